This is an optimization exercise on Yosys and OpenROAD, whose aim is small area and a short achievable clock period, not a production implementation.
Where RTL was checked, it was by simulation tests only, not by an equivalence proof against the original.
Runs are listed by start time; runs that overlapped did not see each other's results, and the first one shown may already differ from the original design.
Not every run is shown, and edits may drop behaviour that the tests do not exercise.
No functional check of the RTL was part of runs 1 and 2.

**flow/design.v**
```verilog
module mux2 #(parameter N = 64)
             (input logic [N-1:0] d0, d1,
              input logic s,
              output logic [N-1:0] y);
    assign y = s ? d1 : d0;
endmodule
module mux4 #(parameter N=64)
                (input logic [N-1:0] d0, d1, d2, d3,
                 input logic [1:0] s,
                 output logic [N-1:0] y);
assign y = s[1] ? (s[0] ? d3 : d2):(s[0] ? d1 : d0);
endmodule
module adder #(parameter N = 64)
              (input logic [N-1:0] a, b,
               output logic [N-1:0] y);
    assign y = a + b;
endmodule
module sl2 #(parameter N = 64)
            (input logic [N-1:0] a,
             output logic [N-1:0] y);
    assign y[0] = 1'b0;
    assign y[1] = 1'b0;
    assign y[N-1:2] = a[N-3:0];
endmodule
module flopr #(parameter N = 64)
              (input logic clk, reset,
               input logic [N-1: 0] d,
               output logic [N-1: 0] q);
    always_ff @(posedge clk, posedge reset)
        if (reset) q <= 'b0;
        else       q <= d;
endmodule
module flopr_e #(parameter N = 64)
                (input logic clk, reset, enable,
                input logic [N-1: 0] d,
                output logic [N-1: 0] q);
    always_ff @(posedge clk, posedge reset)
        if (reset)       q <= '0;
        else if (enable) q <= d;
endmodule
module comp_n #(parameter N=64)
               (input logic [N-1:0] a, b,
                output logic eq);
    assign eq = a == b;
endmodule
module alu #(parameter N=64)
            (input logic [N-1:0] a, b,
             input logic [3:0] ALUControl,
             output logic [N-1:0] result,
             output logic zero);
    always_comb begin
        casez(ALUControl)
            4'b0000: result = a & b;
            4'b0001: result = a | b;
            4'b0010: result = a + b;
            4'b0110: result = a - b;
            4'b0111: result = b;
            default: result = '1;
        endcase
        zero = ~(|result); 
    end
endmodule
module aludec (input  logic [10:0] funct,
                    input  logic [1:0]  aluop,
                    output logic [3:0] alucontrol);
    always_comb
        if (aluop == 2'b00) alucontrol = 4'b0010;          
        else if (aluop == 2'b01) alucontrol = 4'b0111;     
        else if((aluop == 2'b10)  & (funct == 11'b10001011000)) alucontrol = 4'b0010;    
        else if((aluop == 2'b10)  & (funct == 11'b11001011000)) alucontrol = 4'b0110;    
        else if((aluop == 2'b10)  & (funct == 11'b10001010000)) alucontrol = 4'b0000;    
        else if((aluop == 2'b10)  & (funct == 11'b10101010000)) alucontrol = 4'b0001;    
        else alucontrol = 4'b0000;
endmodule
module maindec(
    input logic [10:0] Op,
    input logic ExtIRQ, reset,
    output logic Reg2Loc, MemtoReg, RegWrite, MemRead, MemWrite, Branch, ERet, Exc, BReg,
    output logic [3:0] EStatus,
    output logic [1:0] ALUSrc,
    output logic [1:0] ALUOp);
    logic NotAnInstr;  
    logic [12:0] out;
    assign {Reg2Loc,     
            ALUSrc,      
            MemtoReg,    
            RegWrite,    
            MemRead,     
            MemWrite,    
            Branch,      
            ALUOp,       
            ERet,        
            BReg,        
            NotAnInstr   
            } = out;
    assign Exc = ExtIRQ | NotAnInstr;
    always_comb begin
        if (reset) begin
            {out, EStatus} = '0;
        end
        else begin
            casez (Op)
                11'b100_0101_1000,
                11'b110_0101_1000,
                11'b100_0101_0000,
                11'b101_0101_0000: {out, EStatus} = {13'b0_00_0_1_0_0_0_10_0_0_0, 4'b0000};
                11'b111_1100_0010: {out, EStatus} = {13'b0_01_1_1_1_0_0_00_0_0_0, 4'b0000};
                11'b111_1100_0000: {out, EStatus} = {13'b1_01_0_0_0_1_0_00_0_0_0, 4'b0000};
                11'b101_1010_0???: {out, EStatus} = {13'b1_00_0_0_0_0_1_01_0_0_0, 4'b0000};
                11'b110_1011_0100: {out, EStatus} = {13'b0_00_0_0_0_0_1_01_1_0_0, 4'b0000};
                11'b110_1010_1001: {out, EStatus} = {13'b1_10_0_1_0_0_0_01_0_0_0, 4'b0000};
                11'b110_1011_0000: {out, EStatus} = {13'b0_00_0_0_0_0_1_01_0_1_0, 4'b0000};
                default:           {out, EStatus} = {13'b0_00_0_0_0_0_0_00_0_0_1, 4'b0010};
            endcase
            if (ExtIRQ) EStatus = 4'b0001;
        end
    end
endmodule
module controller(input logic [10:0] instr,
                        input logic ExtIRQ, reset, ExcAck,
                        output logic [1:0] AluSrc,
                        output logic [3:0] AluControl, EStatus,
                        output logic reg2loc, regWrite,Branch,
                                memtoReg, memRead, memWrite, ERet, Exc, ExtIAck, BReg);
    logic [1:0] AluOp_s;
    logic IRQ;
    assign IRQ = ExtIRQ & ~ExcAck;
    maindec     decPpal     (.Op(instr),
                            .ExtIRQ(IRQ),
                            .reset(reset),
                            .Reg2Loc(reg2loc),
                            .ALUSrc(AluSrc),
                            .MemtoReg(memtoReg),
                            .RegWrite(regWrite),
                            .MemRead(memRead),
                            .MemWrite(memWrite),
                            .Branch(Branch),
                            .ALUOp(AluOp_s),
                            .ERet(ERet),
                            .Exc(Exc),
                            .BReg(BReg),
                            .EStatus(EStatus));
    aludec     decAlu     (.funct(instr),
                            .aluop(AluOp_s),
                            .alucontrol(AluControl));
    assign ExtIAck = ExcAck & ExtIRQ;
endmodule
module signext (input logic [31:0] a,
                output logic [63:0] y);
    always_comb
        casez (a[31:21])            
            11'b111_1100_00?0: y = {{55{a[20]}}, a[20:12]};
            11'b101_1010_????: y = {{45{a[23]}}, a[23:5]};   
            default: y = '0;
        endcase
endmodule
module regfile #(parameter N=64)
                (input logic clk,    we3,
                  input logic [4:0] ra1, ra2, wa3,
                  input logic [N-1:0] wd3,
                  output logic [N-1:0] rd1, rd2);
    logic [N-1:0] REGS [0:31];
    always @(posedge clk)
        if (we3)
            REGS[wa3] <= wd3;
        always_comb begin
            rd1 = (ra1 == 5'd31) ? 64'b0 : REGS[ra1];
            rd2 = (ra2 == 5'd31) ? 64'b0 : REGS[ra2];
        end
endmodule
module esync (input logic Exc, resetEsync, reset,
              output logic out);
    assign out = Exc & ~reset;
endmodule
module exception (input logic clk, reset, Exc, ERet,
                  input logic [3:0] EStatus,
                  input logic [63:0] NextPC_X, imem_addr_X, ALUBranch_X,
                  input logic [1:0] EDataSel,
                  output logic ExcAck, EProc_X,
                  output logic [63:0] PCBranch_X, readData_X,
                  output logic [63:0] EVAddr_X);
    logic [63:0] Exc_vector;
    assign Exc_vector = 64'hD8;
    assign EVAddr_X = Exc_vector;
    logic comp_out, sync_out, EProc;
    assign EProc = sync_out & ~reset;
    assign EProc_X = EProc;
    assign ExcAck = comp_out;
    comp_n  #(64) EV_Comp (imem_addr_X, Exc_vector, comp_out);
    esync         ESync   (Exc, comp_out, reset, sync_out);
    logic [63:0] ERR_out, ELR_out;
    logic [3:0] ESR_out;
    flopr_e #(64) ERR     (clk, reset, EProc, NextPC_X, ERR_out);
    flopr_e #(64) ELR     (clk, reset, EProc, imem_addr_X, ELR_out);
    flopr_e #(4)  ESR     (clk, reset, EProc, EStatus , ESR_out);
    mux2    #(64) RET_SEL (ALUBranch_X, ERR_out, ERet, PCBranch_X);
    mux4    #(64) D_SEL   (ERR_out, ELR_out, {60'b0, ESR_out}, 64'b0, EDataSel, readData_X);
endmodule
module fetch #(parameter N=64)
              (input logic PCSrc_F, clk, reset, EProc_F,
               input logic [N-1:0] PCBranch_F, EVAddr_F,
               output logic[N-1:0] imem_addr_F, NextPC_F);
    logic [N-1:0] PC_out, adder_out, mux1_out, mux2_out;
    flopr #(N) PC   (clk, reset, mux2_out, PC_out);
    adder #(N) Add  (PC_out, 64'h4, adder_out);
    mux2  #(N) MUX1 (adder_out, PCBranch_F, PCSrc_F, mux1_out);
    mux2  #(N) MUX2 (mux1_out, EVAddr_F, EProc_F, mux2_out);
    assign imem_addr_F = PC_out;
    assign NextPC_F = mux1_out;
endmodule
module decode #(parameter N = 64)
               (input logic regWrite_D, reg2loc_D, clk,
                input logic [N-1:0] writeData3_D,
                input logic [31:0] instr_D,
                output logic [N-1:0] signImm_D, readData1_D, readData2_D);
    logic [4:0] ra2;
    mux2 #(5) ra2mux    (.d0(instr_D[20:16]), .d1(instr_D[4:0]), .s(reg2loc_D), .y(ra2));
    regfile   registers (.clk(clk), .we3(regWrite_D), .ra1(instr_D[9:5]), .ra2(ra2), .wa3(instr_D[4:0]),
                         .wd3(writeData3_D), .rd1(readData1_D), .rd2(readData2_D));
    signext   ext       (.a(instr_D), .y(signImm_D));
endmodule
module execute #(parameter N=64)
                (input logic [1:0] AluSrc,
                 input logic [3:0] AluControl,
                 input logic [N-1:0] PC_E, signImm_E, readData1_E, readData2_E, readData3_E,
                 output logic [N-1:0] PCBranch_E, aluResult_E, writeData_E,
                 output logic zero_E);
    logic [N-1:0] mux_out, sl2_out;
    mux4  #(N) MUX_E(readData2_E, signImm_E, readData3_E, readData3_E, AluSrc, mux_out);
    alu        ALU(readData1_E, mux_out, AluControl, aluResult_E, zero_E);
    sl2   #(N) ShiftLeft_E(signImm_E, sl2_out);
    adder #(N) Add_E(sl2_out, PC_E, PCBranch_E);
    assign writeData_E = readData2_E;
endmodule
module memory (input logic Branch_M, zero_M,
               output logic PCSrc_M);
    assign PCSrc_M = Branch_M & zero_M;
endmodule
module writeback #(parameter N = 64)
                  (input logic [N-1:0] aluResult_W, DM_readData_W,
                   input logic memtoReg,
                   output logic [N-1:0] writeData3_W);
    mux2 #(64) MtoRmux (.d0(aluResult_W), .d1(DM_readData_W), .s(memtoReg), .y(writeData3_W));
endmodule
module datapath #(parameter N = 64)
                 (input logic reset, clk,
                  input logic reg2loc,
                  input logic [1:0] AluSrc,
                  input logic [3:0] AluControl,
                  input logic Branch,
                  input logic memRead,
                  input logic memWrite,
                  input logic regWrite,
                  input logic memtoReg,
                  input logic BReg,
                  input logic [31:0] IM_readData,
                  input logic [N-1:0] DM_readData,
                  input logic [3:0] EStatus,
                  input logic Exc, ERet,
                  output logic [N-1:0] IM_addr, DM_addr, DM_writeData,
                  output logic DM_writeEnable, DM_readEnable,
                  output logic ExcAck);
    logic PCSrc;
    logic [N-1:0] E_Branch, PCBranch, writeData3, PCBranch_F;
    logic [N-1:0] signImm, readData1, readData2, readData3;
    logic [N-1:0] NextPC, EVAddr;
    logic EProc;
    logic zero;
    fetch #(64)     FETCH      (.PCSrc_F(PCSrc),
                                .clk(clk),
                                .reset(reset),
                                .EProc_F(EProc),
                                .PCBranch_F(PCBranch_F),
                                .EVAddr_F(EVAddr),
                                .imem_addr_F(IM_addr),
                                .NextPC_F(NextPC));
    decode #(64)    DECODE     (.regWrite_D(regWrite),
                                .reg2loc_D(reg2loc),
                                .clk(clk),
                                .writeData3_D(writeData3),
                                .instr_D(IM_readData),
                                .signImm_D(signImm),
                                .readData1_D(readData1),
                                .readData2_D(readData2));
    execute #(64)   EXECUTE    (.AluSrc(AluSrc),
                                .AluControl(AluControl),
                                .PC_E(IM_addr),
                                .signImm_E(signImm),
                                .readData1_E(readData1),
                                .readData2_E(readData2),
                                .readData3_E(readData3),
                                .PCBranch_E(E_Branch),
                                .aluResult_E(DM_addr),
                                .writeData_E(DM_writeData),
                                .zero_E(zero));
    memory          MEMORY     (.Branch_M(Branch),
                                .zero_M(zero),
                                .PCSrc_M(PCSrc));
    writeback #(64) WRITEBACK  (.aluResult_W(DM_addr),
                                .DM_readData_W(DM_readData),
                                .memtoReg(memtoReg),
                                .writeData3_W(writeData3));
    exception       EXCEPTION  (.clk(clk), .reset(reset),
                                .Exc(Exc), .ERet(ERet),
                                .EStatus(EStatus),
                                .NextPC_X(NextPC),
                                .imem_addr_X(IM_addr),
                                .ALUBranch_X(E_Branch),
                                .EDataSel(IM_readData[13:12]),
                                .ExcAck(ExcAck),
                                .EProc_X(EProc),
                                .PCBranch_X(PCBranch),
                                .readData_X(readData3),
                                .EVAddr_X(EVAddr));
    mux2 MUX_BReg (.s(BReg), .y(PCBranch_F), .d0(PCBranch), .d1(readData1));
    assign DM_writeEnable = memWrite;
    assign DM_readEnable = memRead;
endmodule
module processor_arm #(parameter N = 64)
                      (input logic CLOCK_50, reset,
                       input logic ExtIRQ,
                       output logic [N-1:0] IM_addr,
                       input  logic [31:0] IM_readData,
                       output logic [N-1:0] DM_writeData, DM_addr,
                       input  logic [N-1:0] DM_readData,
                       output logic DM_writeEnable, DM_readEnable,
                       output logic ExtIAck);
    logic [31:0] q;
    logic [3:0] AluControl;
    logic reg2loc, regWrite, memtoReg, memRead, memWrite, BReg;
    logic [1:0] AluSrc;
    logic Exc, ExcAck, ERet, Branch;
    logic [3:0] EStatus;
    assign q = IM_readData;
    controller      c  (.reset(reset),
                        .instr(q[31:21]),
                        .ExcAck(ExcAck),
                        .ExtIRQ(ExtIRQ),
                        .AluControl(AluControl),
                        .reg2loc(reg2loc),
                        .regWrite(regWrite),
                        .AluSrc(AluSrc),
                        .Branch(Branch),
                        .memtoReg(memtoReg),
                        .memRead(memRead),
                        .memWrite(memWrite),
                        .Exc(Exc),
                        .ERet(ERet),
                        .EStatus(EStatus),
                        .ExtIAck(ExtIAck),
                        .BReg(BReg));
    datapath #(64)  dp (.reset(reset),
                        .clk(CLOCK_50),
                        .reg2loc(reg2loc),
                        .AluSrc(AluSrc),
                        .AluControl(AluControl),
                        .Branch(Branch),
                        .memRead(memRead),
                        .memWrite(memWrite),
                        .regWrite(regWrite),
                        .memtoReg(memtoReg),
                        .IM_readData(q),
                        .DM_readData(DM_readData),
                        .IM_addr(IM_addr),
                        .DM_addr(DM_addr),
                        .DM_writeData(DM_writeData),
                        .DM_writeEnable(DM_writeEnable),
                        .DM_readEnable(DM_readEnable),
                        .Exc(Exc),
                        .ERet(ERet),
                        .EStatus(EStatus),
                        .ExcAck(ExcAck),
                        .BReg(BReg));
endmodule
```
**flow/run.sh**
```bash
#!/bin/bash
# synth_recipe.tcl (not shown) runs the flow's synth.tcl, then flattens the netlist and writes it again
# the make line also repeats each setting of config.mk as NAME=value (left out here)
make -C /OpenROAD-flow-scripts/flow DESIGN_CONFIG=/design/flow/config.mk WORK_HOME=/design/flow/orfs CLKGATE_MAP_FILE= SYNTH_SCRIPT=/design/flow/synth_recipe.tcl finish
```
**flow/config.mk**
```make
export PLATFORM = sky130hd
export DESIGN_NAME = processor_arm
export DESIGN_NICKNAME = processor_arm
export VERILOG_FILES = /design/flow/design.v
export SDC_FILE = /design/flow/constraint.sdc
export NUM_CORES = 4
export LEC_CHECK = 0
export CAP_MARGIN = 20
export CORE_MARGIN = 2
export CORE_UTILIZATION = 40
export SETUP_SLACK_MARGIN = 0.5
export SLEW_MARGIN = 20
```
**flow/constraint.sdc**
```tcl
create_clock -name core_clock -period 17.0 [get_ports {CLOCK_50}]
set_input_delay 3.4000 -clock core_clock [delete_from_list [all_inputs] [get_ports {CLOCK_50}]]
set_output_delay 3.4000 -clock core_clock [all_outputs]
set_load 0.01 [all_outputs]
```
==> results of run 1 <==
[cell type report]
cell class	instances	area share
Sequential cell	2242	0.422
Multi-Input combinational cell	7922	0.398
Timing Repair Buffer	1503	0.0849
Clock buffer	311	0.0450
Tap cell	4366	0.0347
Clock inverter	169	0.0113
Inverter	122	0.00309
Antenna cell	70	0.00111
[worst max-delay path, delay by kind of cell]
kind                     cells  cell delay (ns)
multiplexers                 1             0.17
AND/OR/NAND/NOR              7             1.96
adder cells (fa/ha/maj)      1             0.35
AO/OA/AOI/OAI               15             3.56
XOR/XNOR                     1             0.17
buffers and inverters       15             3.45
[cells in the mapped netlist (all sizes together) (83+ instances only)]
master and n:
a2111oi 289, a211oi 240, a21o 101, a21oi 442, a311oi 120, a31oi 253, a32oi 162, and3 170
buf 411, clkbuf 604, dfrtp 194, edfxtp 2048, ha 129, inv 120, mux2 165, mux2i 394
mux4 732, nand2 1637, nand3 443, nand4 105, nor2 558, nor3 193, nor4 148, o21ai 493
o22ai 98, xnor2 134, xor2 83
[kinds of logic after synthesis]
logic type,count (synthesis)
buf+inv,1137
fa+ha+maj,133
mux,1291
flops,2242
compound gates,2735
simple gates,3544
xor+xnor,217
[state kept, by name (all words and copies together), names as in the netlist]
name,flops
dp.EXCEPTION.ERR.q,64
dp.EXCEPTION.ELR.q,64
dp.DECODE.registers.REGS,2048
dp.EXCEPTION.ESR.q,2
dp.FETCH.PC.q,64
[per-layer routing]
layer  vias up  global-route usage  wire length [um]
li1      46600                   -                 -
met1     62000               0.547            263000
met2     12600               0.606            307000
met3      3128               0.205            131000
met4        44               0.318             69200
met5         -                   0               290
[cell usage in the layout, fill, tap and decap left out, types with 44 or more instances in the layout]
cell	Yosys	final
sky130_fd_sc_hd__nand4_1	102	102
sky130_fd_sc_hd__mux2i_1	394	383
sky130_fd_sc_hd__buf_4	29	1106
sky130_fd_sc_hd__nor2b_1	46	44
sky130_fd_sc_hd__and2_1	53	51
sky130_fd_sc_hd__inv_1	116	111
sky130_fd_sc_hd__a2111oi_0	263	255
sky130_fd_sc_hd__a22oi_1	60	60
sky130_fd_sc_hd__a31oi_1	249	242
sky130_fd_sc_hd__clkinv_2	0	46
sky130_fd_sc_hd__ha_1	129	129
sky130_fd_sc_hd__nor3_1	189	184
sky130_fd_sc_hd__nor2_1	553	507
sky130_fd_sc_hd__nand3_1	442	440
sky130_fd_sc_hd__clkdlybuf4s50_1	0	274
sky130_fd_sc_hd__and3_1	170	170
sky130_fd_sc_hd__mux2_2	160	160
sky130_fd_sc_hd__dfrtp_1	194	194
sky130_fd_sc_hd__nand2_1	1634	1625
sky130_fd_sc_hd__buf_12	0	94
sky130_fd_sc_hd__a21o_1	101	100
sky130_fd_sc_hd__a32oi_1	162	162
sky130_fd_sc_hd__a21oi_1	439	399
sky130_fd_sc_hd__clkinv_1	2	57
sky130_fd_sc_hd__diode_2	0	70
sky130_fd_sc_hd__nor2_4	1	45
sky130_fd_sc_hd__a211oi_1	235	229
sky130_fd_sc_hd__nor4_1	145	120
sky130_fd_sc_hd__edfxtp_1	2048	2048
sky130_fd_sc_hd__mux4_2	732	732
sky130_fd_sc_hd__a311oi_1	119	118
sky130_fd_sc_hd__o21ai_0	481	474
sky130_fd_sc_hd__clkbuf_16	0	276
sky130_fd_sc_hd__o31ai_1	71	67
sky130_fd_sc_hd__xnor2_1	134	134
sky130_fd_sc_hd__o22ai_1	98	97
sky130_fd_sc_hd__xor2_1	83	83
sky130_fd_sc_hd__o211ai_1	59	59
[timing repair]
action / in CTS / in global routing
hold endpoints to repair: 0 / 0
gates resized for setup: 30 / 41
setup endpoints to repair: 20 / 16
gates cloned: 2 / 2
buffers inserted: 16 / 22
pin swaps: 10 / 15
[per-stage QoR]
step           hold slack, ns  area (sq um)  setup TNS [ns]  instances
2_1_floorplan           0.433        133000               0      11300
3_3_place_gp            0.447        147000          -0.681      16100
3_5_place_dp            0.455        148000          -0.601      16100
4_1_cts                 0.468        157000               0      16600
5_1_grt                 0.485        157000               0      16600
6_report                0.465        157000               0      16700
[worst max-delay path by stage]
stage / start / end / cells past startpoint
2_1_floorplan: reset / DM_addr[60] / 27
3_3_place_gp: IM_readData[22] / DM_addr[63] / 39
3_5_place_dp: IM_readData[22] / DM_addr[63] / 39
4_1_cts: IM_readData[22] / DM_addr[62] / 40
5_1_grt: IM_readData[25] / DM_addr[63] / 43
6_report: IM_readData[24] / DM_addr[56] / 40
==> summary.md, run 1 <==
The detailed-placement wirelength estimate was 521 mm; the maximum clock path buffer count was 4. After detailed routing, the average wire length per cell comes to 46.1 um. By area the synthesized netlist is led by sky130_fd_sc_hd__edfxtp_1 46%, sky130_fd_sc_hd__mux4_2 12%, sky130_fd_sc_hd__nand2_1 4.6%. Yosys mapped the design onto 123 distinct sky130hd cell types. The stage delay of the slowest cell on the critical path was 0.73 ns. STA classifies the critical path endpoint as a primary output.

The worst hold path begins at dp.EXCEPTION.ELR.q[54]. Measured in cells, the most critical reg-to-reg path has a length of 37. Height of the die: 580 um. The biggest area consumer among synthesized cells was sky130_fd_sc_hd__edfxtp_1. The fraction of synthesized cell area taken by the top area cell type was 0.464.

The area growth from synthesis to layout is 18.7%, and the count of state elements after synthesis is 2242. In this run the critical register-to-register path is launched from dp.DECODE.registers.REGS[5][12]. The area share of xor/xnor cells in the synthesized design is 0.0143, and the setup clock skew after layout is 0.0846 ns. After detailed routing, the number of vias per cell comes to 7.45.

The run gives 0 as the final count of negative-setup-slack endpoints. By area, the combinational part of the netlist is dominated by multiplexers. The logs give 116000 for the via count of the first global-routing pass and 336000 sq um for the full die area.

Counting flops with a built-in enable in the synthesized netlist gives 2048. For flop-to-flop paths, the worst setup slack is 6.66 ns. Static timing analysis puts the maximum clock frequency at 60.6 MHz. The number of buffers created by CTS is 265, and the area used by multi-input combinational logic is 62700 sq um. The post-synthesis adder-cell area fraction works out to 0.0126. The fraction of the mapped netlist area in compound gates is 0.145, and the time the final worst path needs with I/O delays and setup is 16.49 ns. Setup repair after global routing could not meet its margin everywhere. Entering global routing, the biggest net connects 90 pins. Data arrival at the endpoint of the critical path: 13.09 ns. The total DRC errors in the routed layout came out at 0. The slew at the pin with the worst max-slew slack is 1.33 ns, and the simple-gate portion of the synthesized area is 0.123.

Utilization of the core after routing: 0.477. The proportion of layout cells with a drive suffix above 1 came out at 0.231. The largest fanout of any net on the critical path is 10, and the required arrival time at the worst endpoint is 13.60 ns.

Critical path class: input pin to primary output. The path category of the worst min-delay check was register to register. The number of H-tree levels was 5. After clock tree synthesis, the clock-pin slew on the worst setup and hold paths is 0.05 ns.

The most used flip-flop cell after synthesis is sky130_fd_sc_hd__edfxtp_1. Registers take 66400 sq um. The relative slew slack came out at 0.115. Counting stages on the worst path, the most repeated cell is sky130_fd_sc_hd__buf_4.

The number of fill cells is 29200. The overall global routing resource usage is 0.443. Routability-driven placement finished with a final weighted congestion of 1.03. End of the worst register-to-register path: dp.FETCH.PC.q[15]. The tools report the initial antenna violation count as 95.

For the residual overflow from global routing, the log shows 0. The average cell area after synthesis is 11.7 sq um, and the row count is 211. For the total via count after detailed routing, the log shows 124000. Clock tree synthesis found a total of 2242 sinks. STA classifies the critical path startpoint as an input pin.

The proportion of synthesized flip-flops having asynchronous set or reset came out at 0.0865. Hold path endpoint: dp.EXCEPTION.ELR.q[54]. The cell area that synthesis handed to floorplanning was 133000 sq um. The run finished with no timing, DRC or antenna violations. The detailed router finished its first iteration with 23600 violations. Yosys printed 8 warnings.

At the placement stage, the worst setup path has a slack of -0.177 ns. The logs give 0.501 for the sequential-to-total area share from yosys stat and 294 for the top-level port count. The number of nets handed over by synthesis was 11500. The number of pins with negative max-slew slack in the final report was 0. The multiplexer fraction of the synthesized cell area was 0.168; the post-cts hold buffer count was 0. After the last flow step, the layout net total stands at 12300.

The worst hold path cell count was 2; the wire length after detailed routing was 770 mm. The number of max-cap violations came out at 0. The pre-antenna-repair detailed-routing pass consisted of 12 iterations. The fraction of the cycle the final worst path needs is 0.970, and the first-pass GRT wire length is 1020 mm.

For this design, the slowest cell found on the critical path is sky130_fd_sc_hd__or4_4. The master cell of the clock root buffer was sky130_fd_sc_hd__clkbuf_16. The number of hold violations in the final report was 0. In this run the horizontal extent of the chip is 580 um. Synthesis handed over a netlist of 11300 instances. Port buffering added 293 buffers. The initial core utilization is 0.402. The core region area is 330000 sq um. The clock reaches the later pin of the worst-skew pair after 0.97 ns. TritonCTS built the clock tree.

The number of nets with antenna violations after routing came out at 0. The setup slack of the critical path after layout is 0.510 ns.
Power of run 1 is not shown: the default activity estimate is doubtful for this run.
==> inputs of run 2 (changes only) <==
==> flow/design.v (replaced) <==
module ao222n (input  logic s0, d0, s1, d1, s2, d2,
               output logic y);
    assign y = ~((s0 & d0) | (s1 & d1) | (s2 & d2));
endmodule
module processor_arm #(parameter N = 64)
                      (input  logic CLOCK_50, reset,
                       input  logic ExtIRQ,
                       output logic [N-1:0] IM_addr,
                       input  logic [31:0] IM_readData,
                       output logic [N-1:0] DM_writeData, DM_addr,
                       input  logic [N-1:0] DM_readData,
                       output logic DM_writeEnable, DM_readEnable,
                       output logic ExtIAck);
    logic [31:0] instr;
    logic [10:0] op;
    assign instr = IM_readData;
    assign op    = instr[31:21];
    logic isR, isLD, isST, isCBZ, isBR, isERET, isMRS, valid;
    assign isR    = (op == 11'b100_0101_1000) | (op == 11'b110_0101_1000) |
                    (op == 11'b100_0101_0000) | (op == 11'b101_0101_0000);
    assign isLD   = op == 11'b111_1100_0010;
    assign isST   = op == 11'b111_1100_0000;
    assign isCBZ  = op[10:3] == 8'b1011_0100;
    assign isERET = op == 11'b110_1011_0100;
    assign isMRS  = op == 11'b110_1010_1001;
    assign isBR   = op == 11'b110_1011_0000;
    assign valid  = isR | isLD | isST | isCBZ | isERET | isMRS | isBR;
    logic regWrite;
    assign regWrite       = (isR | isLD | isMRS) & ~reset;
    assign DM_writeEnable = isST & ~reset;
    assign DM_readEnable  = isLD & ~reset;
    logic [N-1:0] PC, ERR, ELR;
    logic [3:0]   ESR;
    assign IM_addr = PC;
    logic [N*31-1:0] regs;
    logic [N-1:0]    rd1, rd2, wd;
    logic [4:0]      ra1, ra2, wa;
    assign ra1 = instr[9:5];
    assign ra2 = instr[25] ? instr[20:16] : instr[4:0];
    assign wa  = instr[4:0];
    genvar i, b;
    for (i = 0; i < 31; i++) begin : g_reg
        always_ff @(posedge CLOCK_50)
            if (regWrite && wa == i) regs[i*N +: N] <= wd;
    end
    logic [30:0] sel1, sel2;
    for (i = 0; i < 31; i++) begin : g_sel
        assign sel1[i] = ra1 == i;
        assign sel2[i] = ra2 == i;
    end
    for (b = 0; b < N; b++) begin : g_bit
        logic [10:0] n1, n2;
        for (i = 0; i < 10; i++) begin : g_grp
            ao222n c1 (.s0(sel1[3*i]),   .d0(regs[(3*i)*N + b]),
                       .s1(sel1[3*i+1]), .d1(regs[(3*i+1)*N + b]),
                       .s2(sel1[3*i+2]), .d2(regs[(3*i+2)*N + b]), .y(n1[i]));
            ao222n c2 (.s0(sel2[3*i]),   .d0(regs[(3*i)*N + b]),
                       .s1(sel2[3*i+1]), .d1(regs[(3*i+1)*N + b]),
                       .s2(sel2[3*i+2]), .d2(regs[(3*i+2)*N + b]), .y(n2[i]));
        end
        assign n1[10] = ~(sel1[30] & regs[30*N + b]);
        assign n2[10] = ~(sel2[30] & regs[30*N + b]);
        assign rd1[b] = ~&n1;
        assign rd2[b] = ~&n2;
    end
    logic [9:0]   addrLo;
    logic [N-10:0] hiA, hiZ;    
    logic         up, dn;
    assign addrLo = {1'b0, rd1[8:0]} + {1'b0, instr[20:12]};
    assign up     = addrLo[9] & ~instr[20];
    assign dn     = ~addrLo[9] & instr[20];
    always_comb begin
        hiA[0] = 1'b1;
        hiZ[0] = 1'b1;
        for (int k = 1; k <= N-10; k++) begin
            hiA[k] = hiA[k-1] & rd1[9+k-1];
            hiZ[k] = hiZ[k-1] & ~rd1[9+k-1];
        end
    end
    assign DM_addr      = {rd1[N-1:9] ^ ((hiA & {(N-9){up}}) | (hiZ & {(N-9){dn}})), addrLo[8:0]};
    assign DM_writeData = rd2;
    logic [N:0]   sum;
    logic [N-1:0] aluRes, excData;
    assign sum = {rd1, 1'b1} + {rd2 ^ {N{instr[30]}}, instr[30]};
    always_comb
        if (instr[24])      aluRes = sum[N:1];
        else if (instr[29]) aluRes = rd1 | rd2;
        else                aluRes = rd1 & rd2;
    always_comb
        case (instr[13:12])
            2'b00:   excData = ERR;
            2'b01:   excData = ELR;
            2'b10:   excData = {{(N-4){1'b0}}, ESR};
            default: excData = '0;
        endcase
    assign wd = ~instr[28] ? aluRes : (instr[26] ? excData : DM_readData);
    logic         zero, cbzTaken, regTaken, atVec, irq, eproc;
    logic [N-3:0] incr;
    logic [N-1:0] seqPC, nextPC;
    assign zero     = ~(|rd2);
    assign cbzTaken = isCBZ & zero;
    assign regTaken = (isBR | isERET) & zero;
    assign incr     = cbzTaken ? {{(N-21){instr[23]}}, instr[23:5]} : {{(N-3){1'b0}}, 1'b1};
    assign seqPC    = {PC[N-1:2] + incr, PC[1:0]};
    assign nextPC   = regTaken ? (instr[23] ? ERR : rd1) : seqPC;
    assign atVec   = PC == 64'hD8;
    assign irq     = ExtIRQ & ~atVec;
    assign eproc   = (irq | ~valid) & ~reset;
    assign ExtIAck = ExtIRQ & atVec;
    always_ff @(posedge CLOCK_50, posedge reset)
        if (reset)      PC <= '0;
        else if (eproc) PC <= 64'hD8;
        else            PC <= nextPC;
    always_ff @(posedge CLOCK_50, posedge reset)
        if (reset) begin
            ERR <= '0;
            ELR <= '0;
            ESR <= '0;
        end else if (eproc) begin
            ERR <= nextPC;
            ELR <= PC;
            ESR <= irq ? 4'd1 : 4'd2;
        end
endmodule
==> flow/flow/run.sh (new file) <==
#!/bin/bash
set -euo pipefail
bash standard.sh synth > synth.log 2>&1
bash standard.sh SETUP_SLACK_MARGIN=6 finish > layout.log 2>&1
==> flow/standard.sh (new file) <==
#!/bin/bash
# synth_recipe.tcl (not shown) runs the flow's synth.tcl, then flattens the netlist and writes it again
# the make line also repeats each setting of config.mk as NAME=value (left out here)
make -C /OpenROAD-flow-scripts/flow DESIGN_CONFIG=/design/flow/config.mk WORK_HOME=/design/flow/orfs CLKGATE_MAP_FILE= SYNTH_SCRIPT=/design/flow/synth_recipe.tcl "${@:-finish}"
--- a/flow/config.mk
+++ b/flow/config.mk
@@ -8,5 +8,5 @@
 export CAP_MARGIN = 20
 export CORE_MARGIN = 2
 export CORE_UTILIZATION = 40
-export SETUP_SLACK_MARGIN = 0.5
 export SLEW_MARGIN = 20
+export SYNTH_HIERARCHICAL = 1
removed: flow/run.sh
==> summary.md, run 2 <==
The flow ran to the end and the layout has no timing, DRC or antenna violations. The count of clock tree sinks is 2178 (was 2242), and the average cell area after synthesis is 14.4 sq um (was 11.7 sq um). The net count after synthesis was 7055 (was 11500).

The kind of start point of the critical path was an input pin (unchanged). The hold path endpoint is ELR[16] (was dp.EXCEPTION.ELR.q[54]). The tools report the kind of end point of the critical path as a primary output (unchanged). The detailed router's first-iteration violation count is 22100 (was 23600). The sequential-to-total area share from yosys stat was 0.656 (was 0.501); the unique cell type count in the Yosys netlist was 82 (was 123). The tools report the start point of the worst min-delay path as ELR[16] (was dp.EXCEPTION.ELR.q[54]).

Worst-skew pair later-pin latency: 0.93 ns (was 0.97 ns). The number of cells produced by synthesis came out at 6819 (was 11300). Area contributors post-synth: sky130_fd_sc_hd__edfxtp_1 61%, sky130_fd_sc_hd__a222oi_1 13%, sky130_fd_sc_hd__dfrtp_1 4.9% (was sky130_fd_sc_hd__edfxtp_1 46%, sky130_fd_sc_hd__mux4_2 12%, sky130_fd_sc_hd__nand2_1 4.6%). The logs give 0 (unchanged) for the post-cts hold buffer count and 13.60 ns (about the same) for the required arrival time at the worst endpoint. The number of H-tree levels came out at 4 (was 5). The run gives 3 (was 4) as the maximum clock path buffer count.

Critical path class: input pin to primary output (unchanged). The area growth from synthesis to layout is 22.6% (was 18.7%), and the via count of the first global-routing pass is 78000 (was 116000). The run gives 7 (was 8) as the count of yosys warnings during synthesis. Cell with the largest stage delay on the worst path: sky130_fd_sc_hd__a222oi_1 (was sky130_fd_sc_hd__or4_4).

The largest fanout of any net on the critical path came out at 10 (unchanged). The post-synthesis adder-cell area fraction came out at 0.0233 (was 0.0126). Fraction of synthesized cell area taken by the top area cell type: 0.607 (was 0.464). The tools report the row count as 181 (was 211). The final count of negative-setup-slack endpoints was 0 (unchanged); the number of buffers created by CTS was 225 (was 265). The total via count after detailed routing was 84400 (was 124000); the routed length per instance was 43.5 um (was 46.1 um).

The tools report the post-synthesis cell area as 98200 sq um (was 133000 sq um). The chip width works out to 499 um (was 580 um). The tools report the master cell of the clock root buffer as sky130_fd_sc_hd__clkbuf_16 (unchanged). The fraction of the cycle the final worst path needs came out at 0.777 (was 0.970). The dominant combinational cell family by area after synthesis is compound AO/OA/AOI/OAI gates (was multiplexers). The number of pins with negative max-slew slack in the final report was 0 (unchanged). Setup repair after global routing could not meet its margin everywhere. The first-pass GRT wire length is 644 mm (was 1020 mm).

The biggest area consumer among synthesized cells was sky130_fd_sc_hd__edfxtp_1 (unchanged). Maximum operating frequency: 75.7 MHz (was 60.6 MHz). Top post-synthesis cells by count: 1984 x sky130_fd_sc_hd__edfxtp_1, 1280 x sky130_fd_sc_hd__a222oi_1, 561 x sky130_fd_sc_hd__nand2_1, 363 x sky130_fd_sc_hd__nor2_1, 300 x sky130_fd_sc_hd__nand4_1 (was 2048 x sky130_fd_sc_hd__edfxtp_1, 1634 x sky130_fd_sc_hd__nand2_1, 732 x sky130_fd_sc_hd__mux4_2, 604 x sky130_fd_sc_hd__clkbuf_1, 553 x sky130_fd_sc_hd__nor2_1).

The number of cell instances on the worst register-to-register path is 17 (was 37). The number of nets with antenna violations after routing was 0 (unchanged). The time the final worst path needs with I/O delays and setup was 13.21 ns (was 16.49 ns); the relative slew slack was 0.147 (was 0.115). The final weighted congestion in routability-driven placement is 1.06 (was 1.03), and the fraction of the mapped netlist area in compound gates is 0.193 (was 0.145). For the detailed-placement wirelength estimate, the log shows 316 mm (was 521 mm). Wire length after detailed routing: 485 mm (was 770 mm). The most common cell after layout, fill and taps aside was sky130_fd_sc_hd__edfxtp_1 (unchanged).

For the setup clock skew after layout, the log shows 0.103 ns (was 0.0846 ns). The number of cells on the critical path came out at 28 (was 40). Proportion of layout cells with a drive suffix above 1: 0.183 (was 0.231).

The most used cell along the critical path was sky130_fd_sc_hd__buf_4 (unchanged). Initial core utilization: 0.403 (was 0.402). Most common flop cell mapped by yosys: sky130_fd_sc_hd__edfxtp_1 (unchanged).

Most numerous cell in the Yosys netlist: sky130_fd_sc_hd__edfxtp_1 (unchanged). The maximum number of pins on one net before global-route repair was 126 (was 90). The area share of xor/xnor cells in the synthesized design works out to 0.0206 (was 0.0143). The worst hold path cell count is 2 (unchanged). The total DRC errors in the routed layout is 0 (unchanged), and the number of enable-type register cells in the synthesized netlist is 1984 (was 2048). Core region area: 244000 sq um (was 330000 sq um). The run gives 249000 sq um (was 336000 sq um) as the full die area. Data arrival at the endpoint of the critical path: 9.81 ns (was 13.09 ns). The final net count is 7959 (was 12300).

Path category of the worst min-delay check: register to register (unchanged). The number of hold violations in the final report was 0 (unchanged). The overall global routing resource usage was 0.370 (was 0.443). The stage delay of the slowest cell on the critical path is 0.92 ns (was 0.73 ns), and the slew at the pin with the worst max-slew slack is 1.28 ns (was 1.33 ns).

Post-CTS clock slew at the launch and capture registers of the worst setup and hold paths: 0.07 ns (was 0.05 ns). Number of flip-flops in the largest register: 1984 (was 2048). The start of the worst register-to-register path is regs[23] (was dp.DECODE.registers.REGS[5][12]). The multiplexer fraction of the synthesized cell area was 0.0148 (was 0.168); the count of input and output buffers was 293 (unchanged). Commonest cells after routing, fill and taps aside: 1984 x sky130_fd_sc_hd__edfxtp_1, 1280 x sky130_fd_sc_hd__a222oi_1, 534 x sky130_fd_sc_hd__nand2_1, 431 x sky130_fd_sc_hd__buf_4, 300 x sky130_fd_sc_hd__nand4_1 (was 2048 x sky130_fd_sc_hd__edfxtp_1, 1625 x sky130_fd_sc_hd__nand2_1, 1106 x sky130_fd_sc_hd__buf_4, 732 x sky130_fd_sc_hd__mux4_2, 507 x sky130_fd_sc_hd__nor2_1). The count of state elements after synthesis was 2178 (was 2242).

The end of the worst register-to-register path was regs[447] (was dp.FETCH.PC.q[15]). The ratio of routed vias to standard cells is 7.57 (was 7.45), and the proportion of synthesized flip-flops having asynchronous set or reset is 0.0891 (was 0.0865). The top-level port count is 294 (unchanged). Register bank with the most flops: regs (was dp.DECODE.registers.REGS). The setup TNS was 0 ns (unchanged); the number of fill cells was 20700 (was 29200). The iteration count of the initial detailed-routing pass is 22 (was 12), and the simple-gate portion of the synthesized area is 0.0819 (was 0.123). Reg-to-reg setup timing slack: 9.61 ns (was 6.66 ns). TritonCTS built the clock tree. The height of the die was 499 um (was 580 um).

The dominant delay contributor by cell family on the critical path is compound AO/OA/AOI/OAI gates (unchanged). The tools report the residual overflow from global routing as 0 (unchanged). Number of buffers and inverters on the critical path: 9 (was 15). The run gives 0 (unchanged) as the number of max-cap violations. The initial antenna violation count is 49 (was 95).
[run 2: cell type report]
cell class | count | area [sq um] | area share
clock buffers | 269 | 5870 | 0.0488
inverters | 47 | 190 | 0.00158
diodes | 27 | 67.6 | 0.000561
clock inverters | 157 | 1660 | 0.0138
multi-input cells | 4410 | 35700 | 0.297
flip-flops and latches | 2178 | 64400 | 0.535
repair buffers | 861 | 8410 | 0.0699
well taps | 3202 | 4010 | 0.0333
[run 2: what timing repair did]
item	in CTS	in global routing
setup buffers	127	76
pin swaps	131	121
cloned	14	10
gates resized for setup	571	195
endpoints found under the setup margin	978	651
[run 2: modules after synthesis (local to each module, per instance)]
| module | cells inside | flops+latches | copies in the design | cell area (sq um) |
|---|---|---|---|---|
| ao222n | 1 | 0 | 1280 | 10.0 |
| processor_arm | 5539 | 2178 | 1 | 85300 |
[run 2: worst min-delay path: stages (launching register included)]
cell	delay [ns]
sky130_fd_sc_hd__dfrtp_1	0.34
sky130_fd_sc_hd__nand2_1	0.05
sky130_fd_sc_hd__nand2_1	0.05
[run 2: worst max path at each step]
stage                  end      startpoint  slack, ns
2_1_floorplan  DM_addr[63]  IM_readData[8]       4.63
3_3_place_gp   DM_addr[63]  IM_readData[5]       1.16
3_5_place_dp   DM_addr[63]  IM_readData[5]       1.18
4_1_cts        DM_addr[63]  IM_readData[5]       4.07
5_1_grt        DM_addr[63]  IM_readData[5]       3.82
6_report       DM_addr[63]  IM_readData[5]       3.79
[run 2: stage by stage]
stage | worst slack (ns) | cell area [sq um] | cells | utilization | hold WS [ns]
2_1_floorplan | 4.63 | 98800 | 6819 | - | 0.446
3_3_place_gp | 1.16 | 108000 | 10500 | 0.445 | 0.458
3_5_place_dp | 1.18 | 108000 | 10500 | 0.445 | 0.463
4_1_cts | 4.07 | 118000 | 11000 | 0.486 | 0.480
5_1_grt | 3.82 | 120000 | 11100 | 0.494 | 0.496
6_report | 3.79 | 120000 | 11200 | 0.494 | 0.477
[run 2: cells by family after synthesis]
logic type | Yosys count
adders and majority gates | 193
AOI/OAI and AO/OA | 2183
DFF | 2178
and+or+nand+nor | 1657
xor gates and xnor gates | 231
muxes | 140
buffers and inverters | 237
[run 2: metal layers]
metal | GRT usage | part of all wire
met1 | 0.458 | 0.33
met2 | 0.537 | 0.41
met3 | 0.146 | 0.17
met4 | 0.239 | 0.083
met5 | 0.00772 | 0.0022
Power of run 2 is not shown: the default activity estimate is doubtful for this run.
==> inputs of run 3 (changes only) <==
--- a/flow/design.v
+++ b/flow/design.v
@@ -1,6 +1,104 @@
 module ao222n (input  logic s0, d0, s1, d1, s2, d2,
                output logic y);
     assign y = ~((s0 & d0) | (s1 & d1) | (s2 & d2));
+endmodule
+module ao22 (input  logic we, d, wen, q,
+             output logic y);
+    assign y = (we & d) | (wen & q);
+endmodule
+module nand11 (input  logic [10:0] n,
+               output logic y);
+    assign y = ~&n;
+endmodule
+module dec5 (input  logic [4:0] a,
+             output logic [30:0] y);
+    always_comb
+        for (int k = 0; k < 31; k++) y[k] = a == k;
+endmodule
+module carryx #(parameter L = 9)
+              (input  logic [L-1:0] a, b,
+               input  logic s,
+               output logic e);
+    logic [L-1:0] G, T;
+    always_comb begin
+        G = a & b;
+        T = a | b;
+        for (int k = 1; k < L; k = k * 2)
+            for (int i = L-1; i >= k; i--) begin
+                G[i] = G[i] | (T[i] & G[i-k]);
+                T[i] = T[i] & T[i-k];
+            end
+        e = G[L-1] ^ s;
+    end
+endmodule
+module addlo #(parameter L = 9)
+             (input  logic [L-1:0] a, b,
+              output logic [L-1:0] y);
+    assign y = a + b;
+endmodule
+module prefand #(parameter W = 55)
+               (input  logic [W-1:0] w,
+                output logic [W-1:0] T);
+    always_comb begin
+        T = {w[W-2:0], 1'b1};
+        for (int k = 1; k < W; k = k * 2)
+            for (int i = W-1; i >= k; i--)
+                T[i] = T[i] & T[i-k];
+    end
+endmodule
+module flipand (input  logic h, t, e,
+                output logic y);
+    assign y = h ^ (t & e);
+endmodule
+module addsx #(parameter W = 64, L = 9, C = 1)
+             (input  logic [W-1:0] a,
+              input  logic [L-1:0] b,
+              output logic [W-1:0] y);
+    localparam H = W - L;
+    logic [C-1:0] e;
+    logic [H-1:0] T;
+    addlo   #(L) lo (.a(a[L-1:0]), .b(b), .y(y[L-1:0]));
+    prefand #(H) pr (.w(a[W-1:L] ^ {H{b[L-1]}}), .T(T));
+    genvar i;
+    for (i = 0; i < C; i++) begin : g_c
+        carryx #(L) c (.a(a[L-1:0]), .b(b), .s(b[L-1]), .e(e[i]));
+    end
+    for (i = 0; i < H; i++) begin : g_hi
+        flipand f (.h(a[L+i]), .t(T[i]), .e(e[i * C / H]), .y(y[L+i]));
+    end
+endmodule
+module bkadd #(parameter W = 64)
+             (input  logic [W-1:0] a, b,
+              input  logic cin,
+              output logic [W-1:0] s, g, p);
+    logic [W-1:0] G, P;
+    always_comb begin
+        g = a & b;
+        p = a ^ b;
+        G = g;
+        P = p;
+        G[0] = g[0] | (p[0] & cin);
+        for (int l = 0; (1 << l) < W; l++)
+            for (int i = (2 << l) - 1; i < W; i += (2 << l)) begin
+                G[i] = G[i] | (P[i] & G[i - (1 << l)]);
+                P[i] = P[i] & P[i - (1 << l)];
+            end
+        for (int l = 5; l >= 0; l--)
+            for (int i = 3 * (1 << l) - 1; i < W; i += (2 << l)) begin
+                G[i] = G[i] | (P[i] & G[i - (1 << l)]);
+                P[i] = P[i] & P[i - (1 << l)];
+            end
+        s[0] = p[0] ^ cin;
+        for (int i = 1; i < W; i++) s[i] = p[i] ^ G[i-1];
+    end
+endmodule
+module alu #(parameter N = 64)
+            (input  logic [N-1:0] a, b,
+             input  logic [10:0] op,
+             output logic [N-1:0] result);
+    logic [N-1:0] sum, g, p;
+    bkadd #(N) add (.a(a), .b(b ^ {N{op[9]}}), .cin(op[9]), .s(sum), .g(g), .p(p));
+    assign result = op[3] ? sum : (g | ({N{op[8]}} & p));
 endmodule
 module processor_arm #(parameter N = 64)
                       (input  logic CLOCK_50, reset,
@@ -40,52 +138,46 @@
     assign wa  = instr[4:0];
     genvar i, b;
     for (i = 0; i < 31; i++) begin : g_reg
+        logic         we, wen;
+        logic [N-1:0] d;
+        assign we  = regWrite && wa == i;
+        assign wen = ~we;
+        for (b = 0; b < N; b++) begin : g_hold
+            ao22 h (.we(we), .d(wd[b]), .wen(wen), .q(regs[i*N + b]), .y(d[b]));
+        end
         always_ff @(posedge CLOCK_50)
-            if (regWrite && wa == i) regs[i*N +: N] <= wd;
-    end
-    logic [30:0] sel1, sel2;
-    for (i = 0; i < 31; i++) begin : g_sel
-        assign sel1[i] = ra1 == i;
-        assign sel2[i] = ra2 == i;
+            regs[i*N +: N] <= d;
+    end
+    logic [30:0] sel1 [0:3];
+    logic [30:0] sel2 [0:1];
+    for (i = 0; i < 4; i++) begin : g_dec1
+        dec5 d1 (.a(ra1), .y(sel1[i]));
+    end
+    for (i = 0; i < 2; i++) begin : g_dec2
+        dec5 d2 (.a(ra2), .y(sel2[i]));
     end
     for (b = 0; b < N; b++) begin : g_bit
         logic [10:0] n1, n2;
+        logic [30:0] s1, s2;
+        assign s1 = sel1[b / 16];
+        assign s2 = sel2[b / 32];
         for (i = 0; i < 10; i++) begin : g_grp
-            ao222n c1 (.s0(sel1[3*i]),   .d0(regs[(3*i)*N + b]),
-                       .s1(sel1[3*i+1]), .d1(regs[(3*i+1)*N + b]),
-                       .s2(sel1[3*i+2]), .d2(regs[(3*i+2)*N + b]), .y(n1[i]));
-            ao222n c2 (.s0(sel2[3*i]),   .d0(regs[(3*i)*N + b]),
-                       .s1(sel2[3*i+1]), .d1(regs[(3*i+1)*N + b]),
-                       .s2(sel2[3*i+2]), .d2(regs[(3*i+2)*N + b]), .y(n2[i]));
+            ao222n c1 (.s0(s1[3*i]),   .d0(regs[(3*i)*N + b]),
+                       .s1(s1[3*i+1]), .d1(regs[(3*i+1)*N + b]),
+                       .s2(s1[3*i+2]), .d2(regs[(3*i+2)*N + b]), .y(n1[i]));
+            ao222n c2 (.s0(s2[3*i]),   .d0(regs[(3*i)*N + b]),
+                       .s1(s2[3*i+1]), .d1(regs[(3*i+1)*N + b]),
+                       .s2(s2[3*i+2]), .d2(regs[(3*i+2)*N + b]), .y(n2[i]));
         end
-        assign n1[10] = ~(sel1[30] & regs[30*N + b]);
-        assign n2[10] = ~(sel2[30] & regs[30*N + b]);
-        assign rd1[b] = ~&n1;
-        assign rd2[b] = ~&n2;
-    end
-    logic [9:0]   addrLo;
-    logic [N-10:0] hiA, hiZ;    
-    logic         up, dn;
-    assign addrLo = {1'b0, rd1[8:0]} + {1'b0, instr[20:12]};
-    assign up     = addrLo[9] & ~instr[20];
-    assign dn     = ~addrLo[9] & instr[20];
-    always_comb begin
-        hiA[0] = 1'b1;
-        hiZ[0] = 1'b1;
-        for (int k = 1; k <= N-10; k++) begin
-            hiA[k] = hiA[k-1] & rd1[9+k-1];
-            hiZ[k] = hiZ[k-1] & ~rd1[9+k-1];
-        end
-    end
-    assign DM_addr      = {rd1[N-1:9] ^ ((hiA & {(N-9){up}}) | (hiZ & {(N-9){dn}})), addrLo[8:0]};
+        assign n1[10] = ~(s1[30] & regs[30*N + b]);
+        assign n2[10] = ~(s2[30] & regs[30*N + b]);
+        nand11 o1 (.n(n1), .y(rd1[b]));
+        nand11 o2 (.n(n2), .y(rd2[b]));
+    end
+    addsx #(N, 9, 4) AGU (.a(rd1), .b(instr[20:12]), .y(DM_addr));
     assign DM_writeData = rd2;
-    logic [N:0]   sum;
     logic [N-1:0] aluRes, excData;
-    assign sum = {rd1, 1'b1} + {rd2 ^ {N{instr[30]}}, instr[30]};
-    always_comb
-        if (instr[24])      aluRes = sum[N:1];
-        else if (instr[29]) aluRes = rd1 | rd2;
-        else                aluRes = rd1 & rd2;
+    alu #(N) ALU (.a(rd1), .b(rd2), .op(op), .result(aluRes));
     always_comb
         case (instr[13:12])
             2'b00:   excData = ERR;
@@ -95,13 +187,15 @@
         endcase
     assign wd = ~instr[28] ? aluRes : (instr[26] ? excData : DM_readData);
     logic         zero, cbzTaken, regTaken, atVec, irq, eproc;
-    logic [N-3:0] incr;
+    logic [18:0]  incr;
+    logic [N-3:0] seqHi;
     logic [N-1:0] seqPC, nextPC;
     assign zero     = ~(|rd2);
     assign cbzTaken = isCBZ & zero;
     assign regTaken = (isBR | isERET) & zero;
-    assign incr     = cbzTaken ? {{(N-21){instr[23]}}, instr[23:5]} : {{(N-3){1'b0}}, 1'b1};
-    assign seqPC    = {PC[N-1:2] + incr, PC[1:0]};
+    assign incr     = cbzTaken ? instr[23:5] : 19'd1;
+    addsx #(N-2, 19, 1) PCADD (.a(PC[N-1:2]), .b(incr), .y(seqHi));
+    assign seqPC    = {seqHi, PC[1:0]};
     assign nextPC   = regTaken ? (instr[23] ? ERR : rd1) : seqPC;
     assign atVec   = PC == 64'hD8;
     assign irq     = ExtIRQ & ~atVec;
==> flow/run.sh (new file) <==
#!/bin/bash
# synth_recipe.tcl (not shown) runs the flow's synth.tcl, then flattens the netlist and writes it again
# the make line also repeats each setting of config.mk as NAME=value (left out here)
make -C /OpenROAD-flow-scripts/flow DESIGN_CONFIG=/design/flow/config.mk WORK_HOME=/design/flow/orfs CLKGATE_MAP_FILE= SYNTH_SCRIPT=/design/flow/synth_recipe.tcl finish
--- a/flow/config.mk
+++ b/flow/config.mk
@@ -7,6 +7,8 @@
 export LEC_CHECK = 0
 export CAP_MARGIN = 20
 export CORE_MARGIN = 2
-export CORE_UTILIZATION = 40
+export CORE_UTILIZATION = 65
+export CTS_BUF_LIST = sky130_fd_sc_hd__clkbuf_4
+export SETUP_SLACK_MARGIN = 5
 export SLEW_MARGIN = 20
 export SYNTH_HIERARCHICAL = 1
removed: flow/flow/run.sh
removed: flow/standard.sh
==> summary.md, run 3 <==
For the initial core utilization, the log shows 0.653 (was 0.403). The master cell of the clock root buffer is sky130_fd_sc_hd__clkbuf_4 (was sky130_fd_sc_hd__clkbuf_16). The run gives 72 (was 126) as the maximum number of pins on one net before global-route repair. The number of max-cap violations was 1 (was 0); the largest fanout of any net on the critical path was 49 (was 10).

For the final count of negative-setup-slack endpoints, the log shows 0 (unchanged). The post-CTS clock slew at the launch and capture registers of the worst setup and hold paths works out to 0.06 ns (was 0.07 ns). The register bank with the most flops was regs (unchanged).

For the count of yosys warnings during synthesis, the log shows 15 (was 7). The row count was 141 (was 181). Dominant delay contributor by cell family on the critical path: simple AND/OR/NAND/NOR gates (was compound AO/OA/AOI/OAI gates). The overall global routing resource usage came out at 0.585 (was 0.370). The proportion of layout cells with a drive suffix above 1 came out at 0.170 (was 0.183). The cell with the largest stage delay on the worst path was sky130_fd_sc_hd__nor4_2 (was sky130_fd_sc_hd__a222oi_1). Kind of start point of the critical path: an input pin (unchanged). Stage delay of the slowest cell on the critical path: 1.00 ns (was 0.92 ns). The average cell area after synthesis came out at 11.0 sq um (was 14.4 sq um).

The number of buffers and inverters on the critical path was 4 (was 9); the height of the die was 389 um (was 499 um). The slew at the pin with the worst max-slew slack was 1.73 ns (was 1.28 ns). The setup TNS was 0 ns (unchanged); the ratio of routed vias to standard cells was 8.57 (was 7.57). The number of cell instances on the worst register-to-register path works out to 19 (was 17).

For the final net count, the log shows 10100 (was 7959). For the required arrival time at the worst endpoint, the log shows 18.22 ns (was 13.60 ns). Maximum clock path buffer count: 4 (was 3). The flow ran to the end, but the layout failed its checks. The net count after synthesis was 8989 (was 7055); the data arrival at the endpoint of the critical path was 13.44 ns (was 9.81 ns). First-pass GRT wire length: 660 mm (was 644 mm).

The worst-skew pair later-pin latency was 1.41 ns (was 0.93 ns). Commonest cells after routing, fill and taps aside: 1988 x sky130_fd_sc_hd__a22o_1, 1984 x sky130_fd_sc_hd__dfxtp_1, 1281 x sky130_fd_sc_hd__a222oi_1, 813 x sky130_fd_sc_hd__clkbuf_4, 365 x sky130_fd_sc_hd__buf_4 (was 1984 x sky130_fd_sc_hd__edfxtp_1, 1280 x sky130_fd_sc_hd__a222oi_1, 534 x sky130_fd_sc_hd__nand2_1, 431 x sky130_fd_sc_hd__buf_4, 300 x sky130_fd_sc_hd__nand4_1). The logs give 23 (was 22) for the iteration count of the initial detailed-routing pass and 468 mm (was 485 mm) for the wire length after detailed routing. The hold path endpoint is regs[692] (was ELR[16]). The final weighted congestion in routability-driven placement came out at 1.07 (was 1.06). Setup repair after global routing left no endpoint under its margin. For the top-level port count, the log shows 294 (unchanged).

The run gives 147000 sq um (was 244000 sq um) as the core region area. Post-synthesis cell area: 96300 sq um (was 98200 sq um). The tools report the number of cells produced by synthesis as 8765 (was 6819). The count of input and output buffers is 293 (unchanged), and the number of flip-flops in the largest register is 1984 (unchanged).

Traced cell by cell, the critical path runs through clkdlybuf4s50_1, mux2_2, nand2b_1, nor2_4, buf_16, a222oi_1, nand4_1, or3_1, nor4_2, nand4_1, nor4_2, nor2b_1, buf_4, and2_2, buf_4, xor2_1, nand3_2, or4_4, nor4b_1, nand2_1, xnor2_1, a21oi_1, a31oi_1, mux2_1. The critical path class is input pin to register (was input pin to primary output). The start point of the worst min-delay path was regs[692] (was ELR[16]).

The logs give 9.17 ns (was 9.61 ns) for the reg-to-reg setup timing slack and 104000 (was 84400) for the total via count after detailed routing. The routed length per instance works out to 38.5 um (was 43.5 um). For the number of fill cells, the log shows 10300 (was 20700).

The detailed router's first-iteration violation count is 28300 (was 22100). The number of buffers created by CTS came out at 566 (was 225). The time the final worst path needs with I/O delays and setup was 12.22 ns (was 13.21 ns); the setup clock skew after layout was 0.152 ns (was 0.103 ns). Count of clock tree sinks: 2178 (unchanged).

The path category of the worst min-delay check is register to register (unchanged). TritonCTS built the clock tree. Worst hold path cell count: 1 (was 2). Most common cell after layout, fill and taps aside: sky130_fd_sc_hd__a22o_1 (was sky130_fd_sc_hd__edfxtp_1).

The run gives 0 (unchanged) as the number of hold violations in the final report. The area used by multi-input combinational logic is 51900 sq um (was 35700 sq um). The relative slew slack is -0.155 (was 0.147). The maximum operating frequency is 81.9 MHz (was 75.7 MHz), and the full die area is 151000 sq um (was 249000 sq um). Fraction of the cycle the final worst path needs: 0.719 (was 0.777). The start of the worst register-to-register path was regs[1555] (was regs[23]). The number of H-tree levels came out at 6 (was 4). Number of nets with antenna violations after routing: 0 (unchanged).

The run did not pass the layout checks because of capacitance limit, slew limit. The end of the worst register-to-register path is ERR[51] (was regs[447]). The run gives 0 (unchanged) as the post-cts hold buffer count.

The chip width works out to 389 um (was 499 um). The area growth from synthesis to layout is 16.7% (was 22.6%). For the sequential standard cell area, the log shows 44600 sq um (was 64400 sq um). The kind of end point of the critical path was a register (was a primary output). The via count of the first global-routing pass came out at 98600 (was 78000).

The run gives 276 mm (was 316 mm) as the detailed-placement wirelength estimate. For the residual overflow from global routing, the log shows 0 (unchanged). The number of pins with negative max-slew slack in the final report came out at 3 (was 0).

Total DRC errors in the routed layout: 0 (unchanged). The initial antenna violation count was 41 (was 49).
## run 3: area by class of cell
class | instances | area share
Clock buffer | 811 | 0.0542
Antenna cell | 28 | 0.000623
Inverter | 162 | 0.00548
Clock inverter | 127 | 0.00708
Tap cell | 1930 | 0.0215
Sequential cell | 2178 | 0.396
Timing Repair Buffer | 673 | 0.0534
Multi-Input combinational cell | 6253 | 0.461
## run 3: how the worst max path moves through the flow
stage | startpoint | end | slack (ns) | depth (start not counted)
global route | IM_readData[2] | ERR[51] | 4.92 | 24
floorplan | reset | regs[1792] | 5.79 | 5
finish | IM_readData[2] | ERR[51] | 4.78 | 24
global placement | IM_readData[2] | ERR[51] | 3.72 | 24
CTS | IM_readData[9] | DM_addr[62] | 5.00 | 17
detailed placement | IM_readData[3] | ERR[51] | 4.08 | 24
## run 3: metal layers
| metal | global-route usage | part of all wire | vias to the layer above |
|---|---|---|---|
| met5 | 0.0660 | 0.0037 | - |
| met4 | 0.450 | 0.10 | 64 |
| met3 | 0.359 | 0.21 | 3529 |
| met2 | 0.750 | 0.37 | 11800 |
| met1 | 0.688 | 0.32 | 48500 |
| li1 | - | - | 40300 |
## run 3: metrics by stage
stage | cell area (sq um) | hold WS, ns | util | std cells | setup WS (ns)
global placement | 104000 | 0.472 | 0.709 | 11200 | 3.72
finish | 112000 | 0.497 | 0.762 | 12200 | 4.78
CTS | 112000 | 0.495 | 0.758 | 12100 | 5.00
global route | 112000 | 0.508 | 0.762 | 12100 | 4.92
detailed placement | 105000 | 0.475 | 0.709 | 11200 | 4.08
floorplan | 96400 | 0.460 | - | 8765 | 5.79
## run 3: repair_timing
item,CTS,global route
resized for setup,44,51
pin swaps,13,19
cloned,0,2
endpoints found under the setup margin,55,102
buffers inserted,10,8
## run 3: worst reg2reg max path, stage by stage (launching register included)
cell and delay, ns:
sky130_fd_sc_hd__dfxtp_1 0.33, sky130_fd_sc_hd__a222oi_1 0.35, sky130_fd_sc_hd__nand3_1 0.37, sky130_fd_sc_hd__or3_1 0.63
sky130_fd_sc_hd__nor4_2 0.99, sky130_fd_sc_hd__nand4_1 0.71, sky130_fd_sc_hd__nor4_2 0.48, sky130_fd_sc_hd__nor2b_1 0.18
sky130_fd_sc_hd__buf_4 0.26, sky130_fd_sc_hd__and2_2 0.18, sky130_fd_sc_hd__buf_4 0.58, sky130_fd_sc_hd__xor2_1 0.41
sky130_fd_sc_hd__nand3_2 0.23, sky130_fd_sc_hd__or4_4 0.76, sky130_fd_sc_hd__nor4b_1 0.38, sky130_fd_sc_hd__nand2_1 0.12
sky130_fd_sc_hd__xnor2_1 0.16, sky130_fd_sc_hd__a21oi_1 0.14, sky130_fd_sc_hd__a31oi_1 0.08, sky130_fd_sc_hd__mux2_1 0.35
Power of run 3 is not shown: the default activity estimate is doubtful for this run.
==> inputs of run 4 (changes only) <==
--- a/flow/design.v
+++ b/flow/design.v
@@ -67,37 +67,43 @@
         flipand f (.h(a[L+i]), .t(T[i]), .e(e[i * C / H]), .y(y[L+i]));
     end
 endmodule
-module bkadd #(parameter W = 64)
-             (input  logic [W-1:0] a, b,
-              input  logic cin,
-              output logic [W-1:0] s, g, p);
+module pgen #(parameter W = 64)
+            (input  logic [W-1:0] a, b,
+             output logic [W-1:0] g, p);
+    assign g = a & b;
+    assign p = a ^ b;
+endmodule
+module carries #(parameter W = 64)
+               (input  logic [W-1:0] g, p,
+                input  logic cin,
+                output logic [W-1:0] c);
     logic [W-1:0] G, P;
     always_comb begin
-        g = a & b;
-        p = a ^ b;
         G = g;
         P = p;
         G[0] = g[0] | (p[0] & cin);
         for (int l = 0; (1 << l) < W; l++)
-            for (int i = (2 << l) - 1; i < W; i += (2 << l)) begin
-                G[i] = G[i] | (P[i] & G[i - (1 << l)]);
-                P[i] = P[i] & P[i - (1 << l)];
-            end
-        for (int l = 5; l >= 0; l--)
-            for (int i = 3 * (1 << l) - 1; i < W; i += (2 << l)) begin
-                G[i] = G[i] | (P[i] & G[i - (1 << l)]);
-                P[i] = P[i] & P[i - (1 << l)];
-            end
-        s[0] = p[0] ^ cin;
-        for (int i = 1; i < W; i++) s[i] = p[i] ^ G[i-1];
-    end
+            for (int i = 0; i < W; i++)
+                if (((i >> l) & 1) == 1) begin
+                    G[i] = G[i] | (P[i] & G[((i >> l) << l) - 1]);
+                    P[i] = P[i] & P[((i >> l) << l) - 1];
+                end
+        c = {G[W-2:0], cin};
+    end
+endmodule
+module sumx #(parameter W = 64)
+            (input  logic [W-1:0] p, c,
+             output logic [W-1:0] s);
+    assign s = p ^ c;
 endmodule
 module alu #(parameter N = 64)
             (input  logic [N-1:0] a, b,
              input  logic [10:0] op,
              output logic [N-1:0] result);
-    logic [N-1:0] sum, g, p;
-    bkadd #(N) add (.a(a), .b(b ^ {N{op[9]}}), .cin(op[9]), .s(sum), .g(g), .p(p));
+    logic [N-1:0] sum, g, p, c;
+    pgen    #(N) pg (.a(a), .b(b ^ {N{op[9]}}), .g(g), .p(p));
+    carries #(N) cr (.g(g), .p(p), .cin(op[9]), .c(c));
+    sumx    #(N) sm (.p(p), .c(c), .s(sum));
     assign result = op[3] ? sum : (g | ({N{op[8]}} & p));
 endmodule
 module processor_arm #(parameter N = 64)
@@ -149,18 +155,16 @@
             regs[i*N +: N] <= d;
     end
     logic [30:0] sel1 [0:3];
-    logic [30:0] sel2 [0:1];
-    for (i = 0; i < 4; i++) begin : g_dec1
+    logic [30:0] sel2 [0:3];
+    for (i = 0; i < 4; i++) begin : g_dec
         dec5 d1 (.a(ra1), .y(sel1[i]));
-    end
-    for (i = 0; i < 2; i++) begin : g_dec2
         dec5 d2 (.a(ra2), .y(sel2[i]));
     end
     for (b = 0; b < N; b++) begin : g_bit
         logic [10:0] n1, n2;
         logic [30:0] s1, s2;
         assign s1 = sel1[b / 16];
-        assign s2 = sel2[b / 32];
+        assign s2 = sel2[b / 16];
         for (i = 0; i < 10; i++) begin : g_grp
             ao222n c1 (.s0(s1[3*i]),   .d0(regs[(3*i)*N + b]),
                        .s1(s1[3*i+1]), .d1(regs[(3*i+1)*N + b]),
==> flow/flow/run.sh (new file) <==
#!/bin/bash
# Layout flow: the standard synthesis, then the standard ORFS layout with
#  - small buffers on the ports,
#  - a clock tree of clkbuf_8 on clusters of up to 16 flip-flops, no dummy loads.
set -euo pipefail
bash standard.sh synth > synth.log 2>&1
bash standard.sh SETUP_SLACK_MARGIN=6.5 \
  "BUFFER_PORTS_ARGS=-buffer_cell sky130_fd_sc_hd__buf_2" \
  "CTS_ARGS=-sink_clustering_enable -repair_clock_nets -buf_list sky130_fd_sc_hd__clkbuf_8 -dont_use_dummy_load -sink_clustering_size 16 -sink_clustering_max_diameter 50" \
  finish > layout.log 2>&1
==> flow/standard.sh (new file) <==
#!/bin/bash
# synth_recipe.tcl (not shown) runs the flow's synth.tcl, then flattens the netlist and writes it again
# the make line also repeats each setting of config.mk as NAME=value (left out here)
make -C /OpenROAD-flow-scripts/flow DESIGN_CONFIG=/design/flow/config.mk WORK_HOME=/design/flow/orfs CLKGATE_MAP_FILE= SYNTH_SCRIPT=/design/flow/synth_recipe.tcl "${@:-finish}"
--- a/flow/config.mk
+++ b/flow/config.mk
@@ -7,8 +7,6 @@
 export LEC_CHECK = 0
 export CAP_MARGIN = 20
 export CORE_MARGIN = 2
-export CORE_UTILIZATION = 65
-export CTS_BUF_LIST = sky130_fd_sc_hd__clkbuf_4
-export SETUP_SLACK_MARGIN = 5
+export CORE_UTILIZATION = 50
 export SLEW_MARGIN = 20
 export SYNTH_HIERARCHICAL = 1
removed: flow/run.sh
==> summary.md, run 4 <==
The flow ran to the end and the layout has no timing, DRC or antenna violations. The cell with the largest stage delay on the worst path is sky130_fd_sc_hd__or3_1 (was sky130_fd_sc_hd__nor4_2). Post-CTS clock slew at the launch and capture registers of the worst setup and hold paths: 0.04 ns (was 0.06 ns).

The fraction of the cycle the final worst path needs is 0.649 (was 0.719). The run gives 0.581 (was 0.762) as the utilization of the core after routing. The tools report the detailed router's first-iteration violation count as 26100 (was 28300). The chip width came out at 446 um (was 389 um). TritonCTS built the clock tree. The logs give 0.516 (was 0.585) for the overall global routing resource usage and 12500 (was 12200) for the count of placed standard cells in the final layout, fillers left out.

For the first-pass GRT wire length, the log shows 739 mm (was 660 mm). The logs give 5.97 ns (was 4.78 ns) for the setup slack of the critical path after layout and 1.04 (was 1.07) for the final weighted congestion in routability-driven placement. The average cell area after synthesis is 10.9 sq um (was 11.0 sq um). The ratio of routed vias to standard cells is 8.36 (was 8.57).

Data arrival at the endpoint of the critical path: 7.63 ns (was 13.44 ns). The number of nets with antenna violations after routing was 0 (unchanged); the height of the die was 446 um (was 389 um). The cell count after placement was 12100 (was 11200); the largest fanout of any net on the critical path was 16 (was 49).

Top-level port count: 294 (unchanged). Commonest cells after routing, fill and taps aside: 1988 x sky130_fd_sc_hd__a22o_1, 1984 x sky130_fd_sc_hd__dfxtp_1, 1281 x sky130_fd_sc_hd__a222oi_1, 535 x sky130_fd_sc_hd__buf_4, 347 x sky130_fd_sc_hd__nor2_1 (was 1988 x sky130_fd_sc_hd__a22o_1, 1984 x sky130_fd_sc_hd__dfxtp_1, 1281 x sky130_fd_sc_hd__a222oi_1, 813 x sky130_fd_sc_hd__clkbuf_4, 365 x sky130_fd_sc_hd__buf_4). The full die area was 199000 sq um (was 151000 sq um). Setup repair after global routing could not meet its margin everywhere. The count of yosys warnings during synthesis was 15 (unchanged); the slew at the pin with the worst max-slew slack was 1.26 ns (was 1.73 ns). The initial antenna violation count was 62 (was 41); the number of buffers created by CTS was 218 (was 566). The setup clock skew after layout came out at 0.123 ns (was 0.152 ns). The run gives 0 (unchanged) as the post-cts hold buffer count. The final count of negative-setup-slack endpoints is 0 (unchanged). The most used cell along the critical path is sky130_fd_sc_hd__buf_4. The maximum operating frequency is 90.6 MHz (was 81.9 MHz), and the worst slack at placement is 4.08 ns (about the same).

Post-synthesis cell area: 97500 sq um (was 96300 sq um). The critical path class is input pin to primary output (was input pin to register). Most common cell after layout, fill and taps aside: sky130_fd_sc_hd__a22o_1 (unchanged).

The tools report the row count as 162 (was 141). The residual overflow from global routing is 0 (unchanged), and the initial core utilization is 0.502 (was 0.653). Dominant delay contributor by cell family on the critical path: simple AND/OR/NAND/NOR gates (unchanged). The run gives 194000 sq um (was 147000 sq um) as the core region area. The wire length after detailed routing is 542 mm (was 468 mm), and the worst-skew pair later-pin latency is 1.11 ns (was 1.41 ns). The path category of the worst min-delay check is register to register (unchanged). The net count after synthesis is 9174 (was 8989).

Cell Chain, Critical Path: buf_16, buf_12, nand3_1, nor2_1, buf_4, a222oi_1, nand4_1, or3_1, buf_4, xor2_4, nand4_1, buf_4, nor3_2, nand4_4, buf_8, clkbuf_16, nor3_4, nand2_1, xnor2_1, buf_2 (was clkdlybuf4s50_1, mux2_2, nand2b_1, nor2_4, buf_16, a222oi_1, nand4_1, or3_1, nor4_2, nand4_1, nor4_2, nor2b_1, buf_4, and2_2, buf_4, xor2_1, nand3_2, or4_4, nor4b_1, nand2_1, xnor2_1, a21oi_1, a31oi_1, mux2_1). Register bank with the most flops: regs (unchanged). The kind of start point of the critical path is an input pin (unchanged). The area growth from synthesis to layout was 15.9% (was 16.7%); the routed length per instance was 43.5 um (was 38.5 um).

The count of input and output buffers is 293 (unchanged), and the setup TNS is 0 ns (unchanged). The stage delay of the slowest cell on the critical path works out to 0.51 ns (was 1.00 ns). Master cell of the clock root buffer: sky130_fd_sc_hd__clkbuf_8 (was sky130_fd_sc_hd__clkbuf_4). For the via count of the first global-routing pass, the log shows 96600 (was 98600).

The time the final worst path needs with I/O delays and setup works out to 11.03 ns (was 12.22 ns). The total via count after detailed routing came out at 104000 (about the same). Count of clock tree sinks: 2178 (unchanged). For the number of max-cap violations, the log shows 0 (was 1). The total DRC errors in the routed layout is 0 (unchanged), and the number of cells produced by synthesis is 8983 (was 8765). The number of pins with negative max-slew slack in the final report came out at 0 (was 3). The required arrival time at the worst endpoint was 13.60 ns (was 18.22 ns).

The detailed-placement wirelength estimate is 332 mm (was 276 mm), and the number of flip-flops in the largest register is 1984 (unchanged). The final net count was 10100 (about the same). The tools report the number of hold violations in the final report as 0 (unchanged). Relative slew slack: 0.160 (was -0.155). The iteration count of the initial detailed-routing pass was 23 (unchanged); the number of H-tree levels was 4 (was 6). The maximum clock path buffer count was 3 (was 4); the maximum number of pins on one net before global-route repair was 87 (was 72).

Kind of end point of the critical path: a primary output (was a register). The proportion of layout cells with a drive suffix above 1 works out to 0.184 (was 0.170). The number of buffers and inverters on the critical path is 8 (was 4), and the number of fill cells is 16600 (was 10300).
[run 4: changes by cell type in the layout (fill, tap and decap cells not counted), sizes merged, moves of 48 or more]
cell	previous run	this run
mux2i	98	3
o221ai	8	73
buf	389	925
clkdlybuf4s50	280	0
clkinv	103	1
nor4	53	113
nor3	43	104
a21oi	288	240
inv	170	103
clkbuf	813	222
o31ai	12	78
[run 4: worst paths after layout]
path / start / slack, ns / to / depth (start not counted)
worst max-delay path: IM_readData[5] / 5.97 / DM_addr[61] / 20
worst min-delay path: ELR[9] / 0.49 / ELR[9] / 1
worst max register to register: regs[768] / 10.30 / regs[1398] / 23
worst min register to register: ELR[9] / 0.49 / ELR[9] / 1
max in group asynchronous: reset / 13.18 / ERR[22] / 4
min in group asynchronous: reset / 2.53 / ESR[1] / 2
[run 4: what timing repair did]
item,CTS,global route
pin swaps,131,130
gates cloned,18,5
endpoints found under the setup margin,407,994
gates resized for setup,375,154
setup buffers,113,37
[run 4: stage by stage]
stage / instance area (sq um) / hold WS [ns]
after floorplan: 97500 / 0.459
after global placement: 105000 / 0.467
after detailed placement: 105000 / 0.476
after CTS: 112000 / 0.490
after global routing: 113000 / 0.497
final: 113000 / 0.491
[run 4: layout make-up]
cell class / instances / area (sq um) / share of cell area
antenna: 29 / 72.6 / 0.000642
clock buffer: 218 / 3000 / 0.0266
inverter: 104 / 403 / 0.00357
multi-input combinational: 6473 / 54300 / 0.481
sequential: 2178 / 44600 / 0.394
tap: 2542 / 3180 / 0.0281
timing repair buffer: 930 / 7420 / 0.0657
[run 4: per-layer routing]
metal | part of all wire | global-route usage
met1 | 0.33 | 0.614
met2 | 0.38 | 0.695
met3 | 0.17 | 0.242
met4 | 0.11 | 0.432
met5 | 0.0012 | 0.0142
Power of run 4 is not shown: the default activity estimate is doubtful for this run.
==> inputs of run 5 (changes only) <==
--- a/flow/design.v
+++ b/flow/design.v
@@ -6,9 +6,25 @@
              output logic y);
     assign y = (we & d) | (wen & q);
 endmodule
+module and4g (input  logic [3:0] a,
+              output logic y);
+    assign y = &a;
+endmodule
+module and3g (input  logic [2:0] a,
+              output logic y);
+    assign y = &a;
+endmodule
+module nand3g (input  logic [2:0] a,
+               output logic y);
+    assign y = ~&a;
+endmodule
 module nand11 (input  logic [10:0] n,
                output logic y);
-    assign y = ~&n;
+    logic [2:0] m;
+    and4g  g0 (.a(n[3:0]), .y(m[0]));
+    and4g  g1 (.a(n[7:4]), .y(m[1]));
+    and3g  g2 (.a(n[10:8]), .y(m[2]));
+    nand3g g3 (.a(m), .y(y));
 endmodule
 module dec5 (input  logic [4:0] a,
              output logic [30:0] y);
--- a/flow/config.mk
+++ b/flow/config.mk
@@ -6,7 +6,10 @@
 export NUM_CORES = 4
 export LEC_CHECK = 0
 export CAP_MARGIN = 20
+export CELL_PAD_IN_SITES_DETAIL_PLACEMENT = 1
+export CELL_PAD_IN_SITES_GLOBAL_PLACEMENT = 1
 export CORE_MARGIN = 2
 export CORE_UTILIZATION = 50
+export PLACE_DENSITY = 0.55
 export SLEW_MARGIN = 20
 export SYNTH_HIERARCHICAL = 1
==> summary.md, run 5 <==
The kind of start point of the critical path is an input pin (unchanged). The number of hold violations in the final report is 0 (unchanged), and the number of max-cap violations is 2 (was 0). The tools report the first-pass GRT wire length as 746 mm (was 739 mm).

The time the final worst path needs with I/O delays and setup was 11.01 ns (was 11.03 ns). TritonCTS built the clock tree. End of the worst register-to-register path: ERR[61] (was regs[1398]). The number of pins with negative max-slew slack in the final report came out at 6 (was 0). For the number of H-tree levels, the log shows 4 (unchanged).

Worst-skew pair later-pin latency: 1.10 ns (was 1.11 ns). The master cell of the clock root buffer is sky130_fd_sc_hd__clkbuf_8 (unchanged). The total via count after detailed routing came out at 105000 (was 104000). The residual overflow from global routing came out at 0 (unchanged). The slew at the pin with the worst max-slew slack was 1.81 ns (was 1.26 ns). The register bank with the most flops was regs (unchanged). The run gives 33 (was 62) as the initial antenna violation count. The run finished, with violations left.

Iteration count of the initial detailed-routing pass: 19 (was 23). The start of the worst register-to-register path was regs[8] (was regs[768]). For the final count of negative-setup-slack endpoints, the log shows 0 (unchanged).

The path category of the worst min-delay check is register to register (unchanged). For the relative slew slack, the log shows -0.209 (was 0.160). The number of buffers and inverters on the critical path is 8 (unchanged). The end point of the critical path is DM_addr[52] (was DM_addr[61]). The tools report the setup TNS as 0 ns (unchanged). The busiest layer in global routing is met2 (unchanged). The reg-to-reg setup timing slack was 10.06 ns (was 10.30 ns); the detailed router's first-iteration violation count was 21500 (was 26100). The cell with the largest stage delay on the worst path was sky130_fd_sc_hd__a222oi_1 (was sky130_fd_sc_hd__or3_1).

Wire length after detailed routing: 536 mm (was 542 mm). The number of cells on the critical path is 20 (unchanged). The number of buffers created by CTS came out at 217 (was 218). The total DRC errors in the routed layout is 0 (unchanged). The number of cells produced by synthesis came out at 8983 (unchanged). The area used by multi-input combinational logic is 54800 sq um (was 54300 sq um). Commonest cells after routing, fill and taps aside: 1988 x sky130_fd_sc_hd__a22o_1, 1984 x sky130_fd_sc_hd__dfxtp_1, 1281 x sky130_fd_sc_hd__a222oi_1, 512 x sky130_fd_sc_hd__buf_4, 317 x sky130_fd_sc_hd__nor2_1 (was 1988 x sky130_fd_sc_hd__a22o_1, 1984 x sky130_fd_sc_hd__dfxtp_1, 1281 x sky130_fd_sc_hd__a222oi_1, 535 x sky130_fd_sc_hd__buf_4, 347 x sky130_fd_sc_hd__nor2_1). The dominant delay contributor by cell family on the critical path is simple AND/OR/NAND/NOR gates (unchanged).

The ratio of routed vias to standard cells is 8.35 (was 8.36). The tools report the startpoint of the most critical setup path as IM_readData[8] (was IM_readData[5]). The data arrival at the endpoint of the critical path was 7.61 ns (was 7.63 ns); the full die area was 200000 sq um (was 199000 sq um).

The checks that failed: capacitance limit, slew limit. The number of cell instances on the worst register-to-register path came out at 22 (was 23). The fraction of the cycle the final worst path needs was 0.647 (was 0.649). The largest fanout of any net on the critical path is 16 (unchanged), and the height of the die is 447 um (was 446 um).

The run gives 79 (was 87) as the maximum number of pins on one net before global-route repair. The count of clock tree sinks came out at 2178 (unchanged). The sequential standard cell area is 44600 sq um (unchanged), and the global-route met1 utilization is 0.609 (was 0.614). The row count came out at 162 (unchanged).

The logs give 106000 sq um (was 105000 sq um) for the standard cell area after detailed placement and 195000 sq um (was 194000 sq um) for the core region area. The setup clock skew after layout came out at 0.134 ns (was 0.123 ns). The required arrival time at the worst endpoint came out at 13.60 ns (about the same). The detailed-placement wirelength estimate is 327 mm (was 332 mm), and the count of yosys warnings during synthesis is 15 (unchanged). The run gives 0.583 (was 0.581) as the utilization of the core after routing. The critical path class is input pin to primary output (unchanged). For the area of all placed cells without fillers, the log shows 114000 sq um (was 113000 sq um). The final weighted congestion in routability-driven placement was 1.03 (was 1.04); the final net count was 10100 (unchanged). The run gives 102000 (was 96600) as the via count of the first global-routing pass.

The chip width came out at 447 um (was 446 um). The post-cts hold buffer count came out at 0 (unchanged). The tools report the top-level port count as 294 (unchanged). The kind of end point of the critical path is a primary output (unchanged).

The post-CTS clock slew at the launch and capture registers of the worst setup and hold paths works out to 0.05 ns (was 0.04 ns). Most common cell after layout, fill and taps aside: sky130_fd_sc_hd__a22o_1 (unchanged). The overall global routing resource usage came out at 0.508 (was 0.516).

Cell Chain, Critical Path: buf_12, buf_16, nand3b_1, buf_4, nor2_1, buf_4, a222oi_1, and4_4, nand3_4, xor2_4, nand3_4, nor4_4, buf_12, buf_6, nand3_4, buf_4, nor3_2, nand2_1, xnor2_1, buf_2 (was buf_16, buf_12, nand3_1, nor2_1, buf_4, a222oi_1, nand4_1, or3_1, buf_4, xor2_4, nand4_1, buf_4, nor3_2, nand4_4, buf_8, clkbuf_16, nor3_4, nand2_1, xnor2_1, buf_2). Setup repair after global routing could not meet its margin everywhere. The met3 global-route usage is 0.233 (was 0.242), and the initial core utilization is 0.503 (was 0.502). The post-synthesis cell area was 98200 sq um (was 97500 sq um); the routed length per instance was 42.8 um (was 43.5 um). The stage delay of the slowest cell on the critical path was 0.49 ns (was 0.51 ns); the net count after synthesis was 9174 (unchanged). The maximum operating frequency was 90.9 MHz (was 90.6 MHz); the maximum clock path buffer count was 3 (unchanged).

The number of flip-flops in the largest register came out at 1984 (unchanged). The met2 demand-to-capacity share in global routing was 0.705 (was 0.695); the proportion of layout cells with a drive suffix above 1 was 0.190 (was 0.184). The area growth from synthesis to layout was 15.8% (was 15.9%); the number of fill cells was 20600 (was 16600). The run gives 0 (unchanged) as the number of nets with antenna violations after routing. The count of input and output buffers came out at 293 (unchanged).

The average cell area after synthesis came out at 10.9 sq um (about the same).
run 5: worst register-to-register path: cells and delay by family, from the launching register on:
family / cells / cell delay (ns)
buffers and inverters: 6 / 1.49
XOR/XNOR: 2 / 0.56
AO/OA/AOI/OAI: 3 / 0.87
flip-flops: 1 / 0.34
AND/OR/NAND/NOR: 11 / 3.52
run 5: cell type report:
cell class                      instances  share of cell area
Clock buffer                          217              0.0263
Antenna cell                           18            0.000396
Inverter                              104             0.00352
Multi-Input combinational cell       6473               0.482
Tap cell                             2624              0.0289
Timing Repair Buffer                  931              0.0668
Sequential cell                      2178               0.392
run 5: how the worst min path moves through the flow:
stage	startpoint	end	slack, ns	cells past startpoint
after floorplan	ELR[10]	ELR[10]	0.46	1
after global placement	ELR[2]	ELR[2]	0.47	1
after detailed placement	regs[1586]	regs[1586]	0.48	1
after CTS	ELR[9]	ELR[9]	0.49	1
after global routing	ESR[1]	ESR[1]	0.51	1
final	ESR[1]	ESR[1]	0.49	1
run 5: per-stage QoR:
stage                     cells  hold slack [ns]  setup WS, ns
final                     12500            0.492          5.99
after global routing      12500            0.512          6.01
after CTS                 12500            0.491          6.41
after detailed placement  12100            0.478          4.09
after global placement    12100            0.468          3.39
after floorplan            8983            0.459          6.91
run 5: timing repair:
item                                    in CTS  in global routing
resized for setup                          349                221
gates cloned                                15                  6
buffers inserted                           113                 51
endpoints found under the setup margin     238                779
pin swaps                                   79                 76
run 5: per-layer routing:
layer / vias to the layer above / share of wire
met1: 51900 / 0.35
li1: 40700 / -
met4: 32 / 0.092
met5: - / 0.00076
met3: 2636 / 0.17
met2: 9498 / 0.40
Power of run 5 is not shown: the default activity estimate is doubtful for this run.
==> inputs of run 6 (changes only) <==
==> flow/flow/run.sh (replaced) <==
#!/bin/bash
# Layout flow: the standard synthesis, then the standard ORFS layout with
#  - small buffers on the ports,
#  - a clock tree of clkbuf_8 on clusters of up to 16 flip-flops, no dummy loads,
#  - no gate cloning in the repair after global routing (a clone can overload
#    its driver once the nets are routed).
set -euo pipefail
CTS="-sink_clustering_enable -repair_clock_nets -buf_list sky130_fd_sc_hd__clkbuf_8 -dont_use_dummy_load -sink_clustering_size 16 -sink_clustering_max_diameter 50"
bash standard.sh synth > synth.log 2>&1
bash standard.sh SETUP_SLACK_MARGIN=6.5 \
  "BUFFER_PORTS_ARGS=-buffer_cell sky130_fd_sc_hd__buf_2" "CTS_ARGS=$CTS" \
  cts > layout_cts.log 2>&1
bash standard.sh SETUP_SLACK_MARGIN=6.5 SKIP_GATE_CLONING=1 \
  "BUFFER_PORTS_ARGS=-buffer_cell sky130_fd_sc_hd__buf_2" "CTS_ARGS=$CTS" \
  finish > layout.log 2>&1
--- a/flow/config.mk
+++ b/flow/config.mk
@@ -5,11 +5,11 @@
 export SDC_FILE = /design/flow/constraint.sdc
 export NUM_CORES = 4
 export LEC_CHECK = 0
-export CAP_MARGIN = 20
+export CAP_MARGIN = 30
 export CELL_PAD_IN_SITES_DETAIL_PLACEMENT = 1
 export CELL_PAD_IN_SITES_GLOBAL_PLACEMENT = 1
 export CORE_MARGIN = 2
 export CORE_UTILIZATION = 50
 export PLACE_DENSITY = 0.55
-export SLEW_MARGIN = 20
+export SLEW_MARGIN = 30
 export SYNTH_HIERARCHICAL = 1
==> summary.md, run 6 <==
The global-route met1 utilization came out at 0.612 (was 0.609). The tools report the kind of end point of the critical path as a primary output (unchanged). Data arrival at the endpoint of the critical path: 7.52 ns (was 7.61 ns).

The logs give 1.03 (unchanged) for the final weighted congestion in routability-driven placement and 535 mm (was 536 mm) for the wire length after detailed routing. The number of buffers and inverters on the critical path was 6 (was 8). The end of the worst register-to-register path was ERR[62] (was ERR[61]). Startpoint of the most critical setup path: IM_readData[9] (was IM_readData[8]). The number of nets with antenna violations after routing is 0 (unchanged). The number of buffers created by CTS is 212 (was 217). The run gives 13.60 ns (about the same) as the required arrival time at the worst endpoint. The routed length per instance is 42.6 um (was 42.8 um). The iteration count of the initial detailed-routing pass is 15 (was 19). The busiest layer in global routing is met2 (unchanged).

The logs give 105000 (about the same) for the total via count after detailed routing and 79 (unchanged) for the maximum number of pins on one net before global-route repair. The ratio of routed vias to standard cells came out at 8.37 (was 8.35). Path category of the worst min-delay check: register to register (unchanged).

Dominant delay contributor by cell family on the critical path: simple AND/OR/NAND/NOR gates (unchanged). The tools report the top-level port count as 294 (unchanged). The tools report the met2 demand-to-capacity share in global routing as 0.704 (was 0.705). The number of fill cells was 20500 (was 20600); the height of the die was 447 um (unchanged). Commonest cells after routing, fill and taps aside: 1988 x sky130_fd_sc_hd__a22o_1, 1984 x sky130_fd_sc_hd__dfxtp_1, 1281 x sky130_fd_sc_hd__a222oi_1, 522 x sky130_fd_sc_hd__buf_4, 318 x sky130_fd_sc_hd__nor2_1 (was 1988 x sky130_fd_sc_hd__a22o_1, 1984 x sky130_fd_sc_hd__dfxtp_1, 1281 x sky130_fd_sc_hd__a222oi_1, 512 x sky130_fd_sc_hd__buf_4, 317 x sky130_fd_sc_hd__nor2_1). The first-pass GRT wire length was 746 mm (about the same); the final count of negative-setup-slack endpoints was 0 (unchanged). The net count after synthesis was 9174 (unchanged). The full die area was 200000 sq um (unchanged); the post-CTS clock slew at the launch and capture registers of the worst setup and hold paths was 0.08 ns (was 0.05 ns). Cell Chain, Critical Path: buf_16, buf_16, or2_4, buf_4, nor2_4, buf_12, a222oi_1, and4_1, nand3_2, xor2_1, nand3_2, buf_4, nor3_2, nand3_1, nor3_1, nand2_1, xnor2_1, buf_2 (was buf_12, buf_16, nand3b_1, buf_4, nor2_1, buf_4, a222oi_1, and4_4, nand3_4, xor2_4, nand3_4, nor4_4, buf_12, buf_6, nand3_4, buf_4, nor3_2, nand2_1, xnor2_1, buf_2).

The initial antenna violation count is 39 (was 33), and the residual overflow from global routing is 0 (unchanged). The run gives 2178 (unchanged) as the count of clock tree sinks. The final net count was 10100 (about the same); the number of max-cap violations was 0 (was 2). Setup repair after global routing could not meet its margin everywhere. The maximum clock path buffer count was 3 (unchanged); the core region area was 195000 sq um (unchanged). The number of cell instances on the worst register-to-register path came out at 22 (unchanged). Total DRC errors in the routed layout: 0 (unchanged).

The tools report the end point of the critical path as DM_addr[30] (was DM_addr[52]). The tools report the start of the worst register-to-register path as regs[198] (was regs[8]). The number of H-tree levels was 4 (unchanged). The register bank with the most flops is regs (unchanged). The run gives 328 mm (was 327 mm) as the detailed-placement wirelength estimate. The count of yosys warnings during synthesis is 15 (unchanged).

The cell with the largest stage delay on the worst path was sky130_fd_sc_hd__and4_1 (was sky130_fd_sc_hd__a222oi_1). For the standard cell area after detailed placement, the log shows 106000 sq um (about the same). Initial core utilization: 0.503 (unchanged). The slew at the pin with the worst max-slew slack is 1.18 ns (was 1.81 ns). The average cell area after synthesis was 10.9 sq um (unchanged); the setup TNS was 0 ns (unchanged). Time the final worst path needs with I/O delays and setup: 10.92 ns (was 11.01 ns). The tools report the master cell of the clock root buffer as sky130_fd_sc_hd__clkbuf_8 (unchanged). The run gives 0.125 ns (was 0.134 ns) as the setup clock skew after layout. The number of hold violations in the final report was 0 (unchanged); the detailed router's first-iteration violation count was 22400 (was 21500).

The run gives 114000 sq um (about the same) as the area of all placed cells without fillers. Most common cell after layout, fill and taps aside: sky130_fd_sc_hd__a22o_1 (unchanged). The stage delay of the slowest cell on the critical path is 0.43 ns (was 0.49 ns). The area growth from synthesis to layout came out at 15.7% (was 15.8%).

The chip width was 447 um (unchanged); the number of cells produced by synthesis was 8983 (unchanged). The reg-to-reg setup timing slack was 10.12 ns (was 10.06 ns). Largest fanout of any net on the critical path: 8 (was 16). The post-cts hold buffer count was 0 (unchanged).

Via count of the first global-routing pass: 101000 (was 102000). The critical path class was input pin to primary output (unchanged). Relative slew slack: 0.210 (was -0.209). For the met3 global-route usage, the log shows 0.229 (was 0.233).

The worst-skew pair later-pin latency came out at 1.09 ns (was 1.10 ns). TritonCTS built the clock tree. Kind of start point of the critical path: an input pin (unchanged). The row count is 162 (unchanged), and the overall global routing resource usage is 0.508 (about the same). The number of flip-flops in the largest register was 1984 (unchanged); the number of cells on the critical path was 18 (was 20).

The tools report the number of pins with negative max-slew slack in the final report as 0 (was 6). The flow ran to the end and the layout has no timing, DRC or antenna violations. The proportion of layout cells with a drive suffix above 1 came out at 0.188 (was 0.190). The fraction of the cycle the final worst path needs was 0.642 (was 0.647).

The tools report the post-synthesis cell area as 98200 sq um (unchanged). The count of input and output buffers was 293 (unchanged). The maximum operating frequency came out at 91.6 MHz (was 90.9 MHz).
run 6: stage by stage:
step	worst slack, ns	hold WS, ns	cells	utilization
3_5_place_dp	4.09	0.478	12100	0.544
4_1_cts	6.43	0.494	12500	0.575
6_report	6.08	0.493	12600	0.582
2_1_floorplan	6.91	0.459	8983	-
3_3_place_gp	3.39	0.468	12100	0.543
5_1_grt	6.12	0.511	12500	0.582
run 6: what timing repair did:
action | 4_1_cts | 5_1_grt
buffers inserted | 117 | 41
gates resized for setup | 383 | 174
setup endpoints to repair | 205 | 176
cloned | 22 | 0
pin swaps | 96 | 45
run 6: worst min-delay path by stage:
stage | from | endpoint | slack [ns] | cells after the start
finish | ELR[3] | ELR[3] | 0.49 | 1
global route | regs[1601] | regs[1601] | 0.51 | 1
CTS | ELR[9] | ELR[9] | 0.49 | 1
detailed placement | regs[1734] | regs[1734] | 0.48 | 1
global placement | ELR[2] | ELR[2] | 0.47 | 1
floorplan | ELR[10] | ELR[10] | 0.46 | 1
run 6: layout make-up:
| type | instances | area (sq um) | area share |
|---|---|---|---|
| antenna | 28 | 70.1 | 0.000617 |
| clock buffer | 212 | 2920 | 0.0257 |
| inverter | 104 | 398 | 0.00350 |
| multi-input combinational | 6471 | 54700 | 0.482 |
| sequential | 2178 | 44600 | 0.393 |
| tap | 2624 | 3280 | 0.0289 |
| timing repair buffer | 934 | 7560 | 0.0666 |
run 6: metal layers:
layer	vias up	wire, um
li1	40700	-
met1	51900	185000
met2	9707	212000
met3	2709	88500
met4	42	48500
met5	-	864
Power of run 6 is not shown: the default activity estimate is doubtful for this run.
==> inputs of run 7 (changes only) <==
==> flow/flow/run.sh (replaced) <==
#!/bin/bash
# Layout flow: the standard synthesis, then the standard ORFS layout with
#  - small buffers on the ports,
#  - a clock tree of clkbuf_8 on clusters of up to 16 flip-flops, no dummy loads,
#  - no gate cloning in timing repair (a clone can overload its driver once
#    the nets are routed).
set -euo pipefail
CTS="-sink_clustering_enable -repair_clock_nets -buf_list sky130_fd_sc_hd__clkbuf_8 -dont_use_dummy_load -sink_clustering_size 16 -sink_clustering_max_diameter 50"
bash standard.sh synth > synth.log 2>&1
bash standard.sh SETUP_SLACK_MARGIN=6.5 SKIP_GATE_CLONING=1 \
  "BUFFER_PORTS_ARGS=-buffer_cell sky130_fd_sc_hd__buf_2" "CTS_ARGS=$CTS" \
  cts > layout_cts.log 2>&1
bash standard.sh SETUP_SLACK_MARGIN=6.5 SKIP_GATE_CLONING=1 \
  "BUFFER_PORTS_ARGS=-buffer_cell sky130_fd_sc_hd__buf_2" "CTS_ARGS=$CTS" \
  finish > layout.log 2>&1
==> summary.md, run 7 <==
Cell Chain, Critical Path: buf_6, buf_12, buf_16, or3b_4, nor2_4, buf_12, buf_4, a222oi_1, and4_1, nand3_2, xor2_1, nand3_1, nor4_4, buf_6, nand4_4, nor4_2, nand2_1, xnor2_1, buf_2 (was buf_16, buf_16, or2_4, buf_4, nor2_4, buf_12, a222oi_1, and4_1, nand3_2, xor2_1, nand3_2, buf_4, nor3_2, nand3_1, nor3_1, nand2_1, xnor2_1, buf_2). The most common cell after layout, fill and taps aside is sky130_fd_sc_hd__a22o_1 (unchanged). The overall global routing resource usage came out at 0.498 (was 0.508).

The time the final worst path needs with I/O delays and setup was 11.02 ns (was 10.92 ns). The run gives 10.13 ns (was 10.12 ns) as the reg-to-reg setup timing slack. The proportion of layout cells with a drive suffix above 1 came out at 0.188 (about the same). The path category of the worst min-delay check was register to register (unchanged). The net count after synthesis was 9174 (unchanged).

For the number of max-cap violations, the log shows 0 (unchanged). The tools report the kind of start point of the critical path as an input pin (unchanged). The final net count was 10100 (about the same). The number of buffers created by CTS was 212 (unchanged); the number of flip-flops in the largest register was 1984 (unchanged).

For the total via count after detailed routing, the log shows 105000 (about the same). The logs give 0 (unchanged) for the number of hold violations in the final report and 200000 sq um (unchanged) for the full die area. The count of input and output buffers came out at 293 (unchanged). For the area used by multi-input combinational logic, the log shows 54700 sq um (about the same). The hold path endpoint is ELR[3] (unchanged).

The slew at the pin with the worst max-slew slack is 1.22 ns (was 1.18 ns), and the fraction of the cycle the final worst path needs is 0.648 (was 0.642). The count of clock tree sinks came out at 2178 (unchanged). Commonest cells after routing, fill and taps aside: 1988 x sky130_fd_sc_hd__a22o_1, 1984 x sky130_fd_sc_hd__dfxtp_1, 1281 x sky130_fd_sc_hd__a222oi_1, 515 x sky130_fd_sc_hd__buf_4, 325 x sky130_fd_sc_hd__nor2_1 (was 1988 x sky130_fd_sc_hd__a22o_1, 1984 x sky130_fd_sc_hd__dfxtp_1, 1281 x sky130_fd_sc_hd__a222oi_1, 522 x sky130_fd_sc_hd__buf_4, 318 x sky130_fd_sc_hd__nor2_1). The logs give 22600 (was 22400) for the detailed router's first-iteration violation count and 79 (unchanged) for the maximum number of pins on one net before global-route repair.

The critical path class is input pin to primary output (unchanged). The wire length after detailed routing came out at 533 mm (was 535 mm). The setup TNS is 0 ns (unchanged). The number of cells produced by synthesis was 8983 (unchanged). The row count is 162 (unchanged). The flow ran to the end and the layout has no timing, DRC or antenna violations.

The start of the worst register-to-register path was regs[401] (was regs[198]). The post-CTS clock slew at the launch and capture registers of the worst setup and hold paths works out to 0.08 ns (about the same). The run gives 0 (unchanged) as the number of pins with negative max-slew slack in the final report. The initial core utilization came out at 0.503 (unchanged). The iteration count of the initial detailed-routing pass is 17 (was 15), and the count of yosys warnings during synthesis is 15 (unchanged). The area growth from synthesis to layout is 15.6% (was 15.7%), and the residual overflow from global routing is 0 (unchanged).

The worst hold path cell count works out to 1 (unchanged). The tools report the relative slew slack as 0.187 (was 0.210). The run gives 0 (unchanged) as the number of nets with antenna violations after routing. Cell with the largest stage delay on the worst path: sky130_fd_sc_hd__or3b_4 (was sky130_fd_sc_hd__and4_1). Stage delay of the slowest cell on the critical path: 0.40 ns (was 0.43 ns). The tools report the start point of the worst min-delay path as ELR[3] (unchanged). TritonCTS built the clock tree. The detailed-placement wirelength estimate is 328 mm (unchanged), and the largest fanout of any net on the critical path is 16 (was 8). The via count of the first global-routing pass is 101000 (about the same).

The height of the die is 447 um (unchanged), and the final count of negative-setup-slack endpoints is 0 (unchanged). The kind of end point of the critical path is a primary output (unchanged). For the post-cts hold buffer count, the log shows 0 (unchanged). The number of buffers and inverters on the critical path works out to 7 (was 6). The tools report the core region area as 195000 sq um (unchanged). The register bank with the most flops is regs (unchanged). The master cell of the clock root buffer is sky130_fd_sc_hd__clkbuf_8 (unchanged). For the number of H-tree levels, the log shows 4 (unchanged). The end of the worst register-to-register path is regs[950] (was ERR[62]). The tools report the data arrival at the endpoint of the critical path as 7.62 ns (was 7.52 ns). The number of cell instances on the worst register-to-register path was 21 (was 22). Sequential standard cell area: 44600 sq um (unchanged). The final weighted congestion in routability-driven placement is 1.03 (unchanged), and the chip width is 447 um (unchanged). The run gives 90.7 MHz (was 91.6 MHz) as the maximum operating frequency.

The dominant delay contributor by cell family on the critical path was simple AND/OR/NAND/NOR gates (unchanged). The first-pass GRT wire length was 734 mm (was 746 mm); the ratio of routed vias to standard cells was 8.34 (was 8.37). The maximum clock path buffer count was 3 (unchanged).

The setup clock skew after layout came out at 0.118 ns (was 0.125 ns). The tools report the initial antenna violation count as 35 (was 39). The routed length per instance was 42.5 um (was 42.6 um); the number of fill cells was 20500 (about the same). The logs give 294 (unchanged) for the top-level port count and 98200 sq um (unchanged) for the post-synthesis cell area. Total DRC errors in the routed layout: 0 (unchanged).

Setup repair after global routing could not meet its margin everywhere. The worst-skew pair later-pin latency was 1.09 ns (about the same); the average cell area after synthesis was 10.9 sq um (unchanged). The required arrival time at the worst endpoint came out at 13.60 ns (about the same).
==> run 7: timing repair <==
item                       4_1_cts  5_1_grt
setup endpoints to repair      205      147
resized for setup              218      300
pin swaps                       42       55
buffers inserted                76      102
==> run 7: metrics by stage <==
stage               setup WS [ns]  instances  hold WS, ns  area, sq um  utilization
global placement             3.39      12100        0.468       106000        0.543
finish                       5.98      12500        0.495       113000        0.582
global route                 5.97      12500        0.509       113000        0.582
CTS                          6.33      12400        0.494       111000        0.568
floorplan                    6.91       8983        0.459        98200            -
detailed placement           4.09      12100        0.478       106000        0.544
==> run 7: routing by layer <==
metal  vias up  track usage  wire, um
met1     51900        0.607    186000
met2      9398        0.693    212000
met5         -      0.00366       303
met4        28        0.367     46400
met3      2507        0.216     88400
li1      40700            -         -
==> run 7: how the worst max path moves through the flow <==
stage | cells after the start | endpoint | startpoint
after detailed placement | 25 | ERR[61] | IM_readData[3]
after CTS | 19 | DM_addr[56] | IM_readData[8]
after floorplan | 14 | DM_addr[46] | IM_readData[9]
final | 19 | DM_addr[63] | IM_readData[6]
after global placement | 24 | ERR[61] | IM_readData[3]
after global routing | 17 | DM_addr[63] | IM_readData[6]
==> run 7: area by class of cell <==
class | instances | area share
flip-flops and latches | 2178 | 0.393
clock buffers | 212 | 0.0257
diodes | 17 | 0.000375
inverters | 104 | 0.00351
multi-input cells | 6470 | 0.483
well taps | 2624 | 0.0289
repair buffers | 932 | 0.0659
==> run 7: worst register-to-register path, stage by stage, from the launching register on <==
cell and delay, ns:
sky130_fd_sc_hd__dfxtp_1 0.35, sky130_fd_sc_hd__a222oi_1 0.36, sky130_fd_sc_hd__and4_1 0.42, sky130_fd_sc_hd__nand3_1 0.61
sky130_fd_sc_hd__xor2_1 0.34, sky130_fd_sc_hd__ha_1 0.41, sky130_fd_sc_hd__nand4_1 0.56, sky130_fd_sc_hd__nor2_1 0.28
sky130_fd_sc_hd__nand4_1 0.58, sky130_fd_sc_hd__nor3_1 0.37, sky130_fd_sc_hd__buf_4 0.32, sky130_fd_sc_hd__nor2_1 0.15
sky130_fd_sc_hd__inv_2 0.33, sky130_fd_sc_hd__a21oi_2 0.18, sky130_fd_sc_hd__o21bai_1 0.22, sky130_fd_sc_hd__xor2_1 0.17
sky130_fd_sc_hd__inv_1 0.05, sky130_fd_sc_hd__a21oi_1 0.15, sky130_fd_sc_hd__nor2_1 0.07, sky130_fd_sc_hd__a21oi_2 0.14
sky130_fd_sc_hd__buf_4 0.43, sky130_fd_sc_hd__a22o_1 0.30
Power of run 7 is not shown: the default activity estimate is doubtful for this run.
==> inputs of run 8 (changes only) <==
--- a/flow/design.v
+++ b/flow/design.v
@@ -171,16 +171,18 @@
             regs[i*N +: N] <= d;
     end
     logic [30:0] sel1 [0:3];
-    logic [30:0] sel2 [0:3];
-    for (i = 0; i < 4; i++) begin : g_dec
+    logic [30:0] sel2 [0:1];
+    for (i = 0; i < 4; i++) begin : g_dec1
         dec5 d1 (.a(ra1), .y(sel1[i]));
+    end
+    for (i = 0; i < 2; i++) begin : g_dec2
         dec5 d2 (.a(ra2), .y(sel2[i]));
     end
     for (b = 0; b < N; b++) begin : g_bit
         logic [10:0] n1, n2;
         logic [30:0] s1, s2;
         assign s1 = sel1[b / 16];
-        assign s2 = sel2[b / 16];
+        assign s2 = sel2[b / 32];
         for (i = 0; i < 10; i++) begin : g_grp
             ao222n c1 (.s0(s1[3*i]),   .d0(regs[(3*i)*N + b]),
                        .s1(s1[3*i+1]), .d1(regs[(3*i+1)*N + b]),
--- a/flow/config.mk
+++ b/flow/config.mk
@@ -9,7 +9,7 @@
 export CELL_PAD_IN_SITES_DETAIL_PLACEMENT = 1
 export CELL_PAD_IN_SITES_GLOBAL_PLACEMENT = 1
 export CORE_MARGIN = 2
-export CORE_UTILIZATION = 50
-export PLACE_DENSITY = 0.55
+export CORE_UTILIZATION = 58
+export PLACE_DENSITY = 0.62
 export SLEW_MARGIN = 30
 export SYNTH_HIERARCHICAL = 1
==> summary.md, run 8 <==
The run finished, with violations left. The run did not pass the layout checks because of capacitance limit, slew limit. The relative slew slack was -0.346 (was 0.187); the net count after synthesis was 8980 (was 9174).

For the iteration count of the initial detailed-routing pass, the log shows 17 (unchanged). For the total DRC errors in the routed layout, the log shows 0 (unchanged). The fraction of the cycle the final worst path needs came out at 0.700 (was 0.648). The tools report the count of clock tree sinks as 2178 (unchanged). The area growth from synthesis to layout was 15.6% (about the same); the overall global routing resource usage was 0.564 (was 0.498). Proportion of layout cells with a drive suffix above 1: 0.190 (was 0.188). The number of buffers and inverters on the critical path is 7 (unchanged). Reg-to-reg setup timing slack: 9.42 ns (was 10.13 ns). The stage delay of the slowest cell on the critical path works out to 0.76 ns (was 0.40 ns). Cell Chain, Critical Path: buf_6, buf_12, buf_16, buf_16, nand3_4, nor2_1, buf_6, buf_4, a222oi_1, and4_4, nand3_4, xor2_2, nand4_1, nor3_4, nand4_4, and2b_2, nand2_2, xnor2_4, buf_6 (was buf_6, buf_12, buf_16, or3b_4, nor2_4, buf_12, buf_4, a222oi_1, and4_1, nand3_2, xor2_1, nand3_1, nor4_4, buf_6, nand4_4, nor4_2, nand2_1, xnor2_1, buf_2). The tools report the required arrival time at the worst endpoint as 13.60 ns (about the same).

The worst-skew pair later-pin latency is 1.05 ns (was 1.09 ns). By instance count, the cell type seen most on the critical path is sky130_fd_sc_hd__buf_6. The setup clock skew after layout was 0.119 ns (was 0.118 ns).

The maximum operating frequency is 84.0 MHz (was 90.7 MHz). The run gives 294 (unchanged) as the top-level port count. The tools report the master cell of the clock root buffer as sky130_fd_sc_hd__clkbuf_8 (unchanged). The row count was 149 (was 162); the number of flip-flops in the largest register was 1984 (unchanged). The average cell area after synthesis is 11.0 sq um (was 10.9 sq um), and the count of yosys warnings during synthesis is 15 (unchanged).

Commonest cells after routing, fill and taps aside: 1988 x sky130_fd_sc_hd__a22o_1, 1984 x sky130_fd_sc_hd__dfxtp_1, 1281 x sky130_fd_sc_hd__a222oi_1, 411 x sky130_fd_sc_hd__buf_4, 310 x sky130_fd_sc_hd__nand2_1 (was 1988 x sky130_fd_sc_hd__a22o_1, 1984 x sky130_fd_sc_hd__dfxtp_1, 1281 x sky130_fd_sc_hd__a222oi_1, 515 x sky130_fd_sc_hd__buf_4, 325 x sky130_fd_sc_hd__nor2_1). End of the worst register-to-register path: PC[26] (was regs[950]). The run gives 0 (unchanged) as the final count of negative-setup-slack endpoints. The tools report the setup slack of the critical path after layout as 5.10 ns (was 5.98 ns). The chip width came out at 413 um (was 447 um). Core region area: 165000 sq um (was 195000 sq um). Maximum clock path buffer count: 3 (unchanged). The number of max-cap violations is 2 (was 0), and the full die area is 170000 sq um (was 200000 sq um). The path category of the worst min-delay check was register to register (unchanged). The most common cell after layout, fill and taps aside is sky130_fd_sc_hd__a22o_1 (unchanged).

The run gives 35 (unchanged) as the initial antenna violation count. Startpoint of the most critical setup path: IM_readData[6] (unchanged). The number of H-tree levels is 4 (unchanged). The final weighted congestion in routability-driven placement was 1.02 (was 1.03); the count of input and output buffers was 293 (unchanged). Register bank with the most flops: regs (unchanged).

For the number of pins with negative max-slew slack in the final report, the log shows 4 (was 0). The run gives 0.507 ns (was 0.495 ns) as the tightest hold margin. The time the final worst path needs with I/O delays and setup is 11.90 ns (was 11.02 ns), and the maximum number of pins on one net before global-route repair is 79 (unchanged). The number of nets with antenna violations after routing was 0 (unchanged). The setup TNS came out at 0 ns (unchanged).

Data arrival at the endpoint of the critical path: 8.50 ns (was 7.62 ns). Number of cell instances on the worst register-to-register path: 20 (was 21). Dominant delay contributor by cell family on the critical path: simple AND/OR/NAND/NOR gates (unchanged).

Height of the die: 413 um (was 447 um). For the worst slack at placement, the log shows 3.79 ns (was 4.09 ns). The slew at the pin with the worst max-slew slack works out to 2.00 ns (was 1.22 ns).

Critical path class: input pin to primary output (unchanged). The routed length per instance works out to 45.5 um (was 42.5 um). Cell with the largest stage delay on the worst path: sky130_fd_sc_hd__xor2_2 (was sky130_fd_sc_hd__or3b_4). The worst hold path cell count is 1 (unchanged). Via count of the first global-routing pass: 102000 (was 101000). The kind of start point of the critical path is an input pin (unchanged). The first-pass GRT wire length is 713 mm (was 734 mm). For the initial core utilization, the log shows 0.586 (was 0.503).

The run gives 0 (unchanged) as the residual overflow from global routing. For the number of cells produced by synthesis, the log shows 8789 (was 8983). The detailed router's first-iteration violation count is 28900 (was 22600). The hold path endpoint is regs[293] (was ELR[3]).

The largest fanout of any net on the critical path is 13 (was 16), and the number of buffers created by CTS is 191 (was 212). For the final net count, the log shows 9832 (was 10100). TritonCTS built the clock tree. The kind of end point of the critical path is a primary output (unchanged). The wire length after detailed routing was 540 mm (was 533 mm); the ratio of routed vias to standard cells was 9.09 (was 8.34). Setup repair after global routing could not meet its margin everywhere.

The tools report the post-synthesis cell area as 96900 sq um (was 98200 sq um). The detailed-placement wirelength estimate is 299 mm (was 328 mm), and the post-cts hold buffer count is 0 (unchanged). The number of hold violations in the final report came out at 0 (unchanged).

The start of the worst register-to-register path is regs[624] (was regs[401]). The total via count after detailed routing is 108000 (was 105000), and the post-CTS clock slew at the launch and capture registers of the worst setup and hold paths is 0.09 ns (was 0.08 ns). The start point of the worst min-delay path was regs[293] (was ELR[3]).
==> run 8: metrics by stage <==
step                utilization  instances  cell area, sq um
floorplan                     -       8789             96900
global placement          0.627      11400            104000
CTS                       0.663      11700            110000
global route              0.677      11800            112000
detailed placement        0.629      11400            104000
finish                    0.677      11900            112000
==> run 8: metal layers <==
metal	GRT usage	routed length (um)	up-vias	part of all wire
met5	0.0209	1950	-	0.0036
met4	0.382	51400	60	0.095
met3	0.320	109000	4015	0.20
met2	0.760	204000	12200	0.38
met1	0.671	173000	51900	0.32
li1	-	-	39500	-
==> run 8: worst max path at each step <==
stage	end	slack [ns]	depth (start not counted)
final	DM_addr[57]	5.10	19
after global routing	DM_addr[60]	5.22	20
after CTS	DM_addr[55]	6.29	19
after detailed placement	ERR[51]	3.79	25
after global placement	ERR[51]	3.73	25
after floorplan	regs[1024]	6.56	5
==> run 8: area by class of cell <==
type	count	area [sq um]
multi-input combinational	6302	54700
inverter	137	518
sequential	2178	44600
clock buffer	191	2630
antenna	25	62.6
tap	2189	2740
fill	16600	53400
timing repair buffer	831	6720
==> run 8: worst register-to-register path, stage by stage (launching register included) <==
cell                        delay, ns
sky130_fd_sc_hd__dfxtp_1         0.34
sky130_fd_sc_hd__a222oi_1        0.38
sky130_fd_sc_hd__and4_1          0.46
sky130_fd_sc_hd__nand3_1         0.38
sky130_fd_sc_hd__nor4_1          0.44
sky130_fd_sc_hd__nand4_1         0.50
sky130_fd_sc_hd__nor4_4          0.56
sky130_fd_sc_hd__clkbuf_16       0.36
sky130_fd_sc_hd__nor2b_1         0.22
sky130_fd_sc_hd__buf_4           0.27
sky130_fd_sc_hd__and2_1          0.29
sky130_fd_sc_hd__o22ai_1         0.15
sky130_fd_sc_hd__or3_2           0.49
sky130_fd_sc_hd__a32oi_1         0.36
sky130_fd_sc_hd__o21bai_1        0.17
sky130_fd_sc_hd__a211oi_4        0.22
sky130_fd_sc_hd__clkbuf_8        0.37
sky130_fd_sc_hd__nand2_1         0.24
sky130_fd_sc_hd__xnor2_1         0.53
sky130_fd_sc_hd__mux2i_1         0.31
sky130_fd_sc_hd__nor2_1          0.32
==> run 8: timing repair <==
item | 4_1_cts | 5_1_grt
buffers inserted | 108 | 91
gates resized for setup | 443 | 277
pin swaps | 99 | 135
hold endpoints to repair | 0 | 0
endpoints found under the setup margin | 170 | 153
Power of run 8 is not shown: the default activity estimate is doubtful for this run.
==> inputs of run 9 (changes only) <==
==> flow/flow/run.sh (replaced) <==
#!/bin/bash
# Layout flow: the standard synthesis, then the standard ORFS layout with
#  - small buffers on the ports,
#  - a clock tree of clkbuf_8 on clusters of up to 16 flip-flops, no dummy loads,
#  - no gate cloning in the repair after global routing (a clone can overload
#    its driver once the nets are routed).
set -euo pipefail
CTS="-sink_clustering_enable -repair_clock_nets -buf_list sky130_fd_sc_hd__clkbuf_8 -dont_use_dummy_load -sink_clustering_size 16 -sink_clustering_max_diameter 50"
bash standard.sh synth > synth.log 2>&1
bash standard.sh SETUP_SLACK_MARGIN=7 \
  "BUFFER_PORTS_ARGS=-buffer_cell sky130_fd_sc_hd__buf_2" "CTS_ARGS=$CTS" \
  cts > layout_cts.log 2>&1
bash standard.sh SETUP_SLACK_MARGIN=7 SKIP_GATE_CLONING=1 \
  "BUFFER_PORTS_ARGS=-buffer_cell sky130_fd_sc_hd__buf_2" "CTS_ARGS=$CTS" \
  finish > layout.log 2>&1
--- a/flow/config.mk
+++ b/flow/config.mk
@@ -9,7 +9,7 @@
 export CELL_PAD_IN_SITES_DETAIL_PLACEMENT = 1
 export CELL_PAD_IN_SITES_GLOBAL_PLACEMENT = 1
 export CORE_MARGIN = 2
-export CORE_UTILIZATION = 58
-export PLACE_DENSITY = 0.62
+export CORE_UTILIZATION = 50
+export PLACE_DENSITY = 0.55
 export SLEW_MARGIN = 30
 export SYNTH_HIERARCHICAL = 1
==> summary.md, run 9 <==
The flow ran to the end and the layout has no timing, DRC or antenna violations. The total via count after detailed routing is 101000 (was 108000). Post-CTS clock slew at the launch and capture registers of the worst setup and hold paths: 0.05 ns (was 0.09 ns).

The number of nets with antenna violations after routing was 0 (unchanged). Setup TNS: 0 ns (unchanged). The utilization of the core after routing came out at 0.593 (was 0.677). The run gives 44600 sq um (unchanged) as the sequential standard cell area. The tools report the hold path endpoint as ELR[57] (was regs[293]). The maximum operating frequency is 90.4 MHz (was 84.0 MHz). The number of pins with negative max-slew slack in the final report was 0 (was 4). The tools report the setup clock skew after layout as 0.154 ns (was 0.119 ns).

The end of the worst register-to-register path was ERR[51] (was PC[26]). The run gives 193000 sq um (was 165000 sq um) as the core region area. For the final count of negative-setup-slack endpoints, the log shows 0 (unchanged). Setup repair after global routing could not meet its margin everywhere. Slew at the pin with the worst max-slew slack: 1.11 ns (was 2.00 ns). The tools report the start point of the worst min-delay path as ELR[57] (was regs[293]). The logs give 19900 (was 16600) for the number of fill cells and 0 (unchanged) for the residual overflow from global routing. Commonest cells after routing, fill and taps aside: 1988 x sky130_fd_sc_hd__a22o_1, 1984 x sky130_fd_sc_hd__dfxtp_1, 1281 x sky130_fd_sc_hd__a222oi_1, 399 x sky130_fd_sc_hd__buf_4, 290 x sky130_fd_sc_hd__nand2_1 (was 1988 x sky130_fd_sc_hd__a22o_1, 1984 x sky130_fd_sc_hd__dfxtp_1, 1281 x sky130_fd_sc_hd__a222oi_1, 411 x sky130_fd_sc_hd__buf_4, 310 x sky130_fd_sc_hd__nand2_1). The critical path class is input pin to primary output (unchanged).

Count of input and output buffers: 293 (unchanged). The stage delay of the slowest cell on the critical path is 0.75 ns (was 0.76 ns). Cell with the largest stage delay on the worst path: sky130_fd_sc_hd__a222oi_1 (was sky130_fd_sc_hd__xor2_2). The height of the die is 444 um (was 413 um). Register bank with the most flops: regs (unchanged).

The initial core utilization is 0.503 (was 0.586), and the routed length per instance is 41.5 um (was 45.5 um). The tools report the full die area as 197000 sq um (was 170000 sq um). For the relative slew slack, the log shows 0.262 (was -0.346). The tools report the reg-to-reg setup timing slack as 10.05 ns (was 9.42 ns).

TritonCTS built the clock tree. The most common cell after layout, fill and taps aside was sky130_fd_sc_hd__a22o_1 (unchanged). The largest fanout of any net on the critical path came out at 16 (was 13). The tools report the kind of end point of the critical path as a primary output (unchanged). Detailed router's first-iteration violation count: 21700 (was 28900). The required arrival time at the worst endpoint was 13.60 ns (about the same); the average cell area after synthesis was 11.0 sq um (unchanged). The number of flip-flops in the largest register came out at 1984 (unchanged). Start of the worst register-to-register path: regs[320] (was regs[624]). The number of H-tree levels is 4 (unchanged), and the chip width is 444 um (was 413 um). The fraction of the cycle the final worst path needs is 0.650 (was 0.700). The count of clock tree sinks was 2178 (unchanged).

Path category of the worst min-delay check: register to register (unchanged). Cell Chain, Critical Path: buf_16, buf_16, nand3b_1, nor2_1, buf_6, a222oi_1, and4_1, nand3_4, xor2_2, nand4_1, nor4_4, buf_12, nand4_4, buf_12, nor3_4, nand2_1, xnor2_1, buf_2 (was buf_6, buf_12, buf_16, buf_16, nand3_4, nor2_1, buf_6, buf_4, a222oi_1, and4_4, nand3_4, xor2_2, nand4_1, nor3_4, nand4_4, and2b_2, nand2_2, xnor2_4, buf_6). The logs give 507 mm (was 540 mm) for the wire length after detailed routing and 297 mm (was 299 mm) for the detailed-placement wirelength estimate. The cell count after placement was 11700 (was 11400); the number of hold violations in the final report was 0 (unchanged). The number of max-cap violations was 0 (was 2).

The total DRC errors in the routed layout came out at 0 (unchanged). Area growth from synthesis to layout: 17.9% (was 15.6%). For the final weighted congestion in routability-driven placement, the log shows 1.03 (was 1.02).

The number of buffers and inverters on the critical path is 6 (was 7). The first-pass GRT wire length came out at 707 mm (was 713 mm). The tools report the row count as 161 (was 149). The number of buffers created by CTS was 213 (was 191). The dominant delay contributor by cell family on the critical path was simple AND/OR/NAND/NOR gates (unchanged). For the initial antenna violation count, the log shows 23 (was 35). The worst-skew pair later-pin latency is 1.10 ns (was 1.05 ns). The final net count was 9876 (was 9832).

The tools report the maximum number of pins on one net before global-route repair as 81 (was 79). The run gives 15 (unchanged) as the count of yosys warnings during synthesis. The overall global routing resource usage came out at 0.482 (was 0.564). The kind of start point of the critical path is an input pin (unchanged). The net count after synthesis came out at 8980 (unchanged).

The worst hold path cell count was 1 (unchanged); the number of cells produced by synthesis was 8789 (unchanged). The number of cell instances on the worst register-to-register path was 21 (was 20). Maximum clock path buffer count: 3 (unchanged).

The time the final worst path needs with I/O delays and setup was 11.06 ns (was 11.90 ns). The tools report the data arrival at the endpoint of the critical path as 7.66 ns (was 8.50 ns). The run gives 13 (was 17) as the iteration count of the initial detailed-routing pass. The area used by multi-input combinational logic is 55800 sq um (was 54700 sq um), and the via count of the first global-routing pass is 98200 (was 102000). The master cell of the clock root buffer was sky130_fd_sc_hd__clkbuf_8 (unchanged). The top-level port count is 294 (unchanged), and the proportion of layout cells with a drive suffix above 1 is 0.204 (was 0.190).

The ratio of routed vias to standard cells is 8.27 (was 9.09), and the post-synthesis cell area is 96900 sq um (unchanged). The run gives 12200 (was 11900) as the count of placed standard cells in the final layout, fillers left out.
[run 9: per-layer routing]
| layer | vias to the layer above | routed length [um] | GRT usage |
|---|---|---|---|
| met5 | - | 581 | 0.0269 |
| met4 | 18 | 29400 | 0.239 |
| met3 | 2001 | 90000 | 0.234 |
| met2 | 8867 | 202000 | 0.665 |
| met1 | 50700 | 185000 | 0.620 |
| li1 | 39600 | - | - |
[run 9: cell type report]
cell class                 instances  share of cell area
inverter                         137             0.00454
tap                             2526              0.0277
clock buffer                     213              0.0257
sequential                      2178               0.390
timing repair buffer             847              0.0634
antenna                           15            0.000329
multi-input combinational       6308               0.488
[run 9: through the flow]
stage	cell area [sq um]	hold WS [ns]	worst slack, ns
final	114000	0.499	5.94
after floorplan	97100	0.460	7.00
after global routing	114000	0.515	5.95
after global placement	104000	0.472	3.90
after detailed placement	105000	0.478	3.99
after CTS	112000	0.498	6.31
[run 9: worst max path at each step]
stage | startpoint | endpoint | slack, ns | cells after the start
2_1_floorplan | IM_readData[25] | regs[146] | 7.00 | 21
3_3_place_gp | IM_readData[6] | DM_addr[59] | 3.90 | 14
3_5_place_dp | IM_readData[25] | ERR[58] | 3.99 | 25
4_1_cts | IM_readData[5] | DM_addr[53] | 6.31 | 17
5_1_grt | IM_readData[5] | DM_addr[53] | 5.95 | 19
6_report | IM_readData[5] | DM_addr[60] | 5.94 | 18
[run 9: repair_timing]
item,CTS,global route
cloned,19,0
pin swaps,129,128
hold buffers,0,0
gates resized for setup,630,269
setup endpoints to repair,245,224
setup buffers,185,42
Power of run 9 is not shown: the default activity estimate is doubtful for this run.

## re-timing with driven ports
In the flow no input, the clock included, has a driving cell. The finished layouts below were timed again as built, in two steps.
Step 1, drivers: a clkbuf_16 drives CLOCK_50 and a buf_2 each remaining input, both assumed.
Step 2 adds t to the input delays and takes it off the output delays; t is the mean of the earliest and latest rising clock arrival at the registers after step 1. Input paths then give back, and output paths get back, about the clock's delay inside the block.
Slacks: ideal ports / drivers / drivers and shift; pairs: ideal ports / drivers.
| run | shift t [ns] | setup WS [ns] | worst setup path after step 2 | latest minus earliest clock arrival (ns) |
|---|---|---|---|---|
| run 1 | 1.030 | 0.510 / 0.477 / 0.477 | input to output | 0.085 / 0.085 |
| run 2 | 0.986 | 3.786 / 3.712 / 3.712 | input to output | 0.102 / 0.102 |
| run 3 | 1.415 | 4.784 / 4.792 / 3.377 | input to register | 0.152 / 0.152 |
| run 4 | 1.144 | 5.968 / 5.483 / 5.287 | input to register | 0.123 / 0.123 |
| run 5 | 1.124 | 5.993 / 5.928 / 5.302 | input to register | 0.134 / 0.135 |
| run 6 | 1.115 | 6.082 / 5.965 / 5.350 | input to register | 0.125 / 0.126 |
| run 7 | 1.123 | 5.977 / 5.936 / 5.326 | input to register | 0.118 / 0.118 |
| run 8 | 1.079 | 5.101 / 5.019 / 4.657 | input to register | 0.119 / 0.119 |
| run 9 | 1.124 | 5.942 / 5.877 / 5.390 | input to register | 0.155 / 0.155 |
The setup slack of run 3, which loses most, moves by +0.008 ns with the drivers and by -1.407 ns with both steps.
